Context: an optimization exercise on an open-source flow, tuned for small area, a short achievable clock period and few clock cycles per item. The choices shown serve that exercise and are no tape-out recipe. In this exercise RTL edits were held to simulation tests only and were not proved equivalent to the original. The runs stand in the order in which they began. Some may have run side by side, so a run need not build on the results above it, and the first need not be the original design. The series may have gaps, and a smaller design here may also do less where the tests do not look. Power is estimated from default activity; no workload was simulated.

**flow/config.mk**
```make
export PLATFORM = sky130hd
export DESIGN_NAME = core
export DESIGN_NICKNAME = core
export VERILOG_FILES = /design/flow/design.v
export SDC_FILE = /design/flow/constraint.sdc
export NUM_CORES = 4
export LEC_CHECK = 0
export CAP_MARGIN = 20
export CORE_MARGIN = 2
export CORE_UTILIZATION = 40
export SLEW_MARGIN = 20
```
**flow/constraint.sdc**
```tcl
create_clock -name core_clock -period 10.0 [get_ports {clk}]
set_input_delay 2.0000 -clock core_clock [delete_from_list [all_inputs] [get_ports {clk}]]
set_output_delay 2.0000 -clock core_clock [all_outputs]
set_load 0.01 [all_outputs]
```
**flow/design.v**
```verilog
module core(
            input wire        clk,
            input wire        rst,
            input wire        mem_ready,
            input wire [31:0] mem_read_data,
            output reg [31:0] mem_addr,
            output reg        mem_read_valid,
            output reg        mem_write_valid,
            output reg [31:0] mem_write_data,
            output reg [1:0]  mem_width,
            output reg        instruction_retired
);
   localparam MEM_B = 2'd0;
   localparam MEM_H = 2'd1;
   localparam MEM_W = 2'd2;
   reg [31:0] regfile [0:31];
   reg [31:0] pc;
   localparam STATE_FETCH = 0;
   localparam STATE_MEM = 1;
   localparam STATE_EXECUTE = 2;
   localparam STATE_WRITEBACK = 3;
   reg [1:0]  state;
   reg [31:0] instr;
   wire [6:0]  opcode = instr[6:0];  
   wire [4:0]  rd = instr[11:7];  
   wire [2:0]  funct3 = instr[14:12];  
   wire [4:0]  rs1 = instr[19:15];  
   wire [4:0]  rs2 = instr[24:20];  
   wire [6:0]  funct7 = instr[31:25];  
   wire        is_r_type = opcode == 7'b0110011;
   wire        is_i_type = opcode == 7'b0010011 || opcode == 7'b0000011 || opcode == 7'b1100111 || opcode == 7'b1110011;
   wire        is_s_type = opcode == 7'b0100011;
   wire        is_b_type = opcode == 7'b1100011;
   wire        is_u_type = opcode == 7'b0110111 || opcode == 7'b0010111;
   wire        is_j_type = opcode == 7'b1101111;
   wire        is_load   = opcode == 7'b0000011;
   wire        rd_valid = is_r_type || is_i_type || is_u_type || is_j_type;
   wire        is_mem = is_load || is_s_type;
   wire [31:0] imm = (is_i_type? {{20{instr[31]}}, instr[31:20]}:
                      is_s_type? {{20{instr[31]}}, instr[31:25], instr[11:7]}:
                      is_b_type? {{20{instr[31]}}, instr[7], instr[30:25], instr[11:8], 1'b0}:
                      is_u_type? {instr[31:12], 12'b0}:
                      is_j_type? {{12{instr[31]}}, instr[19:12], instr[20], instr[30:21], 1'b0}:
                      32'b0);
   wire signed [31:0] signed_rs1 = regfile[rs1];
   wire signed [31:0] signed_rs2 = regfile[rs2];
   wire signed [31:0] signed_imm = imm;
   wire        is_add   = is_r_type && funct3 == 3'h0 && funct7 == 7'h00;
   wire        is_sub   = is_r_type && funct3 == 3'h0 && funct7 == 7'h20;
   wire        is_xor   = is_r_type && funct3 == 3'h4 && funct7 == 7'h00;
   wire        is_or    = is_r_type && funct3 == 3'h6 && funct7 == 7'h00;
   wire        is_and   = is_r_type && funct3 == 3'h7 && funct7 == 7'h00;
   wire        is_sll   = is_r_type && funct3 == 3'h1 && funct7 == 7'h00;
   wire        is_srl   = is_r_type && funct3 == 3'h5 && funct7 == 7'h00;
   wire        is_sra   = is_r_type && funct3 == 3'h5 && funct7 == 7'h20;
   wire        is_slt   = is_r_type && funct3 == 3'h2 && funct7 == 7'h00;
   wire        is_sltu  = is_r_type && funct3 == 3'h3 && funct7 == 7'h00;
   wire        is_addi  = opcode == 7'b0010011 && funct3 == 3'h0;
   wire        is_xori  = opcode == 7'b0010011 && funct3 == 3'h4;
   wire        is_ori   = opcode == 7'b0010011 && funct3 == 3'h6;
   wire        is_andi  = opcode == 7'b0010011 && funct3 == 3'h7;
   wire        is_slli  = opcode == 7'b0010011 && funct3 == 3'h1 && imm[11:5] == 7'h00;  
   wire        is_srli  = opcode == 7'b0010011 && funct3 == 3'h5 && imm[11:5] == 7'h00;
   wire        is_srai  = opcode == 7'b0010011 && funct3 == 3'h5 && imm[11:5] == 7'h20;
   wire        is_slti  = opcode == 7'b0010011 && funct3 == 3'h2;
   wire        is_sltiu = opcode == 7'b0010011 && funct3 == 3'h3;
   wire        is_lb    = is_load && funct3 == 3'h0;
   wire        is_lh    = is_load && funct3 == 3'h1;
   wire        is_lw    = is_load && funct3 == 3'h2;
   wire        is_lbu   = is_load && funct3 == 3'h4;
   wire        is_lhu   = is_load && funct3 == 3'h5;
   wire        is_sb    = is_s_type && funct3 == 3'h0;
   wire        is_sh    = is_s_type && funct3 == 3'h1;
   wire        is_sw    = is_s_type && funct3 == 3'h2;
   wire        is_beq   = is_b_type && funct3 == 3'h0;
   wire        is_bne   = is_b_type && funct3 == 3'h1;
   wire        is_blt   = is_b_type && funct3 == 3'h4;
   wire        is_bge   = is_b_type && funct3 == 3'h5;
   wire        is_bltu  = is_b_type && funct3 == 3'h6;
   wire        is_bgeu  = is_b_type && funct3 == 3'h7;
   wire        is_jal   = is_j_type;
   wire        is_jalr  = opcode == 7'b1100111 && funct3 == 3'h0;
   wire        is_lui   = opcode == 7'b0110111;
   wire        is_auipc = opcode == 7'b0010111;
   integer     i;
   reg [31:0]  result;
   reg         branch_taken;
   wire [31:0] new_pc = (branch_taken? pc + imm:
                        is_jal?       pc + imm:
                        is_jalr?      (regfile[rs1] + imm) & 32'hfffffffe:
                                      pc + 32'd4);
   always @(posedge clk) begin
      mem_read_valid <= 1'b0;
      mem_write_valid <= 1'b0;
      branch_taken <= 1'b0;
      instruction_retired <= 1'b0;
      if (rst) begin
         pc <= 32'h0;
         mem_addr <= 32'h0;
         mem_width <= MEM_W;
         state <= STATE_FETCH;
         for (i = 0; i < 32; i = i+1) begin
            regfile[i] <= 32'h0;
         end
         mem_read_valid <= 1'b1;
      end
      else begin
         case (state)
           STATE_FETCH: begin
              if (mem_ready) begin
                 instr <= mem_read_data;
                 state <= STATE_EXECUTE;
              end
           end
           STATE_EXECUTE: begin
              result <= (is_add? regfile[rs1] + regfile[rs2]:
                         is_sub? regfile[rs1] - regfile[rs2]:
                         is_xor? regfile[rs1] ^ regfile[rs2]:
                         is_or?  regfile[rs1] | regfile[rs2]:
                         is_and? regfile[rs1] & regfile[rs2]:
                         is_sll? regfile[rs1] << regfile[rs2][4:0]:
                         is_srl? regfile[rs1] >> regfile[rs2][4:0]:
                         is_sra? $unsigned(signed_rs1 >>> regfile[rs2][4:0]):
                         is_slt? signed_rs1 < signed_rs2:
                         is_sltu? regfile[rs1] < regfile[rs2]:
                         is_addi? regfile[rs1] + imm:
                         is_xori? regfile[rs1] ^ imm:
                         is_ori?  regfile[rs1] | imm:
                         is_andi? regfile[rs1] & imm:
                         is_slli? regfile[rs1] << imm[4:0]:
                         is_srli? regfile[rs1] >> imm[4:0]:
                         is_srai? $unsigned(signed_rs1 >>> imm[4:0]):
                         is_slti? signed_rs1 < signed_imm:
                         is_sltiu? regfile[rs1] < imm:
                         is_jal? pc + 4:
                         is_jalr? pc + 4:
                         is_lui? imm:
                         is_auipc? pc + imm:
                         32'd0);
              branch_taken <= (is_beq?  regfile[rs1] == regfile[rs2]:
                               is_bne?  regfile[rs1] != regfile[rs2]:
                               is_blt?  signed_rs1 <  signed_rs2:
                               is_bge?  signed_rs1 >= signed_rs2:
                               is_bltu? regfile[rs1] <  regfile[rs2]:
                               is_bgeu? regfile[rs1] >= regfile[rs2]:
                               1'b0);
              if (is_load) begin
                 mem_addr <= regfile[rs1] + imm;
                 mem_read_valid <= 1'b1;
                 mem_width <= ((is_lb || is_lbu)? MEM_B:
                               (is_lh || is_lhu)? MEM_H:
                               MEM_W);
              end
              if (is_s_type) begin
                 mem_addr <= regfile[rs1] + imm;
                 mem_write_valid <= 1'b1;
                 mem_width <= (is_sb? MEM_B:
                               is_sh? MEM_H:
                               MEM_W);
                 mem_write_data <= regfile[rs2];
              end
              state <= STATE_WRITEBACK;
           end
           STATE_WRITEBACK: begin
              if (~is_mem || mem_ready) begin
                 if (rd_valid && rd != 0) begin
                    regfile[rd] <= (is_load? mem_read_data : result);
                 end
                 pc <= new_pc;
                 mem_read_valid <= 1'b1;
                 mem_addr <= new_pc;
                 mem_width <= MEM_W;
                 state <= STATE_FETCH;
                 instruction_retired <= 1'b1;
              end  
           end  
         endcase  
      end
   end
endmodule  
```
**flow/run.sh**
```bash
#!/bin/bash
# synth_recipe.tcl (not shown) runs the flow's synth.tcl, then flattens the netlist and writes it again
# the make line also repeats each setting of config.mk as NAME=value (left out here)
make -C /OpenROAD-flow-scripts/flow DESIGN_CONFIG=/design/flow/config.mk WORK_HOME=/design/flow/orfs CLKGATE_MAP_FILE= SYNTH_SCRIPT=/design/flow/synth_recipe.tcl finish
```
==> summary.txt, run 1 <==
Worst setup path
  • CP Data Arrival Time: 9.05 ns
  • Critical-path cell list: buf_4, mux4_2, a22o_1, a31oi_1, nand2_1, inv_2, ha_1, o21ai_0, nor2_1, a31oi_1, o21a_1, o31ai_1, a21oi_1, o21a_1, o21ai_0, mux2i_1, o21ai_0, nor4bb_1, o22ai_1
  • Crit end category: flop
  • Worst path depth: 19
  • Cell at the slowest stage of the critical path: nand2_1
  • Reg2Reg Setup Slack: 1.47 ns
  • Worst path max stage delay: roughly 0.80 ns
  • Worst R2R End: result[31]
  • CP Class: reg2reg
  • Depth of the worst register-to-register path: 19
  • Most used cell along the critical path: o21ai_0
  • CP Buf/Inv Count: 2
  • CP Max Fanout: 33
  • Crit path capture: result[31]
  • CP delay by family, top: compound AO/OA/AOI/OAI gates
  • WP data required: about 11 ns
  • CP startpoint kind: flop

Timing
  • Clock skew: ~0.094 ns
  • Setup_tns: 0 ns
  • Slew @ Worst Pin: around 1.3 ns
  • Final Critical Period: 8.53 ns
  • Final setup fails: 0
  • RSZ-0062 raised after global routing: no
  • Final-report max-slew violation count: 0
  • Hold Vio Cnt, Final: 0
  • WHS: about 0.46 ns
  • Ratio of final minimum period to clock period: 0.853
  • Slew margin rel.: 0.139
  • Max Fclk: 117 MHz

Floorplan
  • Die height: approximately 450 µm
  • FP Rows: ~160
  • Die area: about 200,000 µm²
  • # IOs: 104
  • Initial Util: 0.402
  • Core area: between 150,000 and 200,000 µm²
  • Die width: 449 µm

Power and ir drop
  • PwrDens: between 150 and 200 nW/µm²
  • LEAKAGE: ~33 nW
  • Overall power: roughly 15 mW
  • Max VDD drop: 0.000165 V

Route
  • Detailed Route WL: just over 400,000 µm
  • Via density: around 6.9
  • Via Count: approximately 70k
  • Initial DRC Count: roughly 12k
  • First-pass DRT Iterations: 9
  • Antenna viol nets, final: 0
  • Per-cell routed wire length: between 40 and 50 µm
  • Remaining DRCs: 0

Cells and area
  • Layout Cells excl Fill: 10.3k
  • Layout cells sized above 1: 0.145
  • Area Overhead vs Synth: 11.8%
  • Final #Nets: 7,802
  • Design area: roughly 89,000 µm²

Yosys
  • Synthesized area: just under 80,000 µm²
  • Distinct cells, synth: around 100
  • Post-synth top flop: edfxtp_1
  • Ys async rst share: 0
  • Gate count after technology mapping: approximately 7.6k
  • Yosys top cell area share: 0.424
  • Register area share after synthesis: 0.445
  • Number of synthesized flops with an enable pin: 1,120
  • Yosys top cell by area: edfxtp_1
  • Yosys warning count: 1
  • Number of synthesized register bits: ~1.2k
  • Syn Area/Cell: 10.4 µm²
  • Top cells by area, synth: edfxtp_1 (42%), mux4_2 (9.8%), mux2i_1 (8.5%)

Clocking
  • Num CTS Buffers: ~140
  • Clk buf depth: 3
  • Insertion delay to the later sink of the worst-skew pair: slightly below 0.9 ns
  • Clock sinks: 1,202
  • Hold Buf Count CTS: 0
  • Postcts setup bufs: 0
  • Clk slew on worst S/H paths: 0.06 ns
  • H-tree Lvls: 4
  • Root buf cell: clkbuf_16
  • Post-cts sizing count: 0
  • CTS tree: done

Global routing
  • Largest net degree at the start of global routing: between 100 and 150
  • Initial antenna violation count: 27
  • Vias in the first global route: between 60k and 70k
  • Gr ovfl total: 0
  • Total track usage: 0.398
  • Global-route wire length before repair: around 560,000 µm

Outcome
  • Status: timing/DRC/antenna clean

Place
  • Detailed Place HPWL: between 200,000 and 300,000 µm
  • Post-placement cell count: between 10k and 15k
  • PortBufs: between 100 and 150
  • Final GP Congestion: ~1.1
  • Area post-placement: 83,900 µm²

Run
  • Max-Cap Viols: 0

Min path
  • Min-Delay Path Class: reg2reg
metrics by stage:
step | util | worst slack [ns]
floorplan | - | 3.54
global placement | 0.425 | 2.03
detailed placement | 0.426 | 1.87
CTS | 0.449 | 1.83
global route | 0.450 | 1.43
finish | 0.450 | 1.47
cells in the mapped netlist, types with 37 or more instances:
cell type and count:
nor2_1 1507, edfxtp_1 1120, mux2i_1 672, nand2_1 468, clkbuf_1 442, a21oi_1 360, mux4_2 346, o21ai_0 281
ha_1 228, nand3_1 181, a22oi_1 175, inv_1 165, o22ai_1 146, nor3_1 113, buf_2 105, a211oi_1 98
dfxtp_1 82, o211ai_1 75, xnor2_1 60, buf_1 50, buf_4 45, o221ai_1 44, nor4_1 42, a221oi_1 39
a21o_1 37, nand4_1 37
cells in the final DEF (no fill, tap or decap), types with 178 or more instances in the layout:
master,instances
nand3_1,178
nor2_1,1499
ha_1,228
mux4_2,346
buf_4,280
o21ai_0,280
mux2i_1,634
edfxtp_1,1120
nand2_1,405
a21oi_1,360
tightest hold or removal path: cells and delay by family, from the launching register on:
family           cells  cell delay, ns
AND/OR/NAND/NOR      1            0.05
flip-flops           1            0.31
AO/OA/AOI/OAI        1            0.05
kinds of logic after synthesis:
family,share of synthesized area
muxes,0.188
and+or+nand+nor,0.141
DFF,0.445
buffers and inverters,0.0445
AOI/OAI and AO/OA,0.134
other,0.0000473
adders and majority gates,0.0370
xor gates and xnor gates,0.0106
metal layers:
layer,track usage,share of wire
met1,0.468,0.34
met2,0.602,0.44
met3,0.119,0.12
met4,0.323,0.097
met5,0,0.00016
power by group:
part           switching [mW]  total, mW  internal (mW)
Combinational            3.04       4.33           1.29
Sequential              0.171       5.85           5.68
Clock                    2.33       5.14           2.82
flip-flops by register name (all words and copies together) (netlist names), named ones only:
signal,flops
branch_taken,1
instr,32
instruction_retired,1
mem_addr,32
mem_read_valid,1
mem_width,2
mem_write_data,32
mem_write_valid,1
pc,32
regfile,1024
result,32
state,2
final cells by class:
class	count	area [µm²]
Clock inverter	87	933
Timing Repair Buffer	405	3570
Tap cell	2640	3300
Sequential cell	1202	35300
Multi-Input combinational cell	5610	41400
Inverter	178	671
Fill cell	18400	108000
Clock buffer	164	3580
Antenna cell	16	40.0
worst min path at each step:
stage | from | end | slack (ns) | depth (start not counted)
3_5_place_dp | mem_addr[6] | mem_addr[6] | 0.46 | 2
5_1_grt | mem_addr[27] | mem_addr[27] | 0.49 | 2
6_report | mem_addr[0] | mem_addr[0] | 0.46 | 2
3_3_place_gp | mem_addr[27] | mem_addr[27] | 0.44 | 2
4_1_cts | mem_addr[0] | mem_addr[0] | 0.46 | 2
2_1_floorplan | pc[31] | pc[31] | 0.47 | 2
Testbench counts, summed over its fixed seeds: cycles 144,438, instrs 34,171.
==> run 2, diff against run 1 <==
==> flow/design.v (replaced) <==
module core(
            input wire        clk,
            input wire        rst,
            input wire        mem_ready,
            input wire [31:0] mem_read_data,
            output reg [31:0] mem_addr,
            output reg        mem_read_valid,
            output reg        mem_write_valid,
            output wire [31:0] mem_write_data,
            output reg [1:0]  mem_width,
            output reg        instruction_retired
);
   reg [31:0]  rf [1:31];
   reg [31:1]  rf_v;
   reg         ob;       
   reg         ob_ld;    
   reg         ob_st;    
   reg         ob_k;     
   reg         pd;       
   reg         pt;       
   reg         sp;       
   reg         ld_pend;  
   reg [4:0]   ld_rd;
   reg [31:0]  ir;
   reg [31:2]  pc;
   reg [1:0]   st;       
   reg [31:0]  op1, op2;
   reg [1:0]   rc;       
   assign mem_write_data = op2;
   wire [4:0]  opc = ir[6:2];
   wire [4:0]  rd  = ir[11:7];
   wire [2:0]  f3  = ir[14:12];
   wire [4:0]  rs1 = ir[19:15];
   wire [4:0]  rs2 = ir[24:20];
   wire        is_lui   = opc == 5'b01101;
   wire        is_auipc = opc == 5'b00101;
   wire        is_jal   = opc == 5'b11011;
   wire        is_jalr  = opc == 5'b11001;
   wire        is_br    = opc == 5'b11000;
   wire        is_ld    = opc == 5'b00000;
   wire        is_st    = opc == 5'b01000;
   wire        is_opi   = opc == 5'b00100;
   wire        is_op    = opc == 5'b01100;
   wire        is_mem   = is_ld | is_st;
   wire        wr_x2    = (is_lui | is_auipc | is_jal | is_jalr | is_opi | is_op) & (rd != 5'd0);
   wire [31:0] imm_i = {{20{ir[31]}}, ir[31:20]};
   wire [31:0] imm_s = {{20{ir[31]}}, ir[31:25], ir[11:7]};
   wire [31:0] imm_b = {{20{ir[31]}}, ir[7], ir[30:25], ir[11:8], 1'b0};
   wire [31:0] imm_u = {ir[31:12], 12'b0};
   wire [31:0] imm_j = {{12{ir[31]}}, ir[19:12], ir[20], ir[30:21], 1'b0};
   wire [31:0] rv1 = (rs1 != 5'd0 && rf_v[rs1]) ? rf[rs1] : 32'd0;
   wire [31:0] rv2 = (rs2 != 5'd0 && rf_v[rs2]) ? rf[rs2] : 32'd0;
   wire        haz = ld_pend && ld_rd != 5'd0 && (ld_rd == rs1 || ld_rd == rs2 || ld_rd == rd);
   wire        alt = ir[30] & (is_op | (is_opi & f3 == 3'd5));  
   wire        eq  = op1 == op2;
   wire        ltu = op1 < op2;
   wire        lt  = (op1[31] ^ op2[31]) ? op1[31] : ltu;
   wire [31:0] addsub = alt ? op1 - op2 : op1 + op2;
   wire        shl = ~f3[2];
   reg  [31:0] op1r;
   reg  [31:0] shr_r;
   integer     k;
   always @* begin
      for (k = 0; k < 32; k = k + 1) op1r[k] = op1[31-k];
   end
   wire [31:0] shin = shl ? op1r : op1;
   wire signed [32:0] shx = {alt & op1[31] & ~shl, shin};
   wire signed [32:0] shr = shx >>> op2[4:0];
   always @* begin
      for (k = 0; k < 32; k = k + 1) shr_r[k] = shr[31-k];
   end
   reg  [31:0] alu;
   always @* begin
      case (f3)
        3'd0: alu = addsub;
        3'd1: alu = shr_r;
        3'd2: alu = {31'd0, lt};
        3'd3: alu = {31'd0, ltu};
        3'd4: alu = op1 ^ op2;
        3'd5: alu = shr[31:0];
        3'd6: alu = op1 | op2;
        default: alu = op1 & op2;
      endcase
   end
   wire [31:0] agen  = op1 + (is_st ? imm_s : imm_i);
   wire [31:0] pcimm = {pc, 2'b00} + (is_jal ? imm_j : is_br ? imm_b : imm_u);
   wire [31:2] pc4   = pc + 30'd1;
   wire        cond  = (f3[2] ? (f3[1] ? ltu : lt) : eq) ^ f3[0];
   wire        redir = is_jal | is_jalr | (is_br & cond);
   wire [31:2] tgt   = is_jalr ? agen[31:2] : pcimm[31:2];
   wire [31:0] wd = is_lui ? imm_u :
                    is_auipc ? pcimm :
                    (is_jal | is_jalr) ? {pc4, 2'b00} : alu;
   wire        x1      = st == 2'd1 && !haz;
   wire        x2      = st == 2'd2;
   wire        wbs     = st == 2'd3;
   wire        bus_free = ~ob | mem_ready;
   wire        ob_f    = ~ob_ld & ~ob_st;
   wire        ld_ans  = ob & ob_ld & mem_ready;
   wire        st_ans  = ob & ob_st & mem_ready;
   wire        x2_redir = x2 & redir;
   wire        arr     = ob & ob_f & ~ob_k & mem_ready;
   wire        acc     = arr & ~x2_redir;
   wire        wb_late = x2 & wr_x2 & ld_ans;
   wire        rf_we_x = (x2 & wr_x2 & ~ld_ans) | wbs;
   wire        dreq    = (x2 & is_mem) | pd;
   wire        treq    = x2_redir | pt;
   wire        sreq    = (sp | acc) & ~treq;
   wire        iss_d   = dreq & bus_free;
   wire        iss_t   = treq & bus_free;
   wire        iss_s   = sreq & bus_free & ~dreq;
   wire        iss     = iss_d | iss_t | iss_s;
   wire [31:2] seq_a   = (arr ? mem_addr[31:2] : pc) + 30'd1;
   wire        ev_x    = (x2 & ~is_mem & ~wb_late) | wbs;
   wire        ev_m    = ld_ans | st_ans;
   wire [1:0]  rc_all  = rc + {1'b0, ev_x} + {1'b0, ev_m};
   always @(posedge clk) begin
      if (ld_ans && ld_rd != 5'd0) rf[ld_rd] <= mem_read_data;
      else if (rf_we_x) rf[rd] <= wd;
      if (rst) rf_v <= 31'd0;
      else if (ld_ans && ld_rd != 5'd0) rf_v[ld_rd] <= 1'b1;
      else if (rf_we_x) rf_v[rd] <= 1'b1;
      if (x1) begin
         op1 <= rv1;
         op2 <= is_opi ? imm_i : rv2;
      end
      if (acc) begin
         ir <= mem_read_data;
         pc <= mem_addr[31:2];
      end
      if (rst) st <= 2'd0;
      else if (acc) st <= 2'd1;
      else if (x1) st <= 2'd2;
      else if (x2) st <= wb_late ? 2'd3 : 2'd0;
      else if (wbs) st <= 2'd0;
      if (rst) begin
         mem_addr <= 32'd0;
         mem_width <= 2'd2;
         mem_read_valid <= 1'b1;
         mem_write_valid <= 1'b0;
         ob <= 1'b1;
         ob_ld <= 1'b0;
         ob_st <= 1'b0;
         ob_k <= 1'b0;
         pd <= 1'b0;
         pt <= 1'b0;
         sp <= 1'b0;
         ld_pend <= 1'b0;
      end else begin
         mem_read_valid <= iss & ~(iss_d & is_st);
         mem_write_valid <= iss_d & is_st;
         if (iss_d) begin
            mem_addr <= agen;
            mem_width <= {f3[1], f3[0] & ~f3[1]};
         end else if (iss_t) begin
            mem_addr <= {tgt, 2'b00};
            mem_width <= 2'd2;
         end else if (iss_s) begin
            mem_addr <= {seq_a, 2'b00};
            mem_width <= 2'd2;
         end
         if (iss) begin
            ob <= 1'b1;
            ob_ld <= iss_d & is_ld;
            ob_st <= iss_d & is_st;
            ob_k <= 1'b0;
         end else begin
            if (mem_ready) ob <= 1'b0;
            if (x2_redir) ob_k <= 1'b1;
         end
         pd <= dreq & ~bus_free;
         pt <= treq & ~bus_free;
         sp <= sreq & ~iss_s;
         if (iss_d & is_ld) begin
            ld_pend <= 1'b1;
            ld_rd <= rd;
         end else if (ld_ans) begin
            ld_pend <= 1'b0;
         end
      end
      if (rst) begin
         rc <= 2'd0;
         instruction_retired <= 1'b0;
      end else begin
         instruction_retired <= rc_all != 2'd0;
         rc <= rc_all - {1'b0, rc_all != 2'd0};
      end
   end
endmodule  
==> run 2 against run 1 <==
Effect of this change: first-iteration DRC count down 43%; highest routed layer unchanged; register-to-register slack better by 2.2 ns; final cell count down 27%; critical endpoint is now rf[28][31]; total power down 15%; global-route usage down 12 points; non-clock buffer count down 152; critical path type unchanged; hold slack better by 0.026 ns.
==> summary.txt, run 2 <==
Worst setup path
  • CP Class: reg2reg
  • CP Data Arrival Time: 6.79 ns (-2.26 ns)
  • WP data required: 10.48 ns (-0.04 ns)
  • CP startpoint kind: flop
  • Crit end category: flop
  • CP Max Fanout: 31 (-6.1%)

Cells and area
  • Area Overhead vs Synth: 12.5%
  • Layout Cells excl Fill: 7,546 (-27%)
  • Layout cells sized above 1: 0.217 (+0.0717)
  • Most frequent cells in the layout: edfxtp_1 (1,121), mux4_2 (641), nor2_1 (342)
  • Final #Nets: 5,327 (-32%)
  • Biggest register: rf
  • Number of flip-flops in the largest register: 992 (-3.1%)
  • Most common cell after layout, fill and taps aside: edfxtp_1

Global routing
  • Largest net degree at the start of global routing: 127 (+8.5%)
  • Vias in the first global route: 47.9k (-29%)
  • Gr ovfl total: 0 (unchanged)
  • Initial antenna violation count: 6 (-78%)
  • Total track usage: 0.277 (-0.120)
  • Global-route wire length before repair: 356,000 µm (-36%)

Yosys
  • Number of synthesized register bits: 1,206 (+0.33%)
  • Post-synth top flop: edfxtp_1
  • Distinct cells, synth: 91 (-13%)
  • Register area share after synthesis: 0.508 (+0.0632)
  • Synthesized area: 69,700 µm² (-12%)
  • Post-synthesis simple-gate area fraction: 0.0720 (-0.0689)
  • Yosys top cell by area: edfxtp_1
  • Post-synthesis xor/xnor area fraction: 0.0214 (+0.0108)
  • Gate count after technology mapping: 5,094 (-33%)
  • Compound-Gate Fraction of Synth Area: 0.0983 (-0.0358)
  • Top cells by area, synth: edfxtp_1 (48%), mux4_2 (21%), ha_1 (3.2%)
  • Largest family of logic cells by synthesized area: multiplexers
  • Syn Area/Cell: 13.7 µm² (+31%)
  • Yosys warning count: 1 (unchanged)
  • Post-synthesis mux area share: 0.239 (+0.0505)
  • Most frequent cells after synthesis: edfxtp_1 (1,121), mux4_2 (641), nor2_1 (375)
  • Yosys top cell area share: 0.483 (+0.0594)
  • Adder-Cell Fraction of Synth Area: 0.0334 (-0.00355)
  • Ys async rst share: 0 (unchanged)
  • Number of synthesized flops with an enable pin: 1,121 (+0.089%)
  • Top-count cell post-synth: edfxtp_1

Timing
  • Final Critical Period: 6.31 ns (-2.22 ns)
  • Ratio of final minimum period to clock period: 0.631 (-0.222)
  • Setup_tns: 0 ns (unchanged)
  • Slew margin rel.: 0.142 (+0.00226)
  • Slew @ Worst Pin: 1.27 ns (-0.000188 ns)
  • Final-report max-slew violation count: 0 (unchanged)
  • Setup ws final: 3.69 ns (+2.22 ns)
  • Clock skew: 0.0452 ns (-0.0492 ns)
  • RSZ-0062 raised after global routing: no
  • Final setup fails: 0 (unchanged)
  • Max Fclk: 158 MHz (+35%)
  • Hold Vio Cnt, Final: 0 (unchanged)

Place
  • Post-placement cell count: 7,296 (-27%)
  • Detailed Place HPWL: 162,000 µm (-42%)
  • Setup WS pre-CTS: 3.47 ns (+1.60 ns)
  • PortBufs: 103 (unchanged)
  • Final GP Congestion: 1.01 (-5.4%)

Floorplan
  • FP Rows: 153 (-6.1%)
  • Core area: 173,000 µm² (-12%)
  • Die height: 421 µm (-6.3%)
  • Die area: 177,000 µm² (-12%)
  • # IOs: 104 (unchanged)
  • Initial Util: 0.402 (-0.000757)
  • Die width: 421 µm (-6.3%)

Run
  • Max-Cap Viols: 0 (unchanged)

Clocking
  • H-tree Lvls: 4 (unchanged)
  • Root buf cell: clkbuf_16
  • Clk slew on worst S/H paths: 0.07 ns (about the same)
  • Clock sinks: 1,206 (+0.33%)
  • Insertion delay to the later sink of the worst-skew pair: 0.78 ns (-0.09 ns)
  • Hold Buf Count CTS: 0 (unchanged)
  • Clk buf depth: 3 (unchanged)
  • Post-cts sizing count: 0 (unchanged)
  • CTS tree: done
  • Postcts setup bufs: 0 (unchanged)
  • Num CTS Buffers: 133 (-3.6%)

Route
  • Initial DRC Count: 6,752 (-43%)
  • Remaining DRCs: 0 (unchanged)
  • Via Count: 49.9k (-30%)
  • Per-cell routed wire length: 33.3 µm (-17%)
  • Via density: 6.61 (-4.2%)
  • Detailed Route WL: 251,000 µm (-39%)
  • Antenna viol nets, final: 0 (unchanged)
  • First-pass DRT Iterations: 5 (-4)

Power and ir drop
  • Sequential power share: 0.441 (+0.059)
  • Clk pwr share: 0.387 (+0.051)
  • Sw frac: 0.278 (-0.0833)
  • LEAKAGE: 26.2 nW (-21%)
  • Max VDD drop: 0.000194 V (+18%)
  • Net Sw Power: 3.62 mW (-35%)
  • PwrDens: 166 nW/µm² (-3.8%)
  • Comb pwr share: 0.171 (-0.112)
  • Internal power: 9.40 mW (-3.9%)

Min path
  • Min-Delay Path Class: reg2reg

Outcome
  • Status: timing/DRC/antenna clean
run 2: cell count changes after synthesis, sizes merged, moves of 39 or more:
cell | before | now
nand3 | 182 | 89
nor3 | 114 | 75
a211oi | 102 | 31
a21oi | 360 | 321
nand2 | 470 | 300
a22oi | 175 | 15
nor2 | 1512 | 376
buf | 213 | 108
clkbuf | 442 | 265
inv | 176 | 135
mux2i | 672 | 187
o22ai | 146 | 30
mux4 | 346 | 641
ha | 228 | 178
run 2: path summary, 6_finish.rpt:
path,to,cells after the start,from,slack (ns)
max,rf[28][31],14,ir[3],3.69
min reg2reg,mem_width[1],2,mem_width[1],0.49
max reg2reg,rf[28][31],14,ir[3],3.69
min,mem_width[1],2,mem_width[1],0.49
run 2: layout make-up:
type / count / area, µm²
diodes: 4 / 10.0
clock buffers: 171 / 3620
clock inverters: 72 / 842
fillers: 15400 / 95100
inverters: 139 / 522
multi-input cells: 3376 / 32800
flip-flops and latches: 1206 / 35400
well taps: 2325 / 2910
repair buffers: 253 / 2260
run 2: critical path, stage by stage, from the launching register on:
cell       delay, ns
edfxtp_1        0.57
nor4_1          0.77
a21oi_1         0.13
nor2b_1         0.76
a21o_1          0.14
ha_1            0.32
a21oi_1         0.25
nor4b_1         0.45
o21bai_1        0.19
o41ai_1         0.62
o2111ai_1       0.25
a21oi_1         0.21
xnor2_1         0.34
o21ai_0         0.30
o21ba_2         0.70
run 2: routing by layer:
metal	track usage	vias to the layer above	wire length, µm
li1	-	20500	-
met1	0.381	25800	98200
met2	0.429	3056	115000
met3	0.0431	562	23300
met4	0.140	4	14600
met5	0	-	27
run 2: power by group through the flow:
stage          combinational, mW  sequential [mW]  clock (mW)
6_report                    2.23             5.75        5.05
5_1_grt                     2.34             5.75        5.30
4_1_cts                     2.18             5.74        5.11
3_5_place_dp                2.17             5.85           0
3_3_place_gp                2.17             5.85           0
2_1_floorplan               1.44             5.76           0
run 2: cells by family (layout without fill, tap and decap cells):
kind of cell | Yosys count | after routing
AOI/OAI and AO/OA | 1077 | 1077
xor gates and xnor gates | 170 | 170
adders and majority gates | 183 | 183
buffers and inverters | 512 | 635
DFF | 1206 | 1206
muxes | 858 | 858
other | 0 | 4
and+or+nand+nor | 1088 | 1088
run 2: through the flow:
stage | hold WS [ns] | util | power (mW) | area, µm²
4_1_cts | 0.487 | 0.451 | 13.0 | 78300
3_3_place_gp | 0.464 | 0.425 | 8.02 | 73800
2_1_floorplan | 0.424 | - | 7.21 | 69700
3_5_place_dp | 0.473 | 0.425 | 8.02 | 73800
6_report | 0.485 | 0.452 | 13.0 | 78400
5_1_grt | 0.525 | 0.452 | 13.4 | 78400
Testbench counts for the RTL of run 2, summed over its fixed seeds: cycles 91,170, instrs 34,171.
==> run 3, diff against run 2 <==
--- a/flow/config.mk
+++ b/flow/config.mk
@@ -7,2 +7,3 @@
 export LEC_CHECK = 0
+export ABC_CLOCK_PERIOD_IN_PS = 2500
 export CAP_MARGIN = 20
@@ -10,2 +11,3 @@
 export CORE_UTILIZATION = 40
+export SETUP_SLACK_MARGIN = 5
 export SLEW_MARGIN = 20
==> run 3 against run 2 <==
Effect of this change: now fails the layout checks on max-capacitance violations, max-slew violations; combinational power up 6%; core utilization up 0.73 points; critical path depth down 5; hold slack better by 0.0080 ns; worst setup slack better by 1.3 ns; flip-flop and latch count unchanged; clock power down 2%; total power up 0.30%; die area unchanged.
==> summary.txt, run 3 <==
Cells and area
  • Layout Cells excl Fill: 7,616 (+0.93%)
  • Most common cell after layout, fill and taps aside: edfxtp_1
  • Area Overhead vs Synth: 14.3%
  • Biggest register: rf
  • Number of flip-flops in the largest register: 992 (unchanged)
  • Most frequent cells in the layout: edfxtp_1 (1,121), mux4_2 (641), nor2_1 (339)
  • Final #Nets: 5,397 (+1.3%)
  • Layout cells sized above 1: 0.243 (+0.0259)
  • Post-Route Utilization: 0.459 (+0.00734)
  • Design area: 79,600 µm² (+1.6%)

Yosys
  • Syn Area/Cell: 13.7 µm² (unchanged)
  • Ys async rst share: 0 (unchanged)
  • Yosys top cell area share: 0.483 (unchanged)
  • Post-synth top flop: edfxtp_1
  • Top cells by area, synth: edfxtp_1 (48%), mux4_2 (21%), ha_1 (3.2%)
  • Number of synthesized register bits: 1,206 (unchanged)
  • Register area share after synthesis: 0.508 (unchanged)
  • Yosys top cell by area: edfxtp_1
  • Number of synthesized flops with an enable pin: 1,121 (unchanged)
  • Distinct cells, synth: 91 (unchanged)
  • Yosys warning count: 1 (unchanged)
  • Most frequent cells after synthesis: edfxtp_1 (1,121), mux4_2 (641), nor2_1 (375)
  • Synthesized area: 69,700 µm² (unchanged)
  • Top-count cell post-synth: edfxtp_1
  • Gate count after technology mapping: 5,094 (unchanged)

Min path
  • Hold Path Depth: 2 (unchanged)
  • Min-Delay Path Class: reg2reg

Clocking
  • Clk buf depth: 3 (unchanged)
  • Insertion delay to the later sink of the worst-skew pair: 0.80 ns (+0.02 ns)
  • Hold Buf Count CTS: 0 (unchanged)
  • Root buf cell: clkbuf_16
  • Clk slew on worst S/H paths: 0.06 ns (about the same)
  • CTS tree: done
  • Num CTS Buffers: 135 (+1.5%)
  • H-tree Lvls: 4 (unchanged)
  • Clock sinks: 1,206 (unchanged)

Floorplan
  • FP Rows: 153 (unchanged)
  • Core area: 173,000 µm² (unchanged)
  • Die area: 177,000 µm² (unchanged)
  • # IOs: 104 (unchanged)
  • Die width: 421 µm (unchanged)
  • Initial Util: 0.402 (unchanged)
  • Die height: 421 µm (unchanged)

Worst setup path
  • Crit end category: flop
  • CP Class: in2reg
  • Cell at the slowest stage of the critical path: o22ai_4
  • Most used cell along the critical path: buf_4
  • CP Data Arrival Time: 5.54 ns (-1.25 ns)
  • CP startpoint kind: input pin
  • CP Max Fanout: 35 (+13%)
  • Depth of the worst register-to-register path: 12 (-2)
  • Worst path max stage delay: 0.61 ns (-0.16 ns)
  • Critical-path cell list: dlygate4sd2_1, nand3_1, nand2b_1, buf_4, nand2_2, buf_4, nor2_4, o311ai_0, o22ai_4
  • WP data required: 10.51 ns (+0.03 ns)

Timing
  • Hold Vio Cnt, Final: 0 (unchanged)
  • RSZ-0062 raised after global routing: yes
  • Final-report max-slew violation count: 3 (+3)
  • Final setup fails: 0 (unchanged)
  • WHS: 0.493 ns (+0.00801 ns)
  • Setup ws final: 4.98 ns (+1.29 ns)
  • Clock skew: 0.0423 ns (-0.00296 ns)
  • Setup_tns: 0 ns (unchanged)
  • Max Fclk: 199 MHz (+26%)
  • Final Critical Period: 5.02 ns (-1.29 ns)
  • Ratio of final minimum period to clock period: 0.502 (-0.129)
  • Slew margin rel.: -0.0360 (-0.178)
  • Slew @ Worst Pin: 1.53 ns (+0.260 ns)

Global routing
  • Initial antenna violation count: 16 (+10)
  • Largest net degree at the start of global routing: 135 (+6.3%)
  • Global-route wire length before repair: 363,000 µm (+2.0%)
  • Gr ovfl total: 0 (unchanged)
  • Vias in the first global route: 48.1k (+0.59%)
  • Total track usage: 0.284 (+0.00713)

Route
  • Per-cell routed wire length: 34.0 µm (+2.1%)
  • Via Count: 50.1k (+0.41%)
  • Initial DRC Count: 6,702 (-0.74%)
  • First-pass DRT Iterations: 6 (+1)
  • Antenna viol nets, final: 0 (unchanged)
  • Remaining DRCs: 0 (unchanged)
  • Via density: 6.58 (-0.52%)
  • Detailed Route WL: 259,000 µm (+3.1%)

Place
  • Detailed Place HPWL: 168,000 µm (+3.9%)
  • Setup WS pre-CTS: 3.08 ns (-0.390 ns)
  • PortBufs: 103 (unchanged)
  • Area post-placement: 73,900 µm² (+0.12%)
  • Post-placement cell count: 7,296 (unchanged)
  • Final GP Congestion: 1.03 (+1.5%)

Outcome
  • Failed Checks: max-capacitance violations, max-slew violations
  • Status: failed layout checks

Power and ir drop
  • PwrDens: 164 nW/µm² (-1.3%)
  • LEAKAGE: 26.6 nW (+1.8%)
  • Max VDD drop: 0.000152 V (-22%)
  • Overall power: 13.1 mW (+0.30%)

Run
  • Max-Cap Viols: 1 (+1)
-- run 3: cell families after synthesis --
| group | Yosys count | synth area share |
|---|---|---|
| adders and majority gates | 183 | 0.0334 |
| AOI/OAI and AO/OA | 1077 | 0.0983 |
| buffers and inverters | 512 | 0.0283 |
| and+or+nand+nor | 1088 | 0.0720 |
| DFF | 1206 | 0.508 |
| muxes | 858 | 0.239 |
| xor gates and xnor gates | 170 | 0.0214 |
-- run 3: area by class of cell --
class                      count  area [µm²]
multi-input combinational   3384       33500
sequential                  1206       35400
antenna                        4        10.0
clock inverter                86         872
timing repair buffer         313        2920
tap                         2325        2910
inverter                     139         533
fill                       15400       93800
clock buffer                 159        3520
-- run 3: worst paths after layout --
path,from,to,slack [ns]
max,mem_ready,rf[22][6],4.98
min,rf_v[3],rf_v[3],0.49
max reg2reg,ir[14],rf[9][24],5.04
min reg2reg,rf_v[3],rf_v[3],0.49
-- run 3: what timing repair did --
action	CTS	global route
pin swaps	18	10
resized for setup	92	66
endpoints found under the setup margin	1240	943
gates cloned	4	4
buffers inserted	26	34
-- run 3: metal layers --
metal  vias up  share of wire  track usage
met5         -        0.00027            0
li1      20600              -            -
met3       599          0.098       0.0619
met1     25900           0.38        0.377
met4        10          0.061        0.150
met2      2957           0.46        0.440
-- run 3: critical path, delay by kind of cell --
family                 cells  cell delay [ns]
buffers and inverters      3             1.08
and+or+nand+nor            4             1.25
AOI/OAI and AO/OA          2             1.18
-- run 3: power by group --
group	internal (mW)	leakage, nW	switching (mW)
clock	2.77	2.12	2.18
combinational	0.931	13.6	1.43
sequential	5.60	10.9	0.150
total	9.30	26.6	3.76
==> run 4, diff against run 3 <==
==> flow/design.v (replaced) <==
module core(
            input wire        clk,
            input wire        rst,
            input wire        mem_ready,
            input wire [31:0] mem_read_data,
            output reg [31:0] mem_addr,
            output reg        mem_read_valid,
            output reg        mem_write_valid,
            output reg [31:0] mem_write_data,
            output reg [1:0]  mem_width,
            output reg        instruction_retired
);
   reg [31:0]  rf [1:31];
   reg [31:0]  rf_v;     
   reg         ob;       
   reg         ob_ld;    
   reg         ob_st;    
   reg         ob_k;     
   reg         pd;       
   reg         pt;       
   reg         sp;       
   reg         ld_pend;  
   reg [4:0]   ld_rd;
   reg [31:0]  ir;
   reg [31:2]  pc;
   reg [1:0]   st;       
   reg [31:0]  op1, op2;
   reg         w_v;      
   reg [4:0]   w_rd;
   reg [31:0]  w_d;
   reg [1:0]   rc;
   reg         a1;       
   reg         f2;       
   wire [4:0]  opc = ir[6:2];
   wire [4:0]  rd  = ir[11:7];
   wire [2:0]  f3  = ir[14:12];
   wire [4:0]  rs1 = ir[19:15];
   wire [4:0]  rs2 = ir[24:20];
   function [11:0] classify(input [31:0] w);
      reg [4:0] o;
      begin
         o = w[6:2];
         classify = {o == 5'b01100 && w[30] && w[14:12] == 3'd0,
                     (o == 5'b01100 || o == 5'b00100) && w[30] && w[14:12] == 3'd5,
                     o == 5'b01101, o == 5'b00101, o == 5'b11011, o == 5'b11001,
                     o == 5'b11000, o == 5'b00000, o == 5'b01000, o == 5'b00100,
                     o == 5'b01100,
                     (o == 5'b01101 || o == 5'b00101 || o == 5'b11011 || o == 5'b11001 ||
                      o == 5'b00100 || o == 5'b01100) && w[11:7] != 5'd0};
      end
   endfunction
   function classify_opi(input [31:0] w);
      classify_opi = w[6:2] == 5'b00100;
   endfunction
   function [9:0] rsel(input [31:0] w);
      reg alu;
      begin
         alu = w[6:2] == 5'b01100 || w[6:2] == 5'b00100;
         rsel = {alu && w[14:12] == 3'd0, alu && w[14:12] == 3'd1,
                 alu && w[14:12] == 3'd2, alu && w[14:12] == 3'd3,
                 alu && w[14:12] == 3'd4, alu && w[14:12] == 3'd5,
                 alu && w[14:12] == 3'd6, alu && w[14:12] == 3'd7,
                 w[6:2] == 5'b01101 || w[6:2] == 5'b00101 || w[6:2] == 5'b11011,
                 w[6:2] == 5'b11001};
      end
   endfunction
   reg  [9:0]  rs;
   reg  [11:0] cls;
   wire        is_sub   = cls[11];
   wire        is_sra   = cls[10];
   wire        is_lui   = cls[9];
   wire        is_auipc = cls[8];
   wire        is_jal   = cls[7];
   wire        is_jalr  = cls[6];
   wire        is_br    = cls[5];
   wire        is_ld    = cls[4];
   wire        is_st    = cls[3];
   wire        is_opi   = cls[2];
   wire        is_op    = cls[1];
   wire        wr_x2    = cls[0];
   wire        is_mem   = is_ld | is_st;
   wire [31:0] imm_i = {{20{ir[31]}}, ir[31:20]};
   wire [31:0] imm_s = {{20{ir[31]}}, ir[31:25], ir[11:7]};
   wire [31:0] imm_b = {{20{ir[31]}}, ir[7], ir[30:25], ir[11:8], 1'b0};
   wire [31:0] imm_u = {ir[31:12], 12'b0};
   wire [31:0] imm_j = {{12{ir[31]}}, ir[19:12], ir[20], ir[30:21], 1'b0};
   wire [4:0]  in_rs2 = mem_read_data[24:20];
   wire [4:0]  ra = (st == 2'd1) ? rs1 : in_rs2;
   reg  [31:0] rv;
   integer     j;
   always @* begin
      rv = 32'd0;
      for (j = 1; j < 32; j = j + 1)
         rv = rv | (rf[j] & {32{ra == j && rf_v[j]}});
   end
   wire        haz1 = ld_pend && ld_rd != 5'd0 && (ld_rd == rs1 || ld_rd == rd);
   wire        haz2 = ld_pend && ld_rd != 5'd0 && ld_rd == rs2;
   wire [31:0] addsub = op1 + (op2 ^ {32{is_sub}}) + {31'd0, is_sub};
   wire        eq  = op1 == op2;
   wire        ltu = op1 < op2;
   wire        lt  = (op1[31] ^ op2[31]) ? op1[31] : ltu;
   wire        shl = rs[8];
   reg  [31:0] op1r;
   reg  [31:0] shr_r;
   integer     k;
   always @* begin
      for (k = 0; k < 32; k = k + 1) op1r[k] = op1[31-k];
   end
   wire [31:0] shin = shl ? op1r : op1;
   wire signed [32:0] shx = {is_sra & op1[31], shin};
   wire signed [32:0] shr = shx >>> op2[4:0];
   always @* begin
      for (k = 0; k < 32; k = k + 1) shr_r[k] = shr[31-k];
   end
   wire        use_rs1 = is_ld | is_st | is_jalr;
   wire [31:0] aimm  = is_st ? imm_s : (is_ld | is_jalr) ? imm_i :
                       is_jal ? imm_j : is_br ? imm_b : imm_u;
   wire [31:0] asum  = (use_rs1 ? op1 : {pc, 2'b00}) + aimm;
   wire [31:0] agen  = asum;
   wire [31:0] pcimm = asum;
   wire [31:2] pc4   = pc + 30'd1;
   wire        cond  = (f3[2] ? (f3[1] ? ltu : lt) : eq) ^ f3[0];
   wire        redir = is_jalr | (is_br & cond);
   wire [31:2] tgt   = is_jalr ? agen[31:2] : pcimm[31:2];
   wire [31:0] wd = ({32{rs[9]}} & addsub) | ({32{rs[8]}} & shr_r) |
                    {31'd0, rs[7] & lt} | {31'd0, rs[6] & ltu} |
                    ({32{rs[5]}} & (op1 ^ op2)) | ({32{rs[4]}} & shr[31:0]) |
                    ({32{rs[3]}} & (op1 | op2)) | ({32{rs[2]}} & op1 & op2) |
                    ({32{rs[1]}} & op1) | ({32{rs[0]}} & {pc4, 2'b00});
   wire        x1      = st == 2'd1 && !haz1 && !haz2;
   wire        x2      = st == 2'd2;
   wire        wbs     = st == 2'd3;
   wire        bus_free = ~ob | mem_ready;
   wire        ob_f    = ~ob_ld & ~ob_st;
   wire        ld_ans  = ob & ob_ld & mem_ready;
   wire        st_ans  = ob & ob_st & mem_ready;
   wire        x2_redir = x2 & redir;
   wire        arr     = ob & ob_f & ~ob_k & mem_ready;
   wire        acc     = arr & ~x2_redir;
   wire        wb_late = x2 & wr_x2 & ld_ans;
   wire        rf_we_x = (x2 & wr_x2 & ~ld_ans) | wbs;
   wire        dreq    = (x2 & is_mem) | pd;
   wire        in_jal  = mem_read_data[6:2] == 5'b11011;
   wire        jreq    = a1 & is_jal;
   wire        treq    = x2_redir | pt | jreq;
   wire        sreq    = (sp | (acc & ~in_jal)) & ~treq;
   wire        freq    = pt | jreq | (x2 & is_jalr) | sp | (arr & ~in_jal) | x2_redir;
   wire        iss_d   = dreq & bus_free;
   wire        iss_f   = freq & bus_free & ~dreq;
   wire        iss     = iss_d | iss_f;
   wire [31:2] ma4     = mem_addr[31:2] + 30'd1;
   wire [31:2] seq_a   = arr ? ma4 : pc4;
   wire        ev_x    = (x2 & ~is_mem & ~wb_late) | wbs;
   wire        ev_m    = ld_ans | st_ans;
   wire [1:0]  rc_all  = rc + {1'b0, ev_x} + {1'b0, ev_m};
   always @(posedge clk) begin
      if (w_v) rf[w_rd] <= w_d;
      if (rst) rf_v <= 32'd0;
      else if (w_v) rf_v[w_rd] <= 1'b1;
      w_v <= ~rst & ((ld_ans & ld_rd != 5'd0) | rf_we_x);
      w_rd <= ld_ans ? ld_rd : rd;
      w_d <= ld_ans ? mem_read_data : wd;
      if (arr) begin
         if (classify_opi(mem_read_data)) op2 <= {{20{mem_read_data[31]}}, mem_read_data[31:20]};
         else if (w_v && w_rd == in_rs2) op2 <= w_d;
         else op2 <= rv;
      end else if (a1 && f2) begin
         op2 <= w_d;
      end else if (st == 2'd1 && haz2 && ld_ans && !is_opi) begin
         op2 <= mem_read_data;
      end
      f2 <= x2 && wr_x2 && rd == in_rs2 && !classify_opi(mem_read_data);
      if (x1) op1 <= is_lui ? imm_u :
                     is_auipc ? asum :
                     is_jal ? {pc4, 2'b00} :
                     (w_v && w_rd == rs1) ? w_d : rv;
      a1 <= acc & ~rst;
      if (arr) begin
         ir <= mem_read_data;
         cls <= classify(mem_read_data);
         rs <= rsel(mem_read_data);
         pc <= mem_addr[31:2];
      end
      if (rst) st <= 2'd0;
      else if (acc) st <= 2'd1;
      else if (x1) st <= 2'd2;
      else if (x2) st <= wb_late ? 2'd3 : 2'd0;
      else if (wbs) st <= 2'd0;
      if (rst) begin
         mem_addr <= 32'd0;
         mem_width <= 2'd2;
         mem_read_valid <= 1'b1;
         mem_write_valid <= 1'b0;
         ob <= 1'b1;
         ob_ld <= 1'b0;
         ob_st <= 1'b0;
         ob_k <= 1'b0;
         pd <= 1'b0;
         pt <= 1'b0;
         sp <= 1'b0;
         ld_pend <= 1'b0;
      end else begin
         mem_read_valid <= iss & ~(iss_d & is_st);
         mem_write_valid <= iss_d & is_st;
         if (iss) begin
            mem_addr <= dreq ? agen : treq ? {tgt, 2'b00} : {seq_a, 2'b00};
            mem_width <= dreq ? {f3[1], f3[0] & ~f3[1]} : 2'd2;
         end
         if (iss_d) mem_write_data <= op2;
         if (iss) begin
            ob <= 1'b1;
            ob_ld <= iss_d & is_ld;
            ob_st <= iss_d & is_st;
            ob_k <= 1'b0;
         end else begin
            if (mem_ready) ob <= 1'b0;
            if (x2_redir) ob_k <= 1'b1;
         end
         pd <= dreq & ~bus_free;
         pt <= treq & ~iss_f;
         sp <= sreq & ~iss_f;
         if (iss_d & is_ld) begin
            ld_pend <= 1'b1;
            ld_rd <= rd;
         end else if (ld_ans) begin
            ld_pend <= 1'b0;
         end
      end
      if (rst) begin
         rc <= 2'd0;
         instruction_retired <= 1'b0;
      end else begin
         instruction_retired <= rc_all != 2'd0;
         rc <= rc_all - {1'b0, rc_all != 2'd0};
      end
   end
endmodule  
==> flow/flow/run.sh (new file) <==
#!/bin/bash
set -uo pipefail
bash standard.sh SETUP_SLACK_MARGIN=6.0 cts > make_to_cts.log 2>&1 || exit 1
bash standard.sh SETUP_SLACK_MARGIN=5.0 finish > make_finish.log 2>&1
==> flow/standard.sh (new file) <==
#!/bin/bash
# synth_recipe.tcl (not shown) runs the flow's synth.tcl, then flattens the netlist and writes it again
# the make line also repeats each setting of config.mk as NAME=value (left out here)
make -C /OpenROAD-flow-scripts/flow DESIGN_CONFIG=/design/flow/config.mk WORK_HOME=/design/flow/orfs CLKGATE_MAP_FILE= SYNTH_SCRIPT=/design/flow/synth_recipe.tcl "${@:-finish}"
--- a/flow/config.mk
+++ b/flow/config.mk
@@ -7,7 +7,8 @@
 export LEC_CHECK = 0
-export ABC_CLOCK_PERIOD_IN_PS = 2500
+export ABC_CLOCK_PERIOD_IN_PS = 3000
 export CAP_MARGIN = 20
 export CORE_MARGIN = 2
-export CORE_UTILIZATION = 40
-export SETUP_SLACK_MARGIN = 5
+export CORE_UTILIZATION = 50
+export CTS_CLUSTER_DIAMETER = 60
+export CTS_CLUSTER_SIZE = 30
 export SLEW_MARGIN = 20
removed: flow/run.sh
==> run 4 against run 3 <==
Effect of this change: fmax is 16% higher; routed wire length decreased by 2.6%; clock skew grew 0.025 ns; now clean on timing, DRC and antenna; critical path depth increased by 6.
==> summary.txt, run 4 <==
Outcome
  • Status: timing/DRC/antenna clean

Worst setup path
  • Critical Path Start: cls[7]
  • Depth of the worst register-to-register path: 15 (+3)
  • Worst R2R End: op1[17]
  • Reg2Reg Setup Slack: 5.68 ns (+0.64 ns)
  • Worst path depth: 15 (+6)
  • CP Class: reg2reg
  • Critical-path cell list: inv_1, nand2_4, o31ai_2, a22o_2, ha_1, a211oi_4, o21ai_2, a21o_1, a311o_1, a41o_1, a41oi_2, xnor2_4, nor2_4, a31oi_1, mux2_2
  • CP Data Arrival Time: 4.80 ns (-0.74 ns)
  • Crit end category: flop
  • Worst path max stage delay: 0.42 ns (-0.19 ns)
  • WP data required: 10.48 ns (-0.03 ns)
  • Worst r2r src: cls[7]
  • CP Max Fanout: 11 (-69%)
  • CP startpoint kind: flop
  • Cell at the slowest stage of the critical path: edfxtp_1
  • CP Buf/Inv Count: 1 (-2)
  • Crit path capture: op1[17]
  • CP delay by family, top: compound AO/OA/AOI/OAI gates

Yosys
  • Yosys top cell area share: 0.598 (+0.115)
  • Post-synthesis simple-gate area fraction: 0.0906 (+0.0187)
  • Synthesized area: 58,600 µm² (-16%)
  • Yosys top cell by area: edfxtp_1
  • Largest family of logic cells by synthesized area: compound AO/OA/AOI/OAI gates
  • Yosys warning count: 1 (unchanged)
  • Most frequent cells after synthesis: edfxtp_1 (1,168), nand2_1 (361), a22oi_1 (248)
  • Number of synthesized register bits: 1,288 (+6.8%)
  • Top-count cell post-synth: edfxtp_1
  • Ys async rst share: 0 (unchanged)
  • Number of synthesized flops with an enable pin: 1,168 (+4.2%)
  • Distinct cells, synth: 87 (-4.4%)
  • Gate count after technology mapping: 4,489 (-12%)
  • Adder-Cell Fraction of Synth Area: 0.0290 (-0.00444)
  • Top cells by area, synth: edfxtp_1 (60%), dfxtp_1 (4.1%), a22oi_1 (3.2%)
  • Post-synthesis mux area share: 0.0338 (-0.205)
  • Post-synthesis xor/xnor area fraction: 0.0251 (+0.00371)
  • Compound-Gate Fraction of Synth Area: 0.154 (+0.0561)
  • Syn Area/Cell: 13.1 µm² (-4.5%)
  • Register area share after synthesis: 0.639 (+0.131)
  • Post-synth top flop: edfxtp_1

Clocking
  • Clock sinks: 1,288 (+6.8%)
  • Num CTS Buffers: 104 (-23%)
  • Clk buf depth: 3 (unchanged)
  • H-tree Lvls: 3 (-1)
  • Hold Buf Count CTS: 0 (unchanged)
  • Root buf cell: clkbuf_16
  • Insertion delay to the later sink of the worst-skew pair: 0.76 ns (-0.04 ns)
  • Clk slew on worst S/H paths: 0.08 ns (+0.02 ns)
  • CTS tree: done

Route
  • Via Count: 44.2k (-12%)
  • Antenna viol nets, final: 0 (unchanged)
  • Detailed Route WL: 252,000 µm (-2.6%)
  • Initial DRC Count: 6,774 (+1.1%)
  • Remaining DRCs: 0 (unchanged)
  • Via density: 6.96 (+5.8%)
  • Per-cell routed wire length: 39.7 µm (+17%)
  • First-pass DRT Iterations: 6 (unchanged)

Timing
  • Slew margin rel.: 0.0970 (+0.133)
  • Setup_tns: 0 ns (unchanged)
  • Final-report max-slew violation count: 0 (-3)
  • WHS: 0.461 ns (-0.0327 ns)
  • Clock skew: 0.0672 ns (+0.0249 ns)
  • Ratio of final minimum period to clock period: 0.432 (-0.0704)
  • Slew @ Worst Pin: 1.34 ns (-0.190 ns)
  • Hold Vio Cnt, Final: 0 (unchanged)
  • Final Critical Period: 4.32 ns (-0.704 ns)
  • Max Fclk: 232 MHz (+16%)
  • RSZ-0062 raised after global routing: no
  • Final setup fails: 0 (unchanged)

Cells and area
  • Number of flip-flops in the largest register: 992 (unchanged)
  • Most common cell after layout, fill and taps aside: edfxtp_1
  • Biggest register: rf
  • Area Overhead vs Synth: 19.4%
  • Post-Route Utilization: 0.603 (+0.143)
  • Final #Nets: 4,909 (-9.0%)
  • Layout cells sized above 1: 0.189 (-0.0534)
  • Most frequent cells in the layout: edfxtp_1 (1,168), nand2_1 (359), a22oi_1 (235)
  • FILL cells: 9,076 (-41%)

Place
  • Final GP Congestion: 1.08 (+4.7%)
  • Detailed Place HPWL: 143,000 µm (-15%)
  • PortBufs: 103 (unchanged)

Floorplan
  • Initial Util: 0.505 (+0.103)
  • Core area: 116,000 µm² (-33%)
  • # IOs: 104 (unchanged)
  • Die area: 120,000 µm² (-32%)
  • FP Rows: 125 (-18%)
  • Die height: 346 µm (-18%)
  • Die width: 346 µm (-18%)

Run
  • Max-Cap Viols: 0 (-1)

Power and ir drop
  • LEAKAGE: 24.3 nW (-8.8%)
  • Max VDD drop: 0.000196 V (+29%)
  • PwrDens: 193 nW/µm² (+18%)

Global routing
  • Gr ovfl total: 0 (unchanged)
  • Vias in the first global route: 41.9k (-13%)
  • Initial antenna violation count: 9 (-7)
  • Largest net degree at the start of global routing: 61 (-55%)
  • Global-route wire length before repair: 342,000 µm (-5.7%)
  • Total track usage: 0.414 (+0.129)

Min path
  • Min-Delay Path Class: reg2reg
  • Hold Path Depth: 2 (unchanged)
run 4: cell types whose count changed after synthesis, moves of 69 or more:
cell	previous run	this run
a22o_1	14	118
mux4_2	641	30
a221oi_1	17	158
o21ai_0	269	166
a22oi_1	15	248
a21oi_1	321	232
buf_1	82	13
mux2i_1	187	83
nor2_1	375	244
run 4: worst min-delay path by stage:
stage	startpoint	end	slack, ns
CTS	mem_width[1]	mem_width[1]	0.47
floorplan	op2[1]	mem_write_data[1]	0.42
detailed placement	rf_v[11]	rf_v[11]	0.46
global route	mem_addr[1]	mem_addr[1]	0.50
finish	mem_width[1]	mem_width[1]	0.46
global placement	mem_width[1]	mem_width[1]	0.44
run 4: cells by family (layout without fill, tap and decap cells):
kind of cell             Yosys count  count (layout)
XOR/XNOR                         168             168
flip-flops                      1288            1288
multiplexers                     155             155
buffers and inverters            416             757
AO/OA/AOI/OAI                   1257            1257
other                              0               2
adder cells (fa/ha/maj)          134             134
AND/OR/NAND/NOR                 1071            1071
run 4: cell type report:
cell class / instances / area [µm²] / share of cell area
Antenna cell: 2 / 5.00 / 0.0000715
Clock buffer: 115 / 2710 / 0.0386
Clock inverter: 81 / 1040 / 0.0148
Inverter: 137 / 564 / 0.00806
Multi-Input combinational cell: 2785 / 21400 / 0.306
Sequential cell: 1288 / 37500 / 0.536
Tap cell: 1524 / 1910 / 0.0272
Timing Repair Buffer: 424 / 4880 / 0.0697
run 4: per-stage QoR:
step	total power [mW]	std cells	worst slack (ns)	area (µm²)
floorplan	7.78	4489	5.51	59300
detailed placement	8.75	5970	3.55	62300
CTS	13.4	6354	5.80	70000
global route	13.8	6354	5.57	70000
finish	13.5	6356	5.68	70000
global placement	8.75	5970	3.53	62200
run 4: tightest hold or removal path: stages (launching register included):
cell     delay (ns)
dfxtp_1        0.32
inv_1          0.05
a21oi_1        0.05
run 4: power by group:
group,switching [mW],internal (mW)
combinational,1.54,0.819
sequential,0.384,6.27
clock,2.21,2.30
run 4: what timing repair did:
| item | 4_1_cts | 5_1_grt |
|---|---|---|
| setup buffers | 162 | 0 |
| endpoints found under the hold margin | 0 | 0 |
| setup endpoints to repair | 235 | 0 |
| resized for setup | 453 | 0 |
run 4: layer usage:
layer / global-route usage / share of wire / routed length (µm)
met5: 0 / 0.00024 / 61
met3: 0.0791 / 0.10 / 25800
met4: 0.301 / 0.091 / 22800
met2: 0.649 / 0.45 / 114000
met1: 0.515 / 0.35 / 89300
Testbench counts for the RTL of run 4, summed over its fixed seeds: cycles 89,831, instrs 34,171.
==> run 5, diff against run 4 <==
--- a/flow/design.v
+++ b/flow/design.v
@@ -58,3 +58,5 @@
          alu = w[6:2] == 5'b01100 || w[6:2] == 5'b00100;
-         rsel = {alu && w[14:12] == 3'd0, alu && w[14:12] == 3'd1,
+         rsel = {(alu && w[14:12] == 3'd0) || w[6:2] == 5'b01101 || w[6:2] == 5'b00101 ||
+                 w[6:2] == 5'b11011,
+                 alu && w[14:12] == 3'd1,
                  alu && w[14:12] == 3'd2, alu && w[14:12] == 3'd3,
@@ -62,4 +64,3 @@
                  alu && w[14:12] == 3'd6, alu && w[14:12] == 3'd7,
-                 w[6:2] == 5'b01101 || w[6:2] == 5'b00101 || w[6:2] == 5'b11011,
-                 w[6:2] == 5'b11001};
+                 1'b0, w[6:2] == 5'b11001};
       end
@@ -88,8 +89,18 @@
    wire [4:0]  ra = (st == 2'd1) ? rs1 : in_rs2;
+   wire [4:0]  in_op  = mem_read_data[6:2];
+   wire        in_opi = in_op == 5'b00100;
+   wire        in_u   = in_op == 5'b01101 || in_op == 5'b00101;
+   wire        in_j   = in_op == 5'b11011;
+   wire        in_rs2u = in_op == 5'b01100 || in_op == 5'b11000 || in_op == 5'b01000;
+   wire [31:0] imm_in = in_opi ? {{20{mem_read_data[31]}}, mem_read_data[31:20]} :
+                        in_u ? {mem_read_data[31:12], 12'b0} : 32'd4;
    reg  [31:0] rv;
    integer     j;
+   wire        x1st   = st == 2'd1;
+   wire        o_pc   = x1st & (is_auipc | is_jal);
+   wire        o_any  = x1st & (is_auipc | is_jal | is_lui);
    always @* begin
-      rv = 32'd0;
+      rv = (w_d & {32{w_v && w_rd == ra && !o_any}}) | ({pc, 2'b00} & {32{o_pc}});
       for (j = 1; j < 32; j = j + 1)
-         rv = rv | (rf[j] & {32{ra == j && rf_v[j]}});
+         rv = rv | (rf[j] & {32{ra == j && rf_v[j] && !(w_v && w_rd == j) && !o_any}});
    end
@@ -106,5 +117,5 @@
    always @* begin
-      for (k = 0; k < 32; k = k + 1) op1r[k] = op1[31-k];
-   end
-   wire [31:0] shin = shl ? op1r : op1;
+      for (k = 0; k < 32; k = k + 1) op1r[k] = rv[31-k];
+   end
+   wire [31:0] shin = op1;
    wire signed [32:0] shx = {is_sra & op1[31], shin};
@@ -128,3 +139,3 @@
                     ({32{rs[3]}} & (op1 | op2)) | ({32{rs[2]}} & op1 & op2) |
-                    ({32{rs[1]}} & op1) | ({32{rs[0]}} & {pc4, 2'b00});
+                    ({32{rs[0]}} & {pc4, 2'b00});
    wire        x1      = st == 2'd1 && !haz1 && !haz2;
@@ -163,15 +174,12 @@
       if (arr) begin
-         if (classify_opi(mem_read_data)) op2 <= {{20{mem_read_data[31]}}, mem_read_data[31:20]};
-         else if (w_v && w_rd == in_rs2) op2 <= w_d;
-         else op2 <= rv;
+         op2 <= rv;
+      end else if (a1 && (is_opi | is_lui | is_auipc | is_jal)) begin
+         op2 <= is_opi ? imm_i : is_jal ? 32'd4 : imm_u;
       end else if (a1 && f2) begin
          op2 <= w_d;
-      end else if (st == 2'd1 && haz2 && ld_ans && !is_opi) begin
+      end else if (st == 2'd1 && haz2 && ld_ans && (is_op | is_br | is_st)) begin
          op2 <= mem_read_data;
       end
-      f2 <= x2 && wr_x2 && rd == in_rs2 && !classify_opi(mem_read_data);
-      if (x1) op1 <= is_lui ? imm_u :
-                     is_auipc ? asum :
-                     is_jal ? {pc4, 2'b00} :
-                     (w_v && w_rd == rs1) ? w_d : rv;
+      f2 <= x2 && wr_x2 && rd == in_rs2 && in_rs2u;
+      if (x1) op1 <= rs[8] ? op1r : rv;
       a1 <= acc & ~rst;
==> flow/flow/run.sh (replaced) <==
#!/bin/bash
set -uo pipefail
bash standard.sh SETUP_SLACK_MARGIN=6.2 cts > make_to_cts.log 2>&1 || exit 1
bash standard.sh SETUP_SLACK_MARGIN=5.5 finish > make_finish.log 2>&1
==> run 5 against run 4 <==
Effect of this change: still clean; core utilization fell by 0.47 points; die area fell by 1.8%; global-route usage fell by 1.8 points; clock-buffer cell count fell by 6; total power rose by 2.1%; flip-flop and latch count did not move; final area fell by 2.4%; worst setup slack improved by 0.18 ns; hold slack improved by 0.0059 ns; fmax rose by 4.4%; via count fell by 2.8%; critical path type is now in2reg; largest cell class unchanged; highest routed layer unchanged.
==> summary.txt, run 5 <==
Timing
  • Slew @ Worst Pin: 1.18 ns (-0.168 ns)
  • Final Critical Period: 4.14 ns (-0.180 ns)
  • Slew margin rel.: 0.214 (+0.117)
  • Setup_tns: 0 ns (unchanged)
  • Final-report max-slew violation count: 0 (unchanged)
  • Clock skew: 0.0756 ns (+0.00842 ns)
  • Hold Vio Cnt, Final: 0 (unchanged)
  • Max Fclk: 242 MHz (+4.4%)
  • Ratio of final minimum period to clock period: 0.414 (-0.0180)
  • Final setup fails: 0 (unchanged)
  • RSZ-0062 raised after global routing: no

Place
  • PortBufs: 103 (unchanged)
  • Detailed Place HPWL: 141,000 µm (-1.7%)
  • Final GP Congestion: 1.04 (-3.3%)

Floorplan
  • FP Rows: 124 (-0.80%)
  • Initial Util: 0.503 (-0.00120)
  • # IOs: 104 (unchanged)
  • Die width: 343 µm (-0.91%)
  • Die area: 118,000 µm² (-1.8%)
  • Core area: 114,000 µm² (-1.6%)
  • Die height: 343 µm (-0.91%)

Global routing
  • Vias in the first global route: 40.1k (-4.4%)
  • GR Layer Usage met2: 0.621 (-0.0278)
  • Global-route wire length before repair: 322,000 µm (-5.9%)
  • Initial antenna violation count: 16 (+7)
  • GR Layer Usage met1: 0.503 (-0.0119)
  • Largest net degree at the start of global routing: 76 (+25%)
  • GRT met3 Usage: 0.0758 (-0.00325)
  • Gr ovfl total: 0 (unchanged)
  • Total track usage: 0.396 (-0.0176)
  • Busiest grt layer: met2

Yosys
  • Synthesized area: 57,600 µm² (-1.8%)
  • Yosys top cell by area: edfxtp_1
  • Number of synthesized register bits: 1,288 (unchanged)
  • Post-synth top flop: edfxtp_1
  • Number of synthesized flops with an enable pin: 1,168 (unchanged)
  • Yosys warning count: 1 (unchanged)
  • Gate count after technology mapping: 4,399 (-2.0%)
  • Distinct cells, synth: 98 (+13%)
  • Top cells by area, synth: edfxtp_1 (61%), dfxtp_1 (4.2%), a22oi_1 (4.1%)
  • Ys async rst share: 0 (unchanged)
  • Syn Area/Cell: 13.1 µm² (+0.17%)
  • Most frequent cells after synthesis: edfxtp_1 (1,168), nand2_1 (357), a22oi_1 (312)
  • Top-count cell post-synth: edfxtp_1
  • Register area share after synthesis: 0.651 (+0.0119)
  • Yosys top cell area share: 0.609 (+0.0112)

Worst setup path
  • Cell at the slowest stage of the critical path: nor4b_2
  • CP Max Fanout: 32 (+21)
  • CP startpoint kind: input pin
  • CP Class: in2reg
  • CP Data Arrival Time: 4.70 ns (-0.10 ns)
  • Worst path max stage delay: 0.45 ns (+0.03 ns)
  • WP data required: 10.56 ns (+0.08 ns)
  • Critical-path cell list: buf_2, inv_2, o31ai_2, nand2_2, nor4b_2, buf_12, a22oi_1, nand4_1, or4_4, nor2_1, a31oi_1
  • CP delay by family, top: simple AND/OR/NAND/NOR gates
  • CP Buf/Inv Count: 3 (+2)
  • Crit end category: flop

Clocking
  • Root buf cell: clkbuf_16
  • Clk buf depth: 3 (unchanged)
  • Clk slew on worst S/H paths: 0.07 ns (about the same)
  • Num CTS Buffers: 103 (-0.96%)
  • Clock sinks: 1,288 (unchanged)
  • Insertion delay to the later sink of the worst-skew pair: 0.76 ns (about the same)
  • H-tree Lvls: 3 (unchanged)
  • CTS tree: done

Power and ir drop
  • PwrDens: 202 nW/µm² (+4.5%)
  • LEAKAGE: 23.6 nW (-3.0%)
  • Max VDD drop: 0.000188 V (-3.9%)
  • Overall power: 13.8 mW (+2.1%)

Route
  • First-pass DRT Iterations: 7 (+1)
  • Antenna viol nets, final: 0 (unchanged)
  • Detailed Route WL: 236,000 µm (-6.4%)
  • Per-cell routed wire length: 37.8 µm (-4.7%)
  • Initial DRC Count: 5,624 (-17%)
  • Remaining DRCs: 0 (unchanged)
  • Via Count: 43.0k (-2.8%)
  • Via density: 6.89 (-0.99%)

Cells and area
  • FILL cells: 8,872 (-2.2%)
  • Most frequent cells in the layout: edfxtp_1 (1,168), nand2_1 (346), a22oi_1 (298)
  • Most common cell after layout, fill and taps aside: edfxtp_1
  • Biggest register: rf
  • Layout cells sized above 1: 0.177 (-0.0121)
  • Number of flip-flops in the largest register: 992 (unchanged)
  • Area Overhead vs Synth: 18.8%
  • Final #Nets: 4,805 (-2.1%)

Outcome
  • Status: timing/DRC/antenna clean

Min path
  • Min-Delay Path Class: reg2reg

Run
  • Max-Cap Viols: 0 (unchanged)
## run 5: cell types whose count changed in the layout (fill, tap and decap cells not counted), moves of 21 or more
| cell | delta |
|---|---|
| a21oi_1 | -73 |
| a221oi_1 | -32 |
| a222oi_1 | -34 |
| a22oi_1 | +63 |
| buf_4 | -31 |
| inv_1 | -21 |
| nand4_1 | +28 |
| nor2_1 | +29 |
| o2111ai_1 | +21 |
| o21ai_0 | -35 |
| o21ai_1 | +55 |
| o2bb2ai_1 | -24 |
## run 5: power by group
| part | internal (mW) | total, mW | leakage [nW] | switching, mW |
|---|---|---|---|---|
| logic | 0.835 | 2.51 | 10.3 | 1.67 |
| registers | 6.43 | 6.88 | 11.5 | 0.451 |
| clock network | 2.11 | 4.41 | 1.77 | 2.30 |
## run 5: routing by layer
metal	part of all wire	up-vias
li1	-	17800
met1	0.36	21500
met2	0.46	2945
met3	0.10	713
met4	0.080	18
met5	0.00054	-
## run 5: repair_timing
action,CTS,global route
hold buffers,0,0
endpoints found under the setup margin,185,0
buffers inserted,128,0
gates resized for setup,381,0
## run 5: stage by stage
stage / area, µm² / setup WS (ns) / utilization / std cells / hold slack [ns]
finish: 68400 / 5.86 / 0.598 / 6243 / 0.466
CTS: 68300 / 6.04 / 0.598 / 6236 / 0.467
floorplan: 58600 / 5.82 / - / 4399 / 0.424
detailed placement: 61400 / 3.97 / 0.537 / 5886 / 0.453
global route: 68400 / 5.73 / 0.598 / 6237 / 0.488
global placement: 61400 / 4.10 / 0.537 / 5886 / 0.451
## run 5: logic make-up after synthesis
| kind of cell | after synthesis | synth area share |
|---|---|---|
| adder cells (fa/ha/maj) | 135 | 0.0297 |
| AND/OR/NAND/NOR | 1130 | 0.0964 |
| flip-flops | 1288 | 0.651 |
| buffers and inverters | 366 | 0.0254 |
| AO/OA/AOI/OAI | 1217 | 0.153 |
| XOR/XNOR | 169 | 0.0257 |
| multiplexers | 94 | 0.0193 |
## run 5: path summary, 6_finish.rpt
path | start | endpoint | slack [ns] | cells after the start
worst min register to register | mem_width[0] | mem_width[0] | 0.47 | 2
worst max register to register | cls[6] | mem_addr[31] | 5.93 | 18
worst max-delay path | mem_read_data[21] | op1[2] | 5.86 | 11
worst min-delay path | mem_width[0] | mem_width[0] | 0.47 | 2
## run 5: layout make-up
type,count,area (µm²),area share
well taps,1512,1890,0.0277
clock inverters,86,1050,0.0154
inverters,106,423,0.00619
multi-input cells,2751,20500,0.300
flip-flops and latches,1288,37500,0.549
repair buffers,383,4310,0.0631
diodes,6,15.0,0.000220
clock buffers,109,2640,0.0387
repair inverters,2,17.5,0.000256
## run 5: tightest hold or removal path: cells and delay by family, from the launching register on
kind	cells	cell delay, ns
DFF	1	0.32
and+or+nand+nor	1	0.06
AOI/OAI and AO/OA	1	0.06
Testbench counts for the RTL of run 5, summed over its fixed seeds: cycles 89,831, instrs 34,171.
==> run 6, diff against run 5 <==
--- a/flow/design.v
+++ b/flow/design.v
@@ -212,4 +212,6 @@
          mem_write_valid <= iss_d & is_st;
-         if (iss) begin
-            mem_addr <= dreq ? agen : treq ? {tgt, 2'b00} : {seq_a, 2'b00};
+         if (bus_free) begin
+            mem_addr <= (x2 & is_br & cond) ? {pcimm[31:2], 2'b00} :
+                        dreq ? agen :
+                        (pt | jreq | (x2 & is_jalr)) ? {tgt, 2'b00} : {seq_a, 2'b00};
             mem_width <= dreq ? {f3[1], f3[0] & ~f3[1]} : 2'd2;
==> flow/flow/run.sh (replaced) <==
#!/bin/bash
set -uo pipefail
bash standard.sh SETUP_SLACK_MARGIN=6.0 cts > make_to_cts.log 2>&1 || exit 1
bash standard.sh SETUP_SLACK_MARGIN=5.8 finish > make_finish.log 2>&1
==> run 6 against run 5 <==
Effect of this change: sequential share of layout area increased by 0.87 points; clock-buffer cell count unchanged; synthesized cell count decreased by 0.20%; combinational power decreased by 2%; sequential power increased by 1%; area after synthesis about the same; flip-flop and latch count unchanged; clock power about the same; final cell count decreased by 1.2%; fmax decreased by 0.94%; register-to-register slack got worse by 0.11 ns; die area about the same; critical endpoint is now mem_addr[29].
==> summary.txt, run 6 <==
Clocking
  • Num CTS Buffers: 102 (-0.97%)
  • Hold Buf Count CTS: 0 (unchanged)
  • Clock sinks: 1,288 (unchanged)
  • H-tree Lvls: 3 (unchanged)
  • CTS tree: done
  • Clk buf depth: 3 (unchanged)
  • Clk slew on worst S/H paths: 0.08 ns (about the same)
  • Root buf cell: clkbuf_16
  • Insertion delay to the later sink of the worst-skew pair: 0.75 ns (about the same)

Route
  • Via Count: 43.2k (+0.44%)
  • Per-cell routed wire length: 38.9 µm (+2.8%)
  • Antenna viol nets, final: 0 (unchanged)
  • Detailed Route WL: 240,000 µm (+1.5%)
  • Remaining DRCs: 0 (unchanged)
  • First-pass DRT Iterations: 6 (-1)
  • Initial DRC Count: 6,399 (+14%)
  • Via density: 7.01 (+1.7%)

Floorplan
  • Initial Util: 0.504 (about the same)
  • Die area: 118,000 µm² (about the same)
  • Die width: 343 µm (about the same)
  • Die height: 343 µm (about the same)
  • Core area: 114,000 µm² (unchanged)
  • FP Rows: 124 (unchanged)
  • # IOs: 104 (unchanged)

Yosys
  • Yosys warning count: 1 (unchanged)
  • Register area share after synthesis: 0.651 (about the same)
  • Synthesized area: 57,600 µm² (about the same)
  • Top cells by area, synth: edfxtp_1 (61%), dfxtp_1 (4.2%), a221oi_1 (3.3%)
  • Syn Area/Cell: 13.1 µm² (+0.22%)
  • Distinct cells, synth: 81 (-17%)
  • Yosys top cell by area: edfxtp_1
  • Ys async rst share: 0 (unchanged)
  • Number of synthesized register bits: 1,288 (unchanged)
  • Yosys top cell area share: 0.609 (about the same)
  • Top-count cell post-synth: edfxtp_1
  • Number of synthesized flops with an enable pin: 1,168 (unchanged)
  • Gate count after technology mapping: 4,390 (-0.20%)
  • Post-synth top flop: edfxtp_1
  • Most frequent cells after synthesis: edfxtp_1 (1,168), nand2_1 (375), nor2_1 (278)

Power and ir drop
  • LEAKAGE: 23.1 nW (-1.9%)
  • Max VDD drop: 0.000171 V (-8.8%)
  • PwrDens: 206 nW/µm² (+2.2%)

Cells and area
  • Layout cells sized above 1: 0.148 (-0.0294)
  • Most common cell after layout, fill and taps aside: edfxtp_1
  • Area Overhead vs Synth: 16.8%
  • Design area: 67,300 µm² (-1.6%)
  • Final #Nets: 4,724 (-1.7%)
  • Number of flip-flops in the largest register: 992 (unchanged)
  • Biggest register: rf
  • Most frequent cells in the layout: edfxtp_1 (1,168), nand2_1 (360), nor2_1 (244)

Min path
  • Worst Hold End: mem_width[0]
  • Hold Crit Start: mem_width[0]
  • Hold Path Depth: 2 (unchanged)
  • Min-Delay Path Class: reg2reg

Worst setup path
  • Critical-path cell list: inv_1, ha_1, or4_1, or3_4, o22a_1, a21oi_4, mux2i_4, nor3_4, buf_12, or3_1, a311oi_1
  • Worst path max stage delay: 0.59 ns (+0.14 ns)
  • CP delay by family, top: simple AND/OR/NAND/NOR gates
  • WP data required: 10.64 ns (+0.08 ns)
  • CP Class: reg2reg
  • Crit end category: flop
  • Cell at the slowest stage of the critical path: or4_1
  • Reg2Reg Setup Slack: 5.82 ns (-0.11 ns)
  • CP Max Fanout: 7 (-78%)
  • Worst r2r src: op1[12]
  • CP Data Arrival Time: 4.82 ns (+0.12 ns)
  • CP Buf/Inv Count: 2 (-1)
  • Depth of the worst register-to-register path: 11 (-7)
  • CP startpoint kind: flop
  • Worst R2R End: mem_addr[29]

Global routing
  • Gr ovfl total: 0 (unchanged)
  • Total track usage: 0.403 (+0.00655)
  • Largest net degree at the start of global routing: 108 (+42%)
  • Global-route wire length before repair: 327,000 µm (+1.3%)
  • Vias in the first global route: 39.9k (-0.40%)
  • Initial antenna violation count: 12 (-4)

Timing
  • Slew @ Worst Pin: 1.37 ns (+0.189 ns)
  • Ratio of final minimum period to clock period: 0.418 (+0.00394)
  • Hold Vio Cnt, Final: 0 (unchanged)
  • RSZ-0062 raised after global routing: yes
  • Slew margin rel.: 0.0826 (-0.131)
  • Setup_tns: 0 ns (unchanged)
  • Final Critical Period: 4.18 ns (+0.0394 ns)
  • Final setup fails: 0 (unchanged)
  • Clock skew: 0.0727 ns (-0.00294 ns)
  • Max Fclk: 239 MHz (-0.94%)
  • Final-report max-slew violation count: 0 (unchanged)

Outcome
  • Status: timing/DRC/antenna clean

Place
  • PortBufs: 103 (unchanged)
  • Area post-placement: 61,300 µm² (-0.14%)
  • Final GP Congestion: 1.09 (+4.0%)
  • Detailed Place HPWL: 141,000 µm (+0.32%)

Run
  • Max-Cap Viols: 0 (unchanged)
-- run 6: through the flow --
step | std cells | hold WS [ns] | util | setup slack, ns | power, mW
4_1_cts | 6154 | 0.461 | 0.587 | 5.96 | 13.7
3_3_place_gp | 5867 | 0.445 | 0.536 | 4.04 | 9.28
3_5_place_dp | 5867 | 0.448 | 0.536 | 3.97 | 9.29
6_report | 6168 | 0.463 | 0.588 | 5.82 | 13.9
5_1_grt | 6156 | 0.494 | 0.588 | 5.76 | 14.2
2_1_floorplan | 4390 | 0.424 | - | 5.77 | 8.17
-- run 6: worst max-delay path by stage --
stage	to	slack [ns]	cells past startpoint	start
3_5_place_dp	op2[22]	3.97	11	mem_read_data[23]
2_1_floorplan	op1[28]	5.77	11	mem_read_data[21]
3_3_place_gp	op1[9]	4.04	12	mem_read_data[23]
4_1_cts	op1[25]	5.96	15	mem_read_data[23]
5_1_grt	mem_addr[26]	5.76	16	cls[6]
6_report	mem_addr[29]	5.82	11	op1[12]
-- run 6: logic make-up (layout without fill, tap and decap cells) --
logic type / Yosys count / after routing / synth area share
buf+inv: 369 / 622 / 0.0247
simple gates: 1121 / 1121 / 0.0927
compound gates: 1227 / 1227 / 0.158
other cells: 0 / 13 / 0
mux: 87 / 87 / 0.0190
fa+ha+maj: 135 / 135 / 0.0297
flops: 1288 / 1288 / 0.651
xor+xnor: 163 / 163 / 0.0248
-- run 6: layout make-up --
cell class	count	area [µm²]
clock inverters	84	1050
clock buffers	109	2610
diodes	13	32.5
fillers	9040	47100
flip-flops and latches	1288	37500
well taps	1512	1890
multi-input cells	2733	20200
repair buffers	321	3520
inverters	108	433
-- run 6: timing repair --
action | in CTS | in global routing
resized for setup | 278 | 16
endpoints found under the setup margin | 131 | 32
setup buffers | 84 | 1
pin swaps | 63 | 2
cloned | 10 | 0
-- run 6: worst reg2reg max path: cells and delay by family, from the launching register on --
kind	cells	cell delay (ns)
multiplexers	1	0.36
AND/OR/NAND/NOR	4	1.50
AO/OA/AOI/OAI	3	0.82
buffers and inverters	2	0.55
flip-flops	1	0.56
adder cells (fa/ha/maj)	1	0.31
-- run 6: per-layer routing --
| metal | track usage | routed length (µm) | vias up |
|---|---|---|---|
| li1 | - | - | 17700 |
| met5 | 0 | 42 | - |
| met2 | 0.628 | 109000 | 3173 |
| met1 | 0.511 | 85800 | 21600 |
| met3 | 0.0885 | 26500 | 713 |
| met4 | 0.260 | 18800 | 6 |
-- run 6: where the power goes --
part           leakage (nW)  switching (mW)  internal, mW  total, mW
combinational          9.89            1.64         0.833       2.47
sequential             11.5           0.534          6.43       6.96
clock                  1.76            2.24          2.18       4.43
Testbench counts for the RTL of run 6, summed over its fixed seeds: cycles 89,831, instrs 34,171.
==> run 7, diff against run 6 <==
==> flow/flow/run.sh (replaced) <==
#!/bin/bash
set -uo pipefail
bash standard.sh SETUP_SLACK_MARGIN=6.0 cts > make_to_cts.log 2>&1 || exit 1
bash standard.sh SETUP_SLACK_MARGIN=6.0 finish > make_finish.log 2>&1
==> run 7 against run 6 <==
Effect of this change: still clean on timing, DRC and antenna; total power is 0.79% higher; sequential power hardly changed; worst setup slack better by 0.096 ns; clock power hardly changed; area after synthesis stayed put; global-route usage stayed put; synthesized cell count stayed put; first-iteration DRC count is 7.7% higher; clock-buffer cell count stayed put; critical endpoint unchanged.
==> summary.txt, run 7 <==
Cells and area
  • Number of flip-flops in the largest register: 992 (unchanged)
  • Final #Nets: 4,795 (+1.5%)
  • Most frequent cells in the layout: edfxtp_1 (1,168), nand2_1 (359), nor2_1 (234)
  • Most common cell after layout, fill and taps aside: edfxtp_1
  • FILL cells: 8,878 (-1.8%)
  • Sequential cell area: 37,500 µm² (unchanged)
  • Biggest register: rf
  • Area Overhead vs Synth: 19.3%
  • Layout cells sized above 1: 0.178 (+0.0302)
  • Area of the multi-input gates: 20,800 µm² (+3.0%)

Worst setup path
  • CP startpoint kind: flop
  • CP Data Arrival Time: 4.73 ns (-0.09 ns)
  • CP Max Fanout: 7 (unchanged)
  • WP data required: 10.64 ns (about the same)
  • Reg2Reg Setup Slack: 5.92 ns (+0.10 ns)
  • CP Class: reg2reg
  • Critical Path Start: op1[24]
  • Crit end category: flop
  • Depth of the worst register-to-register path: 12 (+1)
  • Worst R2R End: mem_addr[29]
  • Crit path capture: mem_addr[29]
  • Worst r2r src: op1[24]

Yosys
  • Gate count after technology mapping: 4,390 (unchanged)
  • Number of synthesized register bits: 1,288 (unchanged)
  • Top cells by area, synth: edfxtp_1 (61%), dfxtp_1 (4.2%), a221oi_1 (3.3%)
  • Yosys top cell by area: edfxtp_1
  • Register area share after synthesis: 0.651 (unchanged)
  • Post-synth top flop: edfxtp_1
  • Syn Area/Cell: 13.1 µm² (unchanged)
  • Distinct cells, synth: 81 (unchanged)
  • Ys async rst share: 0 (unchanged)
  • Synthesized area: 57,600 µm² (unchanged)
  • Yosys top cell area share: 0.609 (unchanged)
  • Number of synthesized flops with an enable pin: 1,168 (unchanged)
  • Yosys warning count: 1 (unchanged)
  • Top-count cell post-synth: edfxtp_1
  • Most frequent cells after synthesis: edfxtp_1 (1,168), nand2_1 (375), nor2_1 (278)

Global routing
  • Vias in the first global route: 39.9k (unchanged)
  • Initial antenna violation count: 10 (-2)
  • Gr ovfl total: 0 (unchanged)
  • Total track usage: 0.403 (unchanged)
  • Largest net degree at the start of global routing: 108 (unchanged)
  • Global-route wire length before repair: 327,000 µm (unchanged)

Timing
  • Final Critical Period: 4.08 ns (-0.0961 ns)
  • Hold Vio Cnt, Final: 0 (unchanged)
  • Final setup fails: 0 (unchanged)
  • Ratio of final minimum period to clock period: 0.408 (-0.00961)
  • Slew @ Worst Pin: 1.36 ns (-0.00209 ns)
  • Setup ws final: 5.92 ns (+0.0961 ns)
  • Setup_tns: 0 ns (unchanged)
  • Clock skew: 0.0705 ns (-0.00216 ns)
  • RSZ-0062 raised after global routing: yes
  • Max Fclk: 245 MHz (+2.4%)
  • Final-report max-slew violation count: 0 (unchanged)
  • Slew margin rel.: 0.0840 (+0.00140)

Place
  • PortBufs: 103 (unchanged)
  • Final GP Congestion: 1.09 (unchanged)
  • Setup WS pre-CTS: 3.97 ns (unchanged)
  • Detailed Place HPWL: 141,000 µm (unchanged)

Route
  • First-pass DRT Iterations: 5 (-1)
  • Per-cell routed wire length: 39.2 µm (+0.79%)
  • Remaining DRCs: 0 (unchanged)
  • Via density: 7.06 (+0.74%)
  • Via Count: 44.0k (+1.9%)
  • Detailed Route WL: 244,000 µm (+1.9%)
  • Antenna viol nets, final: 0 (unchanged)
  • Initial DRC Count: 6,889 (+7.7%)

Power and ir drop
  • LEAKAGE: 23.7 nW (+2.6%)
  • PwrDens: 203 nW/µm² (-1.3%)
  • Max VDD drop: 0.000173 V (+1.1%)
  • Overall power: 14.0 mW (+0.79%)

Clocking
  • Num CTS Buffers: 102 (unchanged)
  • Hold Buf Count CTS: 0 (unchanged)
  • Root buf cell: clkbuf_16
  • Clk slew on worst S/H paths: 0.08 ns (about the same)
  • H-tree Lvls: 3 (unchanged)
  • Clk buf depth: 3 (unchanged)
  • Insertion delay to the later sink of the worst-skew pair: 0.75 ns (about the same)
  • CTS tree: done
  • Clock sinks: 1,288 (unchanged)

Floorplan
  • Die height: 343 µm (unchanged)
  • Die width: 343 µm (unchanged)
  • FP Rows: 124 (unchanged)
  • Die area: 118,000 µm² (unchanged)
  • Initial Util: 0.504 (unchanged)
  • Core area: 114,000 µm² (unchanged)
  • # IOs: 104 (unchanged)

Min path
  • Min-Delay Path Class: reg2reg

Run
  • Max-Cap Viols: 0 (unchanged)

Outcome
  • Status: timing/DRC/antenna clean
## run 7: changes by cell type in the layout (fill, tap and decap cells not counted), moves of 8 or more
| cell | change |
|---|---|
| a221oi_2 | +41 |
| clkbuf_16 | +10 |
| ha_1 | -9 |
| a221oi_1 | -41 |
| buf_4 | +44 |
| nor2_1 | -10 |
| nor2_2 | +8 |
| buf_12 | +10 |
## run 7: timing repair
item / CTS / global route
resized for setup: 278 / 183
buffers inserted: 84 / 62
cloned: 10 / 10
endpoints found under the setup margin: 131 / 113
pin swaps: 63 / 89
## run 7: cells by family after synthesis
kind of cell | synth area share
AO/OA/AOI/OAI | 0.158
XOR/XNOR | 0.0248
adder cells (fa/ha/maj) | 0.0297
buffers and inverters | 0.0247
flip-flops | 0.651
multiplexers | 0.0190
AND/OR/NAND/NOR | 0.0927
## run 7: cell type report
type                       instances  share of cell area
tap                             1512              0.0275
timing repair buffer             392              0.0634
antenna                           11            0.000401
sequential                      1288               0.546
multi-input combinational       2733               0.303
clock buffer                     109              0.0380
inverter                         108             0.00636
clock inverter                    84              0.0153
## run 7: stage by stage
step	hold slack, ns	utilization	instance area (µm²)	std cells
2_1_floorplan	0.424	-	58300	4390
3_3_place_gp	0.445	0.536	61300	5867
3_5_place_dp	0.448	0.536	61300	5867
4_1_cts	0.461	0.587	67100	6154
5_1_grt	0.494	0.600	68700	6227
6_report	0.464	0.601	68700	6237
## run 7: critical path: stages, from the launching register on
cell and delay (ns):
edfxtp_1 0.71, inv_1 0.22, ha_1 0.40, nor4b_4 0.35, nand3_1 0.15, or3_4 0.36
o22a_1 0.25, a21oi_4 0.30, mux2i_4 0.35, nor3_4 0.09, buf_12 0.17, or3_1 0.38
a311oi_2 0.25
## run 7: power by group
| group | internal [mW] | total [mW] | switching (mW) | leakage (nW) |
|---|---|---|---|---|
| sequential | 6.43 | 6.96 | 0.529 | 11.5 |
| clock | 2.18 | 4.44 | 2.25 | 1.76 |
| combinational | 0.890 | 2.58 | 1.69 | 10.5 |
## run 7: how the worst min path moves through the flow
stage | startpoint | slack, ns | depth (start not counted) | endpoint
after floorplan | op2[1] | 0.42 | 0 | mem_write_data[1]
after global placement | mem_width[0] | 0.45 | 2 | mem_width[0]
after detailed placement | mem_width[0] | 0.45 | 2 | mem_width[0]
after CTS | mem_width[0] | 0.46 | 2 | mem_width[0]
after global routing | mem_width[0] | 0.49 | 2 | mem_width[0]
final | mem_width[0] | 0.46 | 2 | mem_width[0]
## run 7: per-layer routing
layer / up-vias / global-route usage / share of wire
met5: - / 0 / 0.00020
met4: 6 / 0.260 / 0.083
met3: 850 / 0.0885 / 0.12
met2: 3355 / 0.628 / 0.45
met1: 22000 / 0.511 / 0.35
li1: 17900 / - / -
==> run 8, diff against run 7 <==
==> flow/flow/run.sh (replaced) <==
#!/bin/bash
set -uo pipefail
bash standard.sh SETUP_SLACK_MARGIN=6.0 cts > make_to_cts.log 2>&1 || exit 1
bash standard.sh SETUP_SLACK_MARGIN=5.8 finish > make_finish.log 2>&1
--- a/flow/config.mk
+++ b/flow/config.mk
@@ -10,3 +10,3 @@
 export CORE_MARGIN = 2
-export CORE_UTILIZATION = 50
+export CORE_UTILIZATION = 60
 export CTS_CLUSTER_DIAMETER = 60
==> run 8 against run 7 <==
Effect of this change: fmax fell by 4.0%; clock power shrank 4%; total power fell by 2.3%; area after synthesis did not move.
==> summary.txt, run 8 <==
Outcome
  • Status: timing/DRC/antenna clean

Timing
  • Clock skew: 0.0701 ns (-0.000445 ns)
  • Setup_tns: 0 ns (unchanged)
  • Hold Vio Cnt, Final: 0 (unchanged)
  • Slew margin rel.: 0.184 (+0.0997)
  • RSZ-0062 raised after global routing: yes
  • Final Critical Period: 4.25 ns (+0.171 ns)
  • Final-report max-slew violation count: 0 (unchanged)
  • Max Fclk: 235 MHz (-4.0%)
  • Slew @ Worst Pin: 1.22 ns (-0.140 ns)
  • Ratio of final minimum period to clock period: 0.425 (+0.0171)
  • Final setup fails: 0 (unchanged)

Floorplan
  • Core area: 95,000 µm² (-17%)
  • Initial Util: 0.606 (+0.102)
  • Die width: 314 µm (-8.6%)
  • FP Rows: 113 (-8.9%)
  • Die area: 98,500 µm² (-16%)
  • # IOs: 104 (unchanged)
  • Die height: 314 µm (-8.6%)

Worst setup path
  • Depth of the worst register-to-register path: 14 (+2)
  • Worst R2R End: mem_addr[29]
  • Worst r2r src: op1[14]
  • Crit end category: flop
  • CP Data Arrival Time: 4.84 ns (+0.11 ns)
  • Reg2Reg Setup Slack: 5.75 ns (-0.17 ns)
  • WP data required: 10.58 ns (-0.06 ns)
  • CP Class: reg2reg
  • CP startpoint kind: flop
  • CP Max Fanout: 7 (unchanged)

Route
  • Via density: 7.42 (+5.1%)
  • Remaining DRCs: 0 (unchanged)
  • First-pass DRT Iterations: 8 (+3)
  • Per-cell routed wire length: 39.0 µm (-0.45%)
  • Antenna viol nets, final: 0 (unchanged)
  • Detailed Route WL: 231,000 µm (-5.4%)
  • Initial DRC Count: 8,089 (+17%)
  • Via Count: 44.0k (-0.11%)

Yosys
  • Yosys top cell area share: 0.609 (unchanged)
  • Number of synthesized flops with an enable pin: 1,168 (unchanged)
  • Yosys top cell by area: edfxtp_1
  • Top cells by area, synth: edfxtp_1 (61%), dfxtp_1 (4.2%), a221oi_1 (3.3%)
  • Most frequent cells after synthesis: edfxtp_1 (1,168), nand2_1 (375), nor2_1 (278)
  • Number of synthesized register bits: 1,288 (unchanged)
  • Post-synth top flop: edfxtp_1
  • Distinct cells, synth: 81 (unchanged)
  • Top-count cell post-synth: edfxtp_1
  • Synthesized area: 57,600 µm² (unchanged)
  • Register area share after synthesis: 0.651 (unchanged)
  • Syn Area/Cell: 13.1 µm² (unchanged)
  • Yosys warning count: 1 (unchanged)
  • Gate count after technology mapping: 4,390 (unchanged)
  • Ys async rst share: 0 (unchanged)

Global routing
  • Gr ovfl total: 0 (unchanged)
  • Largest net degree at the start of global routing: 74 (-31%)
  • Global-route wire length before repair: 317,000 µm (-2.8%)
  • Initial antenna violation count: 6 (-4)
  • Total track usage: 0.466 (+0.0631)
  • Vias in the first global route: 40.6k (+1.8%)

Cells and area
  • Biggest register: rf
  • Most frequent cells in the layout: edfxtp_1 (1,168), nand2_1 (364), nor2_1 (242)
  • Final #Nets: 4,748 (-0.98%)
  • Number of flip-flops in the largest register: 992 (unchanged)
  • Area Overhead vs Synth: 16.7%
  • Layout cells sized above 1: 0.154 (-0.0242)
  • Post-Route Utilization: 0.707 (+0.106)
  • FILL cells: 6,465 (-27%)
  • Most common cell after layout, fill and taps aside: edfxtp_1

Place
  • PortBufs: 103 (unchanged)
  • Final GP Congestion: 1.07 (-1.7%)
  • Detailed Place HPWL: 136,000 µm (-3.9%)

Clocking
  • Clk slew on worst S/H paths: 0.07 ns (about the same)
  • Insertion delay to the later sink of the worst-skew pair: 0.74 ns (about the same)
  • Root buf cell: clkbuf_16
  • Num CTS Buffers: 93 (-8.8%)
  • Clock sinks: 1,288 (unchanged)
  • Hold Buf Count CTS: 0 (unchanged)
  • H-tree Lvls: 3 (unchanged)
  • Clk buf depth: 3 (unchanged)
  • CTS tree: done

Power and ir drop
  • Max VDD drop: 0.000208 V (+20%)
  • LEAKAGE: 23.2 nW (-2.1%)
  • PwrDens: 203 nW/µm² (about the same)

Min path
  • Hold Crit Start: mem_width[0]
  • Min-Delay Path Class: reg2reg
  • Worst Hold End: mem_width[0]
  • Hold Path Depth: 2 (unchanged)

Run
  • Max-Cap Viols: 0 (unchanged)
==> run 8: cell counts after synthesis <==
Identical to the previous run, type by type.
==> run 8: power by group <==
part           internal, mW  total, mW  switching, mW
logic                 0.855       2.42           1.57
clock network          2.14       4.26           2.11
registers              6.43       6.98          0.547
total                  9.43       13.7           4.23
==> run 8: cells by family after synthesis <==
group / share of synthesized area
flip-flops: 0.651
AO/OA/AOI/OAI: 0.158
AND/OR/NAND/NOR: 0.0927
buffers and inverters: 0.0247
XOR/XNOR: 0.0248
adder cells (fa/ha/maj): 0.0297
multiplexers: 0.0190
==> run 8: through the flow <==
step	instance area, µm²	power, mW	hold slack (ns)	std cells	setup WS [ns]
final	67200	13.7	0.461	5928	5.75
after global routing	67200	14.0	0.488	5921	5.68
after CTS	66800	13.5	0.460	5903	5.77
after detailed placement	61000	9.20	0.447	5622	4.08
after global placement	61000	9.19	0.440	5622	4.08
after floorplan	58300	8.17	0.424	4390	5.77
==> run 8: worst max-delay path by stage <==
stage                            startpoint            to  depth (start not counted)
after detailed placement  mem_read_data[23]       op1[20]                         11
after floorplan           mem_read_data[21]       op1[28]                         11
after CTS                           op1[28]  mem_addr[10]                         15
after global routing                op1[28]  mem_addr[29]                         15
final                               op1[14]  mem_addr[29]                         14
after global placement    mem_read_data[24]        op1[8]                         12
==> run 8: metal layers <==
metal / vias to the layer above / track usage / part of all wire
met2: 3973 / 0.699 / 0.44
met1: 21300 / 0.591 / 0.33
li1: 17700 / - / -
met4: 4 / 0.326 / 0.089
met5: - / 0 / 0.00010
met3: 968 / 0.127 / 0.14
==> run 8: critical path: stages (launching register included) <==
cell and delay (ns):
edfxtp_1 0.62, inv_1 0.25, ha_1 0.39, or4_1 0.60
a21oi_1 0.32, nor3_1 0.15, o22a_4 0.26, a21oi_4 0.17
buf_12 0.14, mux2i_4 0.26, nor3_4 0.09, buf_12 0.15
buf_16 0.13, or3_1 0.34, a311oi_1 0.24
==> run 8: final cells by class <==
| cell class | instances | area [µm²] | share of cell area |
|---|---|---|---|
| Clock inverter | 74 | 1090 | 0.0162 |
| Clock buffer | 99 | 2360 | 0.0351 |
| Multi-Input combinational cell | 2733 | 20400 | 0.303 |
| Tap cell | 1265 | 1580 | 0.0236 |
| Antenna cell | 7 | 17.5 | 0.000261 |
| Inverter | 108 | 428 | 0.00637 |
| Timing Repair Buffer | 354 | 3840 | 0.0572 |
| Sequential cell | 1288 | 37500 | 0.558 |
==> run 8: what timing repair did <==
item / CTS / global route
pin swaps: 73 / 13
cloned: 10 / 2
resized for setup: 274 / 32
setup endpoints to repair: 111 / 64
buffers inserted: 98 / 16
==> run 9, diff against run 8 <==
--- a/flow/design.v
+++ b/flow/design.v
@@ -30,3 +30,3 @@
    reg [31:0]  w_d;
-   reg [1:0]   rc;
+   reg [1:0]   rc;       
    reg         a1;       
@@ -50,5 +50,2 @@
       end
-   endfunction
-   function classify_opi(input [31:0] w);
-      classify_opi = w[6:2] == 5'b00100;
    endfunction
@@ -90,8 +87,3 @@
    wire [4:0]  in_op  = mem_read_data[6:2];
-   wire        in_opi = in_op == 5'b00100;
-   wire        in_u   = in_op == 5'b01101 || in_op == 5'b00101;
-   wire        in_j   = in_op == 5'b11011;
    wire        in_rs2u = in_op == 5'b01100 || in_op == 5'b11000 || in_op == 5'b01000;
-   wire [31:0] imm_in = in_opi ? {{20{mem_read_data[31]}}, mem_read_data[31:20]} :
-                        in_u ? {mem_read_data[31:12], 12'b0} : 32'd4;
    reg  [31:0] rv;
--- a/flow/config.mk
+++ b/flow/config.mk
@@ -10,3 +10,3 @@
 export CORE_MARGIN = 2
-export CORE_UTILIZATION = 60
+export CORE_UTILIZATION = 50
 export CTS_CLUSTER_DIAMETER = 60
==> run 9 against run 8 <==
Effect of this change: worst setup slack better by 0.060 ns; die area up 20%; first-iteration DRC count is 17% lower; critical path type is now in2reg; clock-buffer cell count rose by 12; still clean on timing, DRC and antenna; final cell count increased by 3.8%; largest cell class unchanged; synthesized cell count shrank 0.66%; highest routed layer unchanged; area after synthesis grew 0.59%; via count shrank 1.3%.
==> summary.txt, run 9 <==
Outcome
  • Status: timing/DRC/antenna clean

Min path
  • Worst Hold End: mem_width[0]
  • Hold Crit Start: mem_width[0]
  • Hold Path Depth: 2 (unchanged)
  • Min-Delay Path Class: reg2reg

Cells and area
  • Post-Route Utilization: 0.585 (-0.122)
  • Area Overhead vs Synth: 15.8%
  • Biggest register: rf
  • Most frequent cells in the layout: edfxtp_1 (1,168), nand2_1 (362), a22oi_1 (232)
  • Layout Cells excl Fill: 6,156 (+3.8%)
  • Most common cell after layout, fill and taps aside: edfxtp_1
  • Final #Nets: 4,711 (-0.78%)
  • Sequential cell area: 37,500 µm² (about the same)
  • Area of the multi-input gates: 20,100 µm² (-1.2%)
  • Number of flip-flops in the largest register: 992 (unchanged)
  • FILL cells: 9,160 (+42%)
  • Layout cells sized above 1: 0.148 (-0.00596)

Yosys
  • Ys async rst share: 0 (unchanged)
  • Top cells by area, synth: edfxtp_1 (61%), dfxtp_1 (4.1%), a22oi_1 (3.0%)
  • Gate count after technology mapping: 4,361 (-0.66%)
  • Synthesized area: 57,900 µm² (+0.59%)
  • Post-synthesis simple-gate area fraction: 0.0933 (+0.000533)
  • Number of synthesized flops with an enable pin: 1,168 (unchanged)
  • Post-synth top flop: edfxtp_1
  • Largest family of logic cells by synthesized area: compound AO/OA/AOI/OAI gates
  • Syn Area/Cell: 13.3 µm² (+1.3%)
  • Yosys warning count: 1 (unchanged)
  • Adder-Cell Fraction of Synth Area: 0.0296 (-0.000175)
  • Top-count cell post-synth: edfxtp_1
  • Register area share after synthesis: 0.647 (-0.00384)
  • Yosys top cell by area: edfxtp_1
  • Distinct cells, synth: 100 (+23%)
  • Compound-Gate Fraction of Synth Area: 0.158 (-0.000285)
  • Post-synthesis xor/xnor area fraction: 0.0237 (-0.00105)
  • Post-synthesis mux area share: 0.0226 (+0.00363)
  • Number of synthesized register bits: 1,288 (unchanged)
  • Most frequent cells after synthesis: edfxtp_1 (1,168), nand2_1 (374), nor2_1 (244)
  • Yosys top cell area share: 0.606 (-0.00359)

Worst setup path
  • CP startpoint kind: input pin
  • Crit end category: flop
  • Depth of the worst register-to-register path: 13 (-1)
  • CP Data Arrival Time: 4.72 ns (-0.12 ns)
  • Worst r2r src: op2[2]
  • CP Class: in2reg
  • CP Max Fanout: 6 (-1)
  • Reg2Reg Setup Slack: 5.91 ns (+0.16 ns)
  • Worst R2R End: mem_addr[20]
  • WP data required: 10.53 ns (-0.05 ns)

Global routing
  • Global-route wire length before repair: 320,000 µm (+0.88%)
  • Gr ovfl total: 0 (unchanged)
  • Vias in the first global route: 39.9k (-1.9%)
  • Total track usage: 0.391 (-0.0751)
  • Initial antenna violation count: 12 (+6)
  • Largest net degree at the start of global routing: 65 (-12%)

Route
  • First-pass DRT Iterations: 6 (-2)
  • Per-cell routed wire length: 38.0 µm (-2.4%)
  • Detailed Route WL: 234,000 µm (+1.3%)
  • Via density: 7.05 (-5.0%)
  • Via Count: 43.4k (-1.3%)
  • Remaining DRCs: 0 (unchanged)
  • Initial DRC Count: 6,685 (-17%)
  • Antenna viol nets, final: 0 (unchanged)

Clocking
  • Num CTS Buffers: 105 (+13%)
  • Root buf cell: clkbuf_16
  • Clk slew on worst S/H paths: 0.06 ns (about the same)
  • CTS tree: done
  • Insertion delay to the later sink of the worst-skew pair: 0.77 ns (+0.03 ns)
  • H-tree Lvls: 3 (unchanged)
  • Clock sinks: 1,288 (unchanged)
  • Clk buf depth: 3 (unchanged)

Run
  • Max-Cap Viols: 0 (unchanged)

Timing
  • Final Critical Period: 4.19 ns (-0.0600 ns)
  • Clock skew: 0.0936 ns (+0.0235 ns)
  • Slew @ Worst Pin: 1.05 ns (-0.170 ns)
  • Ratio of final minimum period to clock period: 0.419 (-0.00600)
  • Hold Vio Cnt, Final: 0 (unchanged)
  • Max Fclk: 238 MHz (+1.4%)
  • Final setup fails: 0 (unchanged)
  • RSZ-0062 raised after global routing: yes
  • Final-report max-slew violation count: 0 (unchanged)
  • Setup_tns: 0 ns (unchanged)
  • Slew margin rel.: 0.287 (+0.103)

Floorplan
  • Die height: 344 µm (+9.7%)
  • Die width: 344 µm (+9.7%)
  • Initial Util: 0.505 (-0.101)
  • Die area: 119,000 µm² (+20%)
  • # IOs: 104 (unchanged)
  • FP Rows: 124 (+9.7%)
  • Core area: 115,000 µm² (+21%)

Place
  • Detailed Place HPWL: 141,000 µm (+3.6%)
  • Post-placement cell count: 5,852 (+4.1%)
  • Final GP Congestion: 1.00 (-6.1%)
  • PortBufs: 103 (unchanged)

Power and ir drop
  • PwrDens: 201 nW/µm² (-1.4%)
  • Max VDD drop: 0.000185 V (-11%)
  • LEAKAGE: 22.9 nW (-1.6%)
run 9: cell count changes after synthesis, sizes merged, moves of 17 or more:
cell	delta
a22oi	+74
buf	+52
clkbuf	-52
a22o	-45
a221oi	-36
nor2	-33
o21ai	+31
nor4	+27
a211oi	-24
a31oi	+19
nor4b	-17
run 9: cells by family after synthesis:
| logic type | Yosys count |
|---|---|
| buffers and inverters | 362 |
| adder cells (fa/ha/maj) | 135 |
| AO/OA/AOI/OAI | 1236 |
| multiplexers | 97 |
| flip-flops | 1288 |
| AND/OR/NAND/NOR | 1086 |
| XOR/XNOR | 157 |
run 9: final cells by class:
class,count,area share
Sequential cell,1288,0.559
Multi-Input combinational cell,2714,0.300
Timing Repair Buffer,331,0.0510
Clock buffer,111,0.0400
Tap cell,1512,0.0282
Clock inverter,89,0.0160
Inverter,101,0.00591
Antenna cell,10,0.000373
run 9: how the worst max path moves through the flow:
stage / slack (ns) / to / start
2_1_floorplan: 5.96 / op1[27] / mem_read_data[21]
3_3_place_gp: 3.76 / op1[29] / mem_read_data[20]
3_5_place_dp: 3.69 / op1[29] / mem_read_data[20]
4_1_cts: 5.81 / ld_rd[3] / mem_ready
5_1_grt: 5.75 / op1[1] / w_rd[3]
6_report: 5.81 / rs[9] / mem_read_data[6]
run 9: worst max-delay path: stages:
cell and delay, ns:
clkdlybuf4s50_1 0.95, nor3b_2 0.51, nor2b_2 0.54, nand2b_1 0.35
o311ai_0 0.36
run 9: layer usage:
metal,wire (µm),track usage
met5,38,0
met4,17800,0.247
met3,27800,0.0853
met2,105000,0.600
met1,83600,0.506
run 9: power breakdown:
part | internal (mW) | switching, mW | total (mW)
sequential | 6.36 | 0.397 | 6.76
combinational | 0.723 | 1.49 | 2.22
clock | 2.25 | 2.23 | 4.48
total | 9.33 | 4.12 | 13.5
run 9: repair_timing:
action	in CTS	in global routing
buffers inserted	80	6
pin swaps	51	7
endpoints found under the hold margin	0	0
hold buffers	0	0
gates resized for setup	227	11
gates cloned	7	1
setup endpoints to repair	234	24
run 9: through the flow:
step	hold slack, ns	power [mW]	setup slack, ns	area [µm²]
floorplan	0.421	7.88	5.96	58100
finish	0.462	13.5	5.81	67100
CTS	0.465	13.4	5.81	67000
global placement	0.444	8.85	3.76	61400
global route	0.481	13.8	5.75	67100
detailed placement	0.451	8.87	3.69	61400
Testbench counts for the RTL of run 9, summed over its fixed seeds: cycles 89,831, instrs 34,171.
==> run 10, diff against run 9 <==
==> flow/flow/run.sh (replaced) <==
#!/bin/bash
set -uo pipefail
bash standard.sh SETUP_SLACK_MARGIN=6.0 cts > make_to_cts.log 2>&1 || exit 1
bash standard.sh SETUP_SLACK_MARGIN=6.0 finish > make_finish.log 2>&1
==> run 10 against run 9 <==
Effect of this change: total power is 0.76% higher; die area unchanged; synthesized cell count stayed put; routed wire length up 3.0%; via count increased by 1.7%; clock power about the same; final cell count grew 1.7%; final area is 2.8% higher; fmax grew 2.0%; combinational power is 5% higher; sequential share of layout area is 1.5 points lower; critical endpoint is now op1[19]; critical path depth up 7.
==> summary.txt, run 10 <==
Cells and area
  • Layout cells sized above 1: 0.183 (+0.0355)
  • Layout Cells excl Fill: 6,259 (+1.7%)
  • Most frequent cells in the layout: edfxtp_1 (1,168), nand2_1 (360), a22oi_1 (227)
  • Area Overhead vs Synth: 19.1%
  • Number of flip-flops in the largest register: 992 (unchanged)
  • Most common cell after layout, fill and taps aside: edfxtp_1
  • FILL cells: 8,953 (-2.3%)
  • Final #Nets: 4,817 (+2.3%)
  • Biggest register: rf

Power and ir drop
  • LEAKAGE: 23.8 nW (+3.9%)
  • Max VDD drop: 0.000184 V (-0.67%)
  • PwrDens: 197 nW/µm² (-2.0%)

Yosys
  • Number of synthesized flops with an enable pin: 1,168 (unchanged)
  • Yosys top cell by area: edfxtp_1
  • Yosys warning count: 1 (unchanged)
  • Yosys top cell area share: 0.606 (unchanged)
  • Number of synthesized register bits: 1,288 (unchanged)
  • Top-count cell post-synth: edfxtp_1
  • Distinct cells, synth: 100 (unchanged)
  • Most frequent cells after synthesis: edfxtp_1 (1,168), nand2_1 (374), nor2_1 (244)
  • Top cells by area, synth: edfxtp_1 (61%), dfxtp_1 (4.1%), a22oi_1 (3.0%)
  • Syn Area/Cell: 13.3 µm² (unchanged)
  • Ys async rst share: 0 (unchanged)
  • Register area share after synthesis: 0.647 (unchanged)
  • Post-synth top flop: edfxtp_1
  • Gate count after technology mapping: 4,361 (unchanged)
  • Synthesized area: 57,900 µm² (unchanged)

Worst setup path
  • Crit end category: flop
  • WP data required: 10.48 ns (-0.05 ns)
  • Cell at the slowest stage of the critical path: a211o_1
  • Most used cell along the critical path: buf_12
  • Critical-path cell list: buf_12, clkinvlp_4, a32oi_4, buf_8, nor4_4, buf_4, buf_12, a22o_1, a221oi_2, nand4_1, a211o_1, mux2_4
  • CP startpoint kind: input pin
  • CP Max Fanout: 6 (unchanged)
  • Worst path max stage delay: 0.42 ns (-0.53 ns)
  • CP Data Arrival Time: 4.59 ns (-0.13 ns)
  • CP Class: in2reg

Place
  • PortBufs: 103 (unchanged)
  • Post-placement cell count: 5,852 (unchanged)
  • Detailed Place HPWL: 141,000 µm (unchanged)
  • Final GP Congestion: 1.00 (unchanged)

Floorplan
  • Core area: 115,000 µm² (unchanged)
  • Initial Util: 0.505 (unchanged)
  • Die area: 119,000 µm² (unchanged)
  • Die width: 344 µm (unchanged)
  • FP Rows: 124 (unchanged)
  • # IOs: 104 (unchanged)
  • Die height: 344 µm (unchanged)

Route
  • WL met2: 107,000 µm (+2.2%)
  • Detailed Route WL: 241,000 µm (+3.0%)
  • Routed length on met3: 29,700 µm (+6.8%)
  • M1 wire length: 84,400 µm (+1.0%)
  • Per-cell routed wire length: 38.5 µm (+1.3%)
  • Remaining DRCs: 0 (unchanged)
  • First-pass DRT Iterations: 6 (unchanged)
  • Antenna viol nets, final: 0 (unchanged)
  • Via Count: 44.1k (+1.7%)
  • Initial DRC Count: 6,964 (+4.2%)
  • Via density: 7.05 (about the same)
  • DR top layer: met5

Global routing
  • Gr ovfl total: 0 (unchanged)
  • Largest net degree at the start of global routing: 65 (unchanged)
  • Initial antenna violation count: 11 (-1)
  • Global-route wire length before repair: 320,000 µm (unchanged)
  • Total track usage: 0.391 (unchanged)
  • Vias in the first global route: 39.9k (unchanged)

Outcome
  • Status: timing/DRC/antenna clean

Timing
  • Final-report max-slew violation count: 0 (unchanged)
  • Ratio of final minimum period to clock period: 0.411 (-0.00837)
  • Clock skew: 0.0996 ns (+0.00596 ns)
  • Final Critical Period: 4.11 ns (-0.0837 ns)
  • Final setup fails: 0 (unchanged)
  • Max Fclk: 243 MHz (+2.0%)
  • Hold Vio Cnt, Final: 0 (unchanged)
  • Setup_tns: 0 ns (unchanged)
  • RSZ-0062 raised after global routing: yes
  • Slew @ Worst Pin: 1.09 ns (+0.0322 ns)
  • Slew margin rel.: 0.265 (-0.0218)

Run
  • Max-Cap Viols: 0 (unchanged)

Clocking
  • CTS tree: done
  • Clock sinks: 1,288 (unchanged)
  • Clk buf depth: 3 (unchanged)
  • Num CTS Buffers: 105 (unchanged)
  • Clk slew on worst S/H paths: 0.07 ns (about the same)
  • H-tree Lvls: 3 (unchanged)
  • Root buf cell: clkbuf_16
  • Insertion delay to the later sink of the worst-skew pair: 0.77 ns (about the same)

Min path
  • Min-Delay Path Class: reg2reg
==> run 10: cell count changes in the layout (fill, tap and decap cells not counted), sizes merged <==
cell           change
nor2               +1
diode              -3
clkbuf            +15
buf               +92
clkdlybuf4s50      -2
bufbuf             -2
inv                +1
clkinv             -1
dlymetal6s2s       +2
==> run 10: cell families after synthesis <==
| family | synth area share |
|---|---|
| AOI/OAI and AO/OA | 0.158 |
| xor gates and xnor gates | 0.0237 |
| adders and majority gates | 0.0296 |
| buffers and inverters | 0.0259 |
| DFF | 0.647 |
| muxes | 0.0226 |
| and+or+nand+nor | 0.0933 |
==> run 10: worst max-delay path, delay by kind of cell <==
kind	cells	cell delay, ns
buffers and inverters	5	0.72
muxes	1	0.28
and+or+nand+nor	2	0.38
AOI/OAI and AO/OA	4	1.18
==> run 10: path summary, 6_finish.rpt <==
check | slack (ns) | depth (start not counted) | endpoint | startpoint
setup / recovery | 5.89 | 12 | op1[19] | mem_read_data[20]
hold / removal | 0.46 | 2 | mem_width[0] | mem_width[0]
setup reg to reg | 6.01 | 11 | mem_addr[20] | op1[6]
hold reg to reg | 0.46 | 2 | mem_width[0] | mem_width[0]
==> run 10: through the flow <==
step / util / hold slack (ns) / area, µm² / total power, mW / setup WS [ns]
after global placement: 0.536 / 0.444 / 61400 / 8.85 / 3.76
final: 0.602 / 0.462 / 69000 / 13.6 / 5.89
after CTS: 0.584 / 0.465 / 67000 / 13.4 / 5.81
after floorplan: - / 0.421 / 58100 / 7.88 / 5.96
after detailed placement: 0.536 / 0.451 / 61400 / 8.87 / 3.69
after global routing: 0.601 / 0.484 / 69000 / 13.9 / 5.88
==> run 10: layer usage <==
layer / vias up / GRT usage
met1: 22000 / 0.506
met5: - / 0
li1: 17900 / -
met3: 768 / 0.0853
met4: 10 / 0.247
met2: 3397 / 0.600
==> run 10: cell type report <==
class	count	area [µm²]	area share
inverter	101	404	0.00586
clock buffer	111	2680	0.0389
multi-input combinational	2715	20600	0.299
tap	1512	1890	0.0274
clock inverter	89	1070	0.0156
timing repair buffer	436	4770	0.0692
sequential	1288	37500	0.544
antenna	7	17.5	0.000254
==> run 10: power breakdown <==
group / internal (mW) / switching (mW)
sequential: 6.36 / 0.388
clock: 2.25 / 2.24
combinational: 0.780 / 1.54
==> run 10: timing repair <==
| item | CTS | global route |
|---|---|---|
| setup buffers | 80 | 98 |
| pin swaps | 51 | 92 |
| resized for setup | 227 | 183 |
| hold buffers | 0 | 0 |
| gates cloned | 7 | 15 |
| setup endpoints to repair | 234 | 133 |

## port drivers added, routing unchanged
The results above use ideal ports. As a check the final layouts listed here were re-extracted and re-timed, cells and wires unchanged.
Step 1 assumes that a clkbuf_16 drives the clock port and a buf_2 every other input.
Step 2 also shifts input and output timing later by t, the mid clock arrival at the registers, as if the neighbouring blocks saw the same clock.
Slacks: ideal ports / drivers / drivers and shift; pairs: ideal ports / drivers.
run	shift t [ns]	setup slack, ns	latest minus earliest clock arrival (ns)	pins driven straight from the clock port
run 1	0.911	1.467 / 1.467 / 1.467	0.095 / 0.095	1
run 2	0.837	3.688 / 3.688 / 3.234	0.045 / 0.045	1
run 3	0.861	4.977 / 5.007 / 4.147	0.047 / 0.047	1
run 4	0.813	5.681 / 5.681 / 4.897	0.070 / 0.070	1
run 5	0.807	5.861 / 5.919 / 5.112	0.078 / 0.078	1
run 6	0.797	5.821 / 5.821 / 5.072	0.086 / 0.086	1
run 7	0.798	5.917 / 5.917 / 5.150	0.090 / 0.090	1
run 8	0.778	5.746 / 5.746 / 4.997	0.077 / 0.077	1
run 9	0.804	5.806 / 5.781 / 4.977	0.095 / 0.094	1
run 10	0.799	5.890 / 5.861 / 5.062	0.101 / 0.100	1
For run 3, which loses most, drivers alone change the setup slack by +0.030 ns; drivers and shift together by -0.830 ns.
